This design comes from an exercise in tuning for small area, a short achievable clock period and few clock cycles per item on the open sky130 flow, not from production work. Where RTL was checked, it was by simulation tests only, not by an equivalence proof against the original. Order is by start time. A run may have started before the one above it ended, and the first run may already hold edits. The series may have gaps, and a smaller design here may also do less where the tests do not look. Only the layout flow was run in runs 2 and 5 to 8; the RTL was not checked for function there. Power figures rest on the tool's default switching activity, not on a simulated workload.

### flow/design.v
`timescale 1ns / 1ps 
`timescale 1ns / 1ps
 `timescale 1ns / 1ps 
module muldiv#(parameter XLEN = 32)
(
    input                   clk_i,
    input                   rst_i,
    input  [XLEN-1 : 0]     a_i,
    input  [XLEN-1 : 0]     b_i,
    input                   req_i,
    input  [ 2 : 0]         operation_sel_i,
    output reg [XLEN-1 : 0] muldiv_result_o,
    output reg              ready_o
);
function [XLEN-1 : 0] abs;
    input [XLEN-1 : 0] num;
    abs = num[XLEN-1] ? -num : num;
endfunction
wire operation_mul, operation_mulh, operation_mulhsu, operation_mulhu,
     operation_div, operation_divu, operation_rem, operation_remu;
assign operation_mul = (operation_sel_i == 3'b000);
assign operation_mulh = (operation_sel_i == 3'b001);
assign operation_mulhsu = (operation_sel_i == 3'b010);
assign operation_mulhu = (operation_sel_i == 3'b011);
assign operation_div = (operation_sel_i == 3'b100);
assign operation_divu = (operation_sel_i == 3'b101);
assign operation_rem = (operation_sel_i == 3'b110);
assign operation_remu = (operation_sel_i == 3'b111);
wire is_divider, is_a_zero, is_b_zero,
     is_a_neg, is_b_neg, signed_adjust, mul_overflow;
assign is_divider = operation_sel_i[2];
assign is_a_zero = (a_i == 32'b0);
assign is_b_zero = (b_i == 32'b0);
assign is_a_neg  = a_i[31] & (operation_mulh | operation_mulhsu | operation_div | operation_rem);
assign is_b_neg  = b_i[31] & (operation_mulh | operation_div | operation_rem);
assign signed_adjust = is_a_neg ^ is_b_neg;
assign mul_overflow   = (is_a_neg & (a_i[30: 0] == 31'b0));
wire [XLEN-1 : 0] op_a, op_b;
assign op_a = ( | is_a_neg)? abs(a_i) : a_i;
assign op_b = ( | is_b_neg)? abs(b_i) : b_i;
wire              is_calc_done;
reg  [XLEN-1 : 0] reg32;
reg  [XLEN*2 : 0] result;        
reg  [ 5 : 0]     cnt;
reg  [XLEN-1 : 0]   op_a_r, op_b_r;
reg  [XLEN*2-1 : 0] fast_result, mul0, mul1;
reg  [ 1 : 0]       fast_mul_counter;
assign is_calc_done = !(operation_mul | operation_mulh | operation_mulhsu |
                        operation_mulhu)? ~|cnt : & fast_mul_counter;
wire [XLEN-1 : 0] mull, mulh, quotient, remainder;
assign mull = result[31 : 0];
assign mulh = result[63 : 32];
assign quotient = result[31 : 0];
assign remainder = result[64 : 33];
localparam S_IDLE        = 3'b000,
           S_CALC        = 3'b001,
           S_SIGN_ADJUST = 3'b010,
           S_DONE        = 3'b011,
           S_STALL       = 3'b100;
reg [2 : 0] S, S_nxt;
always @(posedge clk_i)
begin
    if (rst_i)
        S <= S_IDLE;
    else
        S <= S_nxt;
end
always @(*)
begin
    case (S)
        S_IDLE:
            S_nxt = (req_i)? (is_a_zero | is_b_zero)? S_DONE : S_CALC : S_IDLE;
        S_CALC:
            S_nxt = (is_calc_done)? S_SIGN_ADJUST : S_CALC;
        S_SIGN_ADJUST:
            S_nxt = S_DONE;
        S_DONE:
            S_nxt = S_IDLE;
        default:
            S_nxt = S_IDLE;
    endcase
end
wire mul_add = result[0];
wire div_sub = (result[63: 32] >= reg32);
wire [32 : 0] adder_opa, adder_opb;
assign adder_opa = is_divider ? -reg32 : reg32;
assign adder_opb = result[63: 32];
wire [32 : 0] adder_tmp = adder_opa + adder_opb;
wire [64 : 0] result_tmp = {adder_tmp, result[31: 0]};
always @(posedge clk_i)
begin
    if (rst_i || ((S == S_IDLE) & req_i)) begin
        fast_result <= 32'b0;
        fast_mul_counter <= 2'b0; 
    end
    else begin
        op_a_r <= op_a;
        op_b_r <= op_b;
        mul0 <= op_a_r * op_b_r;
        mul1 <= mul0;
        fast_result <= mul1;
        fast_mul_counter <= (& fast_mul_counter)? fast_mul_counter : fast_mul_counter + 1;
    end
end
always @(posedge clk_i)
begin
    if ( (S == S_IDLE) & req_i)
    begin
        if (is_divider)
        begin                        
            if (is_b_zero)
            begin                    
                result[64: 33] <= a_i;
                result[32]  <= 1'b0;
                result[31: 0] <= {32{1'b1}};
            end
            else
            begin
                cnt <= 'd32;
                reg32 <= op_b;
                result <= {1'b0, 32'b0, op_a};   
            end
        end
        else
        begin                        
            if (is_a_zero | is_b_zero)
            begin
                result <= 65'b0;
            end
            else
            begin
                cnt <= 'd31;
                reg32 <= op_a;
                result <= {1'b0, 32'b0, op_b};   
            end
        end
    end
    else if (S == S_CALC)
    begin
        cnt <= cnt - 'd1;
        if (is_divider)
        begin
            result <= (div_sub)? {result_tmp[63 : 0], 1'b1} : {result[63 : 0], 1'b0};
        end
        else
        begin
            result <= (mul_add)? {1'b0, result_tmp[64 : 1]} : {1'b0, result[64 : 1]};
        end
    end
    else if (S == S_SIGN_ADJUST)
    begin
        if (is_divider)
        begin
            result[64: 33] <= (is_a_neg)? -remainder : remainder;
            result[31: 0] <= (signed_adjust)? -quotient : quotient;
        end
        else
        begin
            result <= (operation_mulh | operation_mulhu)? (signed_adjust)? -fast_result : fast_result
                    : (operation_mulhsu)? (is_a_neg)? -fast_result : fast_result : fast_result;
        end
    end
end
always @(posedge clk_i)
begin
    if (S == S_DONE || S == S_STALL)
        ready_o <= 1;
    else
        ready_o <= 0;
end
always @(posedge clk_i)
begin
    if (S == S_DONE)
        muldiv_result_o <= ( {32{operation_mul}} & mull)
                      | ( {32{operation_mulh | operation_mulhsu | operation_mulhu}} & mulh)
                      | ( {32{operation_div | operation_divu}} & quotient)
                      | ( {32{operation_rem | operation_remu}} & remainder)
                      ;
    else
        muldiv_result_o <= muldiv_result_o;
end
endmodule
### flow/run.sh
#!/bin/bash
# synth_recipe.tcl (not shown) runs the flow's synth.tcl, then flattens the netlist and writes it again
# the make line also repeats each setting of config.mk as NAME=value (left out here)
make -C /OpenROAD-flow-scripts/flow DESIGN_CONFIG=/design/flow/config.mk WORK_HOME=/design/flow/orfs CLKGATE_MAP_FILE= SYNTH_SCRIPT=/design/flow/synth_recipe.tcl finish
### flow/config.mk
export PLATFORM = sky130hd
export DESIGN_NAME = muldiv
export DESIGN_NICKNAME = muldiv
export VERILOG_FILES = /design/flow/design.v
export SDC_FILE = /design/flow/constraint.sdc
export NUM_CORES = 4
export LEC_CHECK = 0
export CAP_MARGIN = 20
export CORE_MARGIN = 2
export CORE_UTILIZATION = 40
export PLACE_DENSITY = 0.6
export SLEW_MARGIN = 20
### flow/constraint.sdc
create_clock -name core_clock -period 8.5 [get_ports {clk_i}]
set_input_delay 1.7000 -clock core_clock [delete_from_list [all_inputs] [get_ports {clk_i}]]
set_output_delay 1.7000 -clock core_clock [all_outputs]
set_load 0.01 [all_outputs]
==> out/qor.yml, run 1 <==
finish:
  num-fill-cells: 13700
  nNetsFinal: 7293
  drive_above_1_share_pct: 5.21
  final-seq-area_sq_um: 11200
  area_growth_pct: 9.56
  multi_input_area_sq_um: 40500
  fin_area_sq_um: 62000
routing:
  routed_wl_mm: 180
  drt_iter0_markers: 3822
  ant_nets: 0
  routed-via-count: 43100
  vias_per_cell: 5.44
  drc: 0
  first_pass_iters: 6
  wl_per_cell_um: 22.8
die:
  io_pins: 103
  num_rows: 138
  die-area_sq_um: 145000
  initial_core_util_pct: 40.1
  core_area_sq_um: 141000
  die_w_um: 380
  dieHeight_um: 380
synth:
  syn-instance-count: 6023
  synth_edf_count: 326
  synth_cell_type_count: 84
  synthFlopType: "edfxtp_1"
  yosys-top-cells-area: "fa_1 32%, edfxtp_1 17%, ha_1 7.5%"
  synth_top_area_cell: "fa_1"
  synth.net_count: 7329
  synth_seq_area_share_pct: 19.8
  yosys_warnings: 1
  synthArstFlopShare_pct: 0
  yosys_register_bits: 396
  synth_top_area_share_pct: 31.7
  avgSynthCellArea_sq_um: 9.40
  synth_area_sq_um: 56600
sta:
  fin_tns_setup_ns: 0
  fin_skew_ns: 0.0363
  fmax_ghz: 0.122
  rsz0062_at_grt: "no"
  finalCritPeriodShare_pct: 96.0
  drv_slew: 0
  finalCriticalPeriod_ns: 8.16
  worst_hold_slack_ns: 0.413
  max-slew-margin-rel_pct: 10.8
  hold_viol_final: 0
  setup-violations-final: 0
  tightest_slew_ns: 1.33
placed_design:
  hpwl_mm: 142
  gp_congestion: 0.979
  place_area_sq_um: 60100
  io_buffers: 102
outcome:
  status: "timing/DRC/antenna clean"
clock_network:
  cts-htree-levels: 2
  cts_tree: "yes"
  cts_buffers: 45
  root_buffer: "clkbuf_16"
  clock_path_buffers: 3
  path_clk_slew_ns: 0.06
  cts.sinks: 396
  cts_hold_buf: 0
  insertion_delay_ns: 0.61
flow_run:
  cap_violations: 0
setup_path:
  max_stage_delay_ns: 0.55
  crit_path_cell_trace: "buf_12 > and2_1 > fa_1 > fa_1 > fa_1 > inv_1 > fa_1 > inv_1 > fa_1 > fa_1 > fa_1 > inv_1 > fa_1 > inv_1 > ha_1 > a21o_1 > a21o_1 > a21o_1 > a2111oi_2 > a211o_1 > a2111oi_0 > or3_1 > a311o_1 > xor2_1"
  setup.worst_path.start_class: "flop"
  cp.required_ns: 8.83
  reg2regPathDepth: 24
  cp_max_fo: 8
  crit_type: "reg2reg"
  crit_path_top_delay_cell: "fa_1"
  worst_setup_path_end_kind: "flop"
  crit_path_frequent_cell: "fa_1"
  cp.arrival_ns: 8.49
global_route:
  grt_pass1_vias: 44100
  antenna_found_initial: 10
  grt_overflow: 0
  groute.usage.overall_pct: 25.1
  grt_pass1_wl_mm: 276
  grt_max_degree: 178
hold_path:
  hp-class: "reg2reg"
  hold_depth: 0
==> Yosys cell counts, types with 14 or more instances <==
cell type / instances
and2_1: 653
nand3_1: 35
o211ai_1: 22
o31ai_1: 43
o21ai_0: 148
o21bai_1: 19
clkbuf_1: 331
nor2_1: 256
inv_1: 987
or4_1: 14
fa_1: 897
a31oi_1: 32
edfxtp_1: 326
nand4_1: 29
a21o_1: 69
nor2b_1: 16
a21oi_1: 255
a221oi_1: 19
xor2_1: 117
nand2_1: 635
ha_1: 339
a211oi_1: 36
buf_1: 14
nor4_1: 30
mux2i_1: 74
dfxtp_1: 70
nand2b_1: 29
nor3_1: 61
xnor2_1: 179
o22ai_1: 49
and3_1: 16
or3_1: 23
==> through the flow <==
stage	setup WS (ns)	std cells	utilization (%)
after floorplan	0.595	6023	-
after global placement	-0.137	7805	42.6
after detailed placement	-0.173	7806	42.6
after CTS	0.0684	7889	43.7
after global routing	0.0158	7913	43.9
final	0.336	7920	44.0
==> placed cells by master, fill, tap and decap left out, drive strengths merged, types with 32 or more instances in the layout <==
| cell type | synthesis | routed |
|---|---|---|
| inv | 988 | 992 |
| nor2 | 257 | 257 |
| nand3 | 35 | 35 |
| nand2 | 636 | 636 |
| mux2i | 74 | 74 |
| clkbuf | 331 | 59 |
| fa | 897 | 897 |
| a21oi | 255 | 255 |
| o31ai | 43 | 43 |
| o21ai | 164 | 164 |
| and2 | 654 | 654 |
| xor2 | 117 | 117 |
| nor3 | 63 | 63 |
| nor4 | 35 | 35 |
| ha | 339 | 339 |
| buf | 15 | 162 |
| clkdlybuf4s50 | 0 | 101 |
| xnor2 | 179 | 179 |
| a211oi | 36 | 36 |
| o22ai | 49 | 49 |
| a31oi | 32 | 32 |
| edfxtp | 326 | 326 |
| dfxtp | 70 | 70 |
| a21o | 69 | 69 |
==> final timing paths <==
path | slack [ns] | startpoint | to
setup / recovery | 0.34 | op_a_r[13] | mul0[58]
hold / removal | 0.41 | mul0[36] | mul1[36]
setup reg to reg | 0.34 | op_a_r[13] | mul0[58]
hold reg to reg | 0.41 | mul0[36] | mul1[36]
==> routing by layer <==
layer / track usage [%] / vias to the layer above / wire, um
met5: 0 / - / 30
met4: 9.33 / 4 / 7290
met3: 3.76 / 311 / 13200
met2: 40.3 / 1581 / 84100
met1: 34.3 / 22100 / 75600
li1: - / 19100 / -
==> final cells by class <==
cell class,instances,share of cell area [%]
timing repair buffer,263,4.37
inverter,989,5.99
clock inverter,24,0.450
sequential,396,18.0
antenna,7,0.0282
multi-input combinational,4292,65.3
clock buffer,59,2.00
tap,1890,3.81
==> sequential cells by signal, indices dropped and copies added (netlist names) <==
register and flops:
muldiv_result_o 32, mul1 64, op_a_r 32, fast_result 64, fast_mul_counter 2, S 2, mul0 64, op_b_r 32
reg32 32, result 65, cnt 6, ready_o 1
==> kinds of logic after synthesis <==
| logic type | share of synthesized area [%] |
|---|---|
| compound gates | 9.20 |
| xor+xnor | 4.58 |
| fa+ha+maj | 39.2 |
| buf+inv | 8.86 |
| flops | 19.8 |
| mux | 1.75 |
| simple gates | 16.6 |
==> critical path: cells and delay by family (launching register included) <==
family | cells | cell delay (ns)
XOR/XNOR | 1 | 0.17
flip-flops | 1 | 0.52
adder cells (fa/ha/maj) | 9 | 4.27
AO/OA/AOI/OAI | 7 | 1.96
AND/OR/NAND/NOR | 2 | 0.58
buffers and inverters | 5 | 0.40
==> repair_timing <==
action                                  4_1_cts  5_1_grt
gates resized for setup                       4        8
buffers inserted                              0       24
pin swaps                                     0        2
endpoints found under the setup margin        6       10
Testbench counts, summed over its fixed seeds: cycles 66,369, ops 3,200.
Power of run 1 is left out: the tool's default activity adds up to more than one toggle a clock period on the data nets, which glitch-free logic cannot reach.
==> inputs of run 2 (changes only) <==
==> flow/design.v (replaced) <==
`timescale 1ns / 1ps 
`timescale 1ns / 1ps
 `timescale 1ns / 1ps 
module muldiv#(parameter XLEN = 32)
(
    input                   clk_i,
    input                   rst_i,
    input  [XLEN-1 : 0]     a_i,
    input  [XLEN-1 : 0]     b_i,
    input                   req_i,
    input  [ 2 : 0]         operation_sel_i,
    output [XLEN-1 : 0]     muldiv_result_o,
    output reg              ready_o
);
localparam K = 4;                  
localparam NSTEP = 32 / K;
localparam S_IDLE = 3'd0, S_MUL = 3'd1, S_NORM = 3'd2, S_DIV = 3'd3,
           S_FIX  = 3'd4, S_DONE = 3'd5;
reg  [2:0]  S;
reg  [4:0]  cnt;
reg  [32:0] acc_hi;    
reg  [31:0] acc_lo;    
reg  [32:0] opd;       
reg         neg;       
reg         out_hi;    
wire [2:0] op = operation_sel_i;
wire is_div  = op[2];
wire a_sgn   = (op == 3'd1) | (op == 3'd2) | (op == 3'd4) | (op == 3'd6);
wire b_sgn   = (op == 3'd1) | (op == 3'd4) | (op == 3'd6);
wire a_neg   = a_sgn & a_i[31];
wire b_neg   = b_sgn & b_i[31];
wire b_zero  = (b_i == 32'b0);
wire is_rem  = op[1];
wire [31:0] a_abs = a_neg ? -a_i : a_i;
wire [31:0] b_abs = b_neg ? -b_i : b_i;
wire        last_step = (cnt == 5'd0);
wire [K:0]  digit = {last_step & b_sgn & acc_lo[K-1], acc_lo[K-1:0]};
wire signed [33+K:0] prod = $signed(opd) * $signed(digit);
wire signed [33+K:0] mt   = $signed({acc_hi[32], acc_hi}) + prod;
function [5:0] bitlen;
    input [31:0] x;
    integer i;
    begin
        bitlen = 6'd0;
        for (i = 0; i < 32; i = i + 1)
            if (x[i]) bitlen = i + 1;
    end
endfunction
wire [5:0]  la = bitlen(acc_lo);
wire [5:0]  lb = bitlen(opd[31:0]);
wire        q_zero = (la < lb);
wire [5:0]  nq = la - lb;              
wire [4:0]  sh = 5'd31 - nq[4:0];      
wire [63:0] norm = {32'b0, acc_lo} << sh;
wire [32:0] rem_sh = {acc_hi[31:0], acc_lo[31]};
wire [33:0] dsub   = {1'b0, rem_sh} - {1'b0, opd};
wire        q_bit  = ~dsub[33];
wire [31:0] fix_src = is_rem ? acc_hi[31:0] : acc_lo;
always @(posedge clk_i)
begin
    if (rst_i) begin
        S <= S_IDLE;
        ready_o <= 1'b0;
    end
    else begin
        ready_o <= 1'b0;
        case (S)
            S_IDLE:
                if (req_i) begin
                    if (!is_div) begin
                        acc_hi <= 33'b0;
                        acc_lo <= b_i;
                        opd    <= {a_neg, a_i};
                        cnt    <= NSTEP - 1;
                        out_hi <= (op != 3'd0);
                        S      <= S_MUL;
                    end
                    else if (b_zero) begin
                        acc_hi <= {1'b0, a_i};
                        acc_lo <= 32'hffffffff;
                        out_hi <= is_rem;
                        S      <= S_DONE;
                        ready_o <= 1'b1;
                    end
                    else begin
                        acc_lo <= a_abs;
                        opd    <= {1'b0, b_abs};
                        neg    <= is_rem ? a_neg : (a_neg ^ b_neg);
                        S      <= S_NORM;
                    end
                end
            S_MUL: begin
                acc_hi <= mt[33+K:K];
                acc_lo <= {mt[K-1:0], acc_lo[31:K]};
                cnt    <= cnt - 5'd1;
                if (last_step) begin
                    S <= S_DONE;
                    ready_o <= 1'b1;
                end
            end
            S_NORM: begin
                if (q_zero) begin
                    acc_hi <= {1'b0, a_i};
                    acc_lo <= 32'b0;
                    out_hi <= is_rem;
                    S      <= S_DONE;
                    ready_o <= 1'b1;
                end
                else begin
                    acc_hi <= {1'b0, norm[63:32]};
                    acc_lo <= norm[31:0];
                    cnt    <= nq[4:0];
                    S      <= S_DIV;
                end
            end
            S_DIV: begin
                acc_hi <= q_bit ? dsub[32:0] : rem_sh;
                acc_lo <= {acc_lo[30:0], q_bit};
                cnt    <= cnt - 5'd1;
                out_hi <= is_rem;
                if (last_step) begin
                    if (neg)
                        S <= S_FIX;
                    else begin
                        S <= S_DONE;
                        ready_o <= 1'b1;
                    end
                end
            end
            S_FIX: begin
                acc_lo <= -fix_src;
                out_hi <= 1'b0;
                S      <= S_DONE;
                ready_o <= 1'b1;
            end
            default:    
                S <= S_IDLE;
        endcase
    end
end
assign muldiv_result_o = out_hi ? acc_hi[31:0] : acc_lo;
endmodule
==> run 2 against run 1 <==
Effect of this change:
- critical path type is now in2reg
- still clean
- wire length decreased by 56%
- global-route usage is 6.1 points higher
- die area shrank 65%
==> out/qor.yml, run 2 <==
die:
  die_w_um: 225
  die-area_sq_um: 50500
  num_rows: 80
  dieHeight_um: 225
  initial_core_util_pct: 40.7
  io_pins: 103
  core_area_sq_um: 47800
setup_path:
  crit_cells: 21
  critPathTopFamily: "compound AO/OA/AOI/OAI gates"
  worst_setup_path_end_kind: "flop"
  cp_max_fo: 5
  crit_end: "acc_hi[18]"
  cp-startpoint: "operation_sel_i[0]"
  worst-path-buf-inv: 2
  r2r_start: "opd[4]"
  crit_path_cell_trace: "clkdlybuf4s50_1 > nand2b_1 > o21ai_2 > nand3_1 > or2_2 > fa_1 > fa_1 > fa_1 > fa_1 > inv_1 > ha_1 > a21o_1 > a41oi_1 > o21ai_0 > a221o_1 > a31o_2 > a311o_1 > a311oi_1 > xnor2_1 > a222oi_1 > o21ai_0"
  reg2regPathDepth: 20
  crit_path_top_delay_cell: "fa_1"
  timing.rr.end: "acc_hi[11]"
  max_stage_delay_ns: 0.61
  cp.arrival_ns: 8.12
  crit_type: "in2reg"
  crit_path_frequent_cell: "fa_1"
  regToRegSetupSlack_ns: 1.53
  cp.required_ns: 8.64
  setup.worst_path.start_class: "input pin"
hold_path:
  hp-class: "reg2reg"
  hold_depth: 5
synth:
  synth_commonest_cells: "224 x nand2_1, 210 x a21oi_1, 200 x nor2_1"
  yosys_register_bits: 109
  synth_top_area_share_pct: 16.2
  synth_area_sq_um: 19500
  yosys_warnings: 1
  synthMostInstantiatedCell: "nand2_1"
  synthArstFlopShare_pct: 0
  avgSynthCellArea_sq_um: 8.14
  synth_top_area_cell: "edfxtp_1"
  synthFlopType: "edfxtp_1"
  synth_edf_count: 105
  syn-instance-count: 2391
  synth.net_count: 2711
  yosys-top-cells-area: "edfxtp_1 16%, fa_1 14%, ha_1 7.5%"
  synth_cell_type_count: 77
  synth_seq_area_share_pct: 16.6
clock_network:
  cts_buffers: 9
  ctsResizeCount: 0
  cts_tree: "yes"
  root_buffer: "clkbuf_16"
  path_clk_slew_ns: 0.09
  cts-htree-levels: 3
  insertion_delay_ns: 0.41
  clock_path_buffers: 2
  post_cts_buffers: 0
  cts_hold_buf: 0
  cts.sinks: 109
finish:
  drive_above_1_share_pct: 6.10
  antenna_cells: 0
  nNetsFinal: 2711
  area_growth_pct: 9.73
  most-common-layout-cells: "224 x nand2_1, 210 x a21oi_1, 199 x nor2_1"
  largestRegisters: "acc_hi (33), opd (33), acc_lo (32)"
  layout_commonest_cell: "nand2_1"
sta:
  fin_skew_ns: 0.0237
  hold_viol_final: 0
  finalCriticalPeriod_ns: 7.98
  drv_slew: 0
  max-slew-margin-rel_pct: 27.8
  fmax_ghz: 0.125
  setup-violations-final: 0
  finalCritPeriodShare_pct: 93.9
  fin_tns_setup_ns: 0
  tightest_slew_ns: 1.08
  rsz0062_at_grt: "no"
routing:
  routed-via-count: 19200
  routed_wl_mm: 78.9
  first_pass_iters: 8
  vias_per_cell: 6.38
  drc: 0
  wl_per_cell_um: 26.2
  ant_nets: 0
  drt_iter0_markers: 2345
outcome:
  status: "timing/DRC/antenna clean"
placed_design:
  gp_congestion: 1.00
  hpwl_mm: 61.8
  io_buffers: 102
global_route:
  grt_max_degree: 92
  grt_pass1_wl_mm: 118
  grt_pass1_vias: 18200
  antenna_found_initial: 2
  grt_overflow: 0
  groute.usage.overall_pct: 31.2
flow_run:
  cap_violations: 0
## run 2: metal layers
metal  wire length (um)  vias up  global-route usage, %
li1                   -     8598                      -
met1              33000     9414                   43.5
met2              34800     1064                   47.7
met3               7720      133                   5.72
met4               3460        0                   12.5
met5                  0        -                      0
## run 2: cells by family after synthesis
kind of cell	after synthesis	share of synthesized area (%)
buffers and inverters	322	6.30
multiplexers	155	9.19
adder cells (fa/ha/maj)	250	21.2
AO/OA/AOI/OAI	662	21.3
AND/OR/NAND/NOR	736	18.3
XOR/XNOR	157	7.06
flip-flops	109	16.6
## run 2: cell type report
| type | instances | area (sq um) |
|---|---|---|
| fillers | 4812 | 26500 |
| multi-input cells | 1960 | 15100 |
| flip-flops and latches | 109 | 3230 |
| repair buffers | 147 | 1350 |
| well taps | 615 | 769 |
| inverters | 164 | 616 |
| clock buffers | 9 | 225 |
| clock inverters | 6 | 71.3 |
## run 2: how the worst min path moves through the flow
| stage | start | to | slack [ns] |
|---|---|---|---|
| after floorplan | cnt[4] | cnt[4] | 0.63 |
| after global placement | neg | S[0] | 0.68 |
| after detailed placement | neg | S[0] | 0.69 |
| after CTS | neg | S[0] | 0.69 |
| after global routing | neg | S[0] | 0.76 |
| final | neg | S[0] | 0.69 |
## run 2: tightest hold or removal path: stages, from the launching register on
cell and delay (ns):
edfxtp_1 0.33, nand2_1 0.07, nand2_1 0.06, a221oi_1 0.06, o21ai_0 0.07, a21oi_1 0.06
## run 2: metrics by stage
stage	utilization (%)	cells	setup WS, ns	hold slack (ns)	cell area [sq um]
2_1_floorplan	-	2391	0.679	0.629	19500
3_3_place_gp	44.0	2995	0.240	0.684	21100
3_5_place_dp	44.0	2995	0.205	0.693	21100
4_1_cts	44.7	3010	0.563	0.692	21400
5_1_grt	44.7	3010	0.259	0.756	21400
6_report	44.7	3010	0.516	0.687	21400
Power of run 2 is left out for the same reason.
==> inputs of run 3 (changes only) <==
==> flow/design.v (replaced) <==
`timescale 1ns / 1ps 
`timescale 1ns / 1ps
 `timescale 1ns / 1ps 
module muldiv#(parameter XLEN = 32)
(
    input                   clk_i,
    input                   rst_i,
    input  [XLEN-1 : 0]     a_i,
    input  [XLEN-1 : 0]     b_i,
    input                   req_i,
    input  [ 2 : 0]         operation_sel_i,
    output [XLEN-1 : 0]     muldiv_result_o,
    output reg              ready_o
);
reg st_idle, st_mul, st_corr, st_norm, st_div, st_fix, st_done;
reg  [4:0]  cnt;       
reg  [32:0] acc_hi;    
reg  [31:0] acc_lo;    
reg  [32:0] opd;       
reg         corr;      
reg         negq;      
reg         negr;      
reg         is_rem, out_hi;
reg  [5:0]  la, lb;    
reg c_one1, c_two1, c_neg1, c_one2, c_two2, c_neg2;
reg c_z0, c_z1, c_cz, c_cin;
wire [2:0] op = operation_sel_i;
wire is_div  = op[2];
wire a_sgn   = (op == 3'd1) | (op == 3'd2) | (op == 3'd4) | (op == 3'd6);
wire b_sgn   = (op == 3'd1) | (op == 3'd4) | (op == 3'd6);
wire a_neg   = a_sgn & a_i[31];
wire b_neg   = b_sgn & b_i[31];
wire b_zero  = (b_i == 32'b0);
wire [36:0] m1x = {{4{opd[32]}}, opd};
wire [36:0] m2x = {{3{opd[32]}}, opd, 1'b0};
wire [36:0] pp1 = ({37{c_one1}} & m1x | {37{c_two1}} & m2x) ^ {37{c_neg1}};
wire [36:0] pp2 = ({37{c_one2}} & m1x | {37{c_two2}} & m2x) ^ {37{c_neg2}};
wire [36:0] row_x = {{4{acc_hi[32]}}, acc_hi};
wire [36:0] row_y = pp1;
wire [36:0] row_z = {pp2[34:0], c_z1, c_z0};
wire [36:0] csa_s = row_x ^ row_y ^ row_z;
wire [36:0] csa_c = {(row_x[35:0] & row_y[35:0]) | (row_x[35:0] & row_z[35:0]) |
                     (row_y[35:0] & row_z[35:0]), c_cz};
wire [37:0] tsum  = {csa_s, c_cin} + {csa_c, c_cin};
wire [36:0] T     = tsum[37:1];
wire        q_bit = ~T[36];
function [2:0] booth;
    input [2:0] x;
    booth = {x[2], x[1] ^ x[0], (x[2] & ~x[1] & ~x[0]) | (~x[2] & x[1] & x[0])};
endfunction
function [5:0] bitlen;
    input [31:0] x;
    integer i;
    begin
        bitlen = 6'd0;
        for (i = 0; i < 32; i = i + 1)
            if (x[i]) bitlen = i + 1;
    end
endfunction
wire [5:0]  nq = la - lb;                  
wire        q_zero = negq ? T[36] : nq[5];
wire [32:0] dnorm = opd << nq[4:0];
wire        last = (cnt == 5'd0);
wire start     = (st_idle | st_done) & req_i;
wire mul_end   = st_mul & last;
wire norm_end  = st_norm & q_zero;
wire div_end   = st_div & last;
wire fix_next  = (norm_end | div_end) & is_rem & negr;
wire done_next = (start & is_div & b_zero) | (mul_end & ~corr) | st_corr |
                 ((norm_end | div_end) & ~(is_rem & negr)) | st_fix;
always @(posedge clk_i)
begin
    if (rst_i) begin
        st_idle <= 1'b1;
        st_mul  <= 1'b0;
        st_corr <= 1'b0;
        st_norm <= 1'b0;
        st_div  <= 1'b0;
        st_fix  <= 1'b0;
        st_done <= 1'b0;
        ready_o <= 1'b0;
    end
    else begin
        st_idle <= (st_idle | st_done) & ~req_i;
        st_mul  <= (start & ~is_div) | (st_mul & ~last);
        st_corr <= mul_end & corr;
        st_norm <= start & is_div & ~b_zero;
        st_div  <= (st_norm & ~q_zero) | (st_div & ~last);
        st_fix  <= fix_next;
        st_done <= done_next;
        ready_o <= done_next;
    end
end
always @(posedge clk_i)
begin
    is_rem <= op[1];
    negq   <= (a_neg ^ b_neg) & ~b_zero & ~op[1];
    negr   <= a_neg & ~b_zero;
    corr   <= ~b_sgn & b_i[31] & (op[1:0] != 2'b00);
    out_hi <= is_div ? op[1] : (op[1:0] != 2'b00);
    la     <= bitlen(a_i ^ {32{a_neg}}) + {5'd0, a_neg};
    lb     <= bitlen(b_neg ? (~b_i | 32'd1) : b_i);
end
always @(posedge clk_i)
begin
    if (st_mul)
        acc_hi <= T[36:4];
    else if (st_corr | st_norm | (st_div & q_bit))
        acc_hi <= T[32:0];
    else if (st_fix)
        acc_hi <= ~T[32:0];             
    else if (!st_div)
        acc_hi <= is_div ? {1'b0, a_i ^ {32{a_neg & ~b_zero}}} : 33'b0;
    if (st_mul)
        acc_lo <= {T[3:0], acc_lo[31:4]};
    else if (st_div)
        acc_lo <= {acc_lo[30:0], q_bit ^ negq};
    else if (st_norm)
        acc_lo <= {32{negq & ~q_zero}};
    else
        acc_lo <= is_div ? 32'hffffffff : b_i;
    if (st_norm)
        opd <= dnorm;
    else if (st_div)
        opd <= {opd[32], opd[32:1]};
    else
        opd <= is_div ? {b_neg, b_i} : {a_neg, a_i};
    if (st_norm)
        cnt <= nq[4:0];
    else if (st_mul | st_div)
        cnt <= cnt - 5'd1;
    else
        cnt <= 5'd7;
end
always @(posedge clk_i)
begin
    {c_one1, c_two1, c_neg1, c_one2, c_two2, c_neg2} <= 6'b0;
    {c_z0, c_z1, c_cz, c_cin} <= 4'b0;
    if (st_idle | st_done) begin
        if (!is_div) begin
            {c_neg1, c_one1, c_two1} <= booth({b_i[1:0], 1'b0});
            {c_neg2, c_one2, c_two2} <= booth(b_i[3:1]);
            c_z0  <= b_i[1];
            c_z1  <= b_i[3];
            c_cz  <= b_i[3];
            c_cin <= b_i[3];
        end
        else begin
            c_one1 <= (a_neg ^ b_neg) & ~op[1];
            c_neg1 <= (a_neg ^ b_neg) & ~op[1] & ~b_neg;
            c_z0   <= (a_neg ^ b_neg) & ~op[1] & ~b_neg;
            c_cz   <= a_neg;
        end
    end
    else if (st_mul) begin
        if (!last) begin
            {c_neg1, c_one1, c_two1} <= booth(acc_lo[5:3]);
            {c_neg2, c_one2, c_two2} <= booth(acc_lo[7:5]);
            c_z0  <= acc_lo[5];
            c_z1  <= acc_lo[7];
            c_cz  <= acc_lo[7];
            c_cin <= acc_lo[7];
        end
        else
            c_one1 <= 1'b1;             
    end
    else if ((st_norm & ~q_zero) | (st_div & ~last)) begin
        c_one1 <= 1'b1;                 
        c_neg1 <= ~opd[32];
        c_z0   <= ~opd[32];
    end
    else if (st_norm | st_div)
        c_neg1 <= 1'b1;                 
end
assign muldiv_result_o = out_hi ? acc_hi[31:0] : acc_lo;
endmodule
--- a/flow/config.mk
+++ b/flow/config.mk
@@ -9,4 +9,5 @@
 export CORE_MARGIN = 2
 export CORE_UTILIZATION = 40
 export PLACE_DENSITY = 0.6
+export SETUP_SLACK_MARGIN = 5.0
 export SLEW_MARGIN = 20
==> run 3 against run 2 <==
Effect of this change:
- area after synthesis shrank 25%
- utilization increased by 11 points
- critical path depth is 5 lower
- sequential share of layout area rose by 0.53 points
- via count down 13%
- setup slack better by 3.7 ns
- synthesized cell count decreased by 22%
- cell area shrank 7.0%
- critical endpoint is now acc_hi[8]
- largest cell class unchanged
==> out/qor.yml, run 3 <==
outcome:
  status: "timing/DRC/antenna clean"
setup_path:
  max_stage_delay_ns: 0.50
  cp.arrival_ns: 4.50
  crit_path_cell_trace: "buf_4 > buf_16 > a22oi_2 > xnor2_2 > fa_1 > ha_4 > o21a_2 > o32ai_4 > or4_4 > o221ai_4 > or4_4 > buf_12 > and3_4 > o221ai_2 > o211ai_1 > o21ai_1"
  crit_path_frequent_cell: "or4_4"
  setup.worst_path.start_class: "flop"
  critPathTopFamily: "compound AO/OA/AOI/OAI gates"
  cp_max_fo: 8
  worst-path-buf-inv: 3
  crit_type: "reg2reg"
  crit_path_top_delay_cell: "fa_1"
  cp.required_ns: 8.68
  worst_setup_path_end_kind: "flop"
synth:
  avgSynthCellArea_sq_um: 7.82
  synth_cell_type_count: 89
  synth_commonest_cells: "160 x nand2_1, 160 x nor2_1, 128 x clkbuf_1"
  yosys_register_bits: 135
  synthFlopType: "dfxtp_1"
  synth_top_area_cell: "dfxtp_1"
  yosys_warnings: 1
  synth_seq_area_share_pct: 21.0
  synth_top_area_share_pct: 13.8
  synth.net_count: 2010
  synth_area_sq_um: 14500
  yosys-top-cells-area: "dfxtp_1 14%, edfxtp_1 7.2%, xnor2_1 6.9%"
  synth_edf_count: 35
  synthArstFlopShare_pct: 0
  syn-instance-count: 1857
sta:
  drv_slew: 0
  hold_viol_final: 0
  fin_ws_ns: 4.18
  finalCritPeriodShare_pct: 50.8
  max-slew-margin-rel_pct: 31.1
  fin_tns_setup_ns: 0
  tightest_slew_ns: 1.03
  setup-violations-final: 0
  fin_skew_ns: 0.0145
  rsz0062_at_grt: "yes"
  finalCriticalPeriod_ns: 4.32
  fmax_ghz: 0.231
finish:
  antenna_cells: 0
  area_growth_pct: 36.8
  layout_commonest_cell: "nor2_1"
  drive_above_1_share_pct: 27.5
  nNetsFinal: 2151
  num-fill-cells: 3118
  postLayoutCoreUtil_pct: 55.7
  most-common-layout-cells: "157 x nor2_1, 153 x nand2_1, 114 x a21oi_1"
  largestRegisters: "acc_hi (33), opd (33), acc_lo (32)"
hold_path:
  hp-class: "reg2reg"
placed_design:
  place_ws_ns: 3.03
  hpwl_mm: 44.9
  gp_congestion: 0.993
  io_buffers: 102
pwr:
  leakage_uw: 0.00768
  vdd_drop_max_v: 0.000279
  power.density_nw_per_um2: 407
clock_network:
  cts_tree: "yes"
  cts_buffers: 17
  cts.sinks: 135
  insertion_delay_ns: 0.44
  root_buffer: "clkbuf_16"
  path_clk_slew_ns: 0.07
  clock_path_buffers: 2
  cts-htree-levels: 4
routing:
  routed_wl_mm: 69.4
  vias_per_cell: 6.73
  ant_nets: 0
  routed-via-count: 16600
  drc: 0
  wl_per_cell_um: 28.1
  first_pass_iters: 8
  drt_iter0_markers: 2237
die:
  initial_core_util_pct: 40.7
  num_rows: 69
  dieHeight_um: 195
  die_w_um: 195
  io_pins: 103
  core_area_sq_um: 35700
  die-area_sq_um: 37800
global_route:
  antenna_found_initial: 0
  grt_max_degree: 70
  groute.usage.overall_pct: 34.7
  grt_pass1_vias: 15600
  grt_overflow: 0
  grt_pass1_wl_mm: 99.4
flow_run:
  cap_violations: 0
[run 3: cell count changes in the layout (fill, tap and decap cells not counted), moves of 53 or more]
cell             change
inv_1              -115
ha_1               -102
a21oi_1             -96
fa_1                -96
clkdlybuf4s50_1     -79
and2_1              -73
nand2_1             -71
edfxtp_1            -70
dfxtp_1             +62
buf_4               +61
dlygate4sd2_1       +58
a22oi_1             +53
[run 3: metal layers]
| metal | share of wire (%) | wire length [um] | GRT usage (%) | vias to the layer above |
|---|---|---|---|---|
| met5 | 0 | 0 | 0 | - |
| met4 | 7.3 | 5070 | 19.7 | 0 |
| met3 | 12 | 8370 | 8.19 | 293 |
| met2 | 42 | 29200 | 52.4 | 1300 |
| met1 | 39 | 26800 | 45.5 | 7899 |
| li1 | - | - | - | 7155 |
[run 3: stage by stage]
stage | instances | total power, uW | instance area (sq um) | hold slack [ns]
2_1_floorplan | 1857 | 4130 | 15000 | 0.428
3_3_place_gp | 2273 | 5350 | 15800 | 0.452
3_5_place_dp | 2273 | 5400 | 15800 | 0.458
4_1_cts | 2437 | 7330 | 19000 | 0.480
5_1_grt | 2472 | 8430 | 19900 | 0.515
6_report | 2472 | 8080 | 19900 | 0.499
[run 3: area by class of cell]
| cell class | count | area [sq um] | share of cell area, % |
|---|---|---|---|
| sequential | 135 | 3110 | 15.7 |
| tap | 461 | 577 | 2.90 |
| clock inverter | 15 | 159 | 0.800 |
| timing repair buffer | 279 | 3020 | 15.2 |
| multi-input combinational | 1510 | 12400 | 62.2 |
| inverter | 55 | 209 | 1.05 |
| clock buffer | 17 | 425 | 2.14 |
[run 3: worst reg2reg max path: cells and delay by family (launching register included)]
kind                     cells  cell delay [ns]
AO/OA/AOI/OAI                7             1.20
AND/OR/NAND/NOR              3             1.04
adder cells (fa/ha/maj)      2             0.84
buffers and inverters        3             0.45
flip-flops                   1             0.37
XOR/XNOR                     1             0.17
[run 3: path summary, 6_finish.rpt]
check         start   endpoint  slack (ns)  depth (start not counted)
max reg2reg  c_one1  acc_hi[8]        4.18                         16
min reg2reg    corr    st_corr        0.50                          1
min            corr    st_corr        0.50                          1
max          c_one1  acc_hi[8]        4.18                         16
[run 3: where the power goes]
group	internal, uW	leakage (uW)	switching (uW)
Clock	415	0.000282	345
Sequential	857	0.00124	276
Combinational	2630	0.00616	3560
Total	3900	0.00768	4180
[run 3: repair_timing]
action	in CTS	in global routing
hold buffers	0	0
pin swaps	110	93
buffers inserted	111	30
gates cloned	21	5
endpoints found under the hold margin	0	0
resized for setup	335	116
endpoints found under the setup margin	148	121
[run 3: logic make-up after synthesis]
| logic type | after synthesis | synth area share, % |
|---|---|---|
| AO/OA/AOI/OAI | 637 | 29.7 |
| XOR/XNOR | 140 | 8.44 |
| adder cells (fa/ha/maj) | 83 | 9.12 |
| buffers and inverters | 222 | 6.26 |
| flip-flops | 135 | 21.0 |
| multiplexers | 114 | 8.35 |
| AND/OR/NAND/NOR | 526 | 17.1 |
Testbench counts for the RTL of run 3, summed over its fixed seeds: cycles 30,115, ops 3,200.
==> inputs of run 4 (changes only) <==
--- a/flow/config.mk
+++ b/flow/config.mk
@@ -9,5 +9,5 @@
 export CORE_MARGIN = 2
 export CORE_UTILIZATION = 40
 export PLACE_DENSITY = 0.6
-export SETUP_SLACK_MARGIN = 5.0
+export SETUP_SLACK_MARGIN = 4.0
 export SLEW_MARGIN = 20
==> run 4 against run 3 <==
Effect of this change:
- wire length is 9.7% lower
- critical path depth is 5 lower
- maximum frequency is 6.2% lower
- register-to-register slack worse by 0.07 ns
- area after synthesis stayed put
- power is 17% lower
- combinational power is 22% lower
- final cell count is 5.9% lower
- setup slack worse by 0.28 ns
- non-clock buffer count is 143 lower
- critical endpoint is now la[4]
==> out/qor.yml, run 4 <==
synth:
  synthFlopType: "dfxtp_1"
  synth_commonest_cells: "160 x nand2_1, 160 x nor2_1, 128 x clkbuf_1"
  yosys-top-cells-area: "dfxtp_1 14%, edfxtp_1 7.2%, xnor2_1 6.9%"
  synth_top_area_share_pct: 13.8
  synth.net_count: 2010
  avgSynthCellArea_sq_um: 7.82
  synth_top_area_cell: "dfxtp_1"
  yosys_warnings: 1
  syn-instance-count: 1857
  synth_area_sq_um: 14500
  synth_cell_type_count: 89
  synthArstFlopShare_pct: 0
  synth_seq_area_share_pct: 21.0
  yosys_register_bits: 135
  synth_edf_count: 35
sta:
  max-slew-margin-rel_pct: 37.0
  fin_tns_setup_ns: 0
  hold_viol_final: 0
  fin_ws_ns: 3.89
  rsz0062_at_grt: "yes"
  fmax_ghz: 0.217
  tightest_slew_ns: 0.938
  drv_slew: 0
  fin_skew_ns: 0.0162
  finalCriticalPeriod_ns: 4.61
  finalCritPeriodShare_pct: 54.2
  setup-violations-final: 0
placed_design:
  io_buffers: 102
  place_inst: 2275
  gp_congestion: 1.03
  place_ws_ns: 2.67
  hpwl_mm: 46.6
global_route:
  grt_overflow: 0
  grt_pass1_wl_mm: 91.1
  groute.usage.overall_pct: 31.9
  antenna_found_initial: 3
  grt_max_degree: 75
  grt_pass1_vias: 14100
die:
  initial_core_util_pct: 40.7
  num_rows: 69
  io_pins: 103
  die_w_um: 195
  dieHeight_um: 195
  die-area_sq_um: 37800
  core_area_sq_um: 35700
hold_path:
  hold_depth: 2
  hp-class: "reg2reg"
finish:
  nNetsFinal: 2006
  largestRegisters: "acc_hi (33), opd (33), acc_lo (32)"
  fin_cells: 2327
  final-seq-area_sq_um: 3080
  most-common-layout-cells: "160 x nand2_1, 160 x nor2_1, 121 x a21oi_1"
  drive_above_1_share_pct: 12.0
  multi_input_area_sq_um: 11100
  area_growth_pct: 16.4
  num-fill-cells: 3530
clock_network:
  root_buffer: "clkbuf_16"
  cts_hold_buf: 0
  cts-htree-levels: 4
  insertion_delay_ns: 0.45
  cts_tree: "yes"
  clock_path_buffers: 2
  path_clk_slew_ns: 0.06
  cts_buffers: 17
  cts.sinks: 135
setup_path:
  cp_max_fo: 9
  crit_type: "in2reg"
  worst_setup_path_end_kind: "flop"
  cp.arrival_ns: 4.94
  cp.required_ns: 8.84
  setup.worst_path.start_class: "input pin"
  reg2regPathDepth: 15
routing:
  routed-via-count: 15500
  ant_nets: 0
  first_pass_iters: 6
  drc: 0
  drt_iter0_markers: 1996
  routed_wl_mm: 62.7
  vias_per_cell: 6.66
  wl_per_cell_um: 26.9
pwr:
  leakage_uw: 0.00634
  vdd_drop_max_v: 0.000205
  power.density_nw_per_um2: 399
flow_run:
  cap_violations: 0
outcome:
  status: "timing/DRC/antenna clean"
-- run 4: changes by cell type in the layout (fill, tap and decap cells not counted), sizes merged, moves of 2 or more --
cell / delta
clkdlybuf4s15: -7
clkinvlp: -2
buf: -139
bufbuf: -3
clkinv: +2
clkbuf: -4
inv: -4
dlymetal6s2s: -6
clkdlybuf4s50: +77
dlygate4sd2: -58
-- run 4: power breakdown --
group / internal (uW) / switching [uW] / leakage, uW
Combinational: 1800 / 3050 / 0.00482
Sequential: 854 / 297 / 0.00123
Clock: 425 / 309 / 0.000286
Total: 3080 / 3650 / 0.00634
-- run 4: through the flow --
step                      instance area (sq um)  utilization, %  power, uW  hold slack, ns
after CTS                                 16500            46.3       6300           0.460
final                                     16900            47.4       6740           0.464
after global routing                      16900            47.4       7080           0.504
after floorplan                           14500               -       4000           0.428
after global placement                    15700            43.9       5420           0.451
after detailed placement                  15700            43.9       5420           0.447
-- run 4: layout make-up --
| class | instances | share of cell area [%] |
|---|---|---|
| clock buffer | 20 | 2.77 |
| sequential | 135 | 18.2 |
| antenna | 1 | 0.0148 |
| multi-input combinational | 1508 | 65.8 |
| timing repair buffer | 136 | 8.04 |
| tap | 461 | 3.41 |
| clock inverter | 11 | 0.562 |
| inverter | 55 | 1.22 |
-- run 4: path summary, 6_finish.rpt --
path           start         end  slack [ns]
min             negr      st_fix        0.46
max          a_i[21]       la[4]        3.89
min reg2reg     negr      st_fix        0.46
max reg2reg   c_one1  acc_hi[22]        4.11
-- run 4: cells by family after synthesis --
family	share of synthesized area, %
AO/OA/AOI/OAI	29.7
XOR/XNOR	8.44
adder cells (fa/ha/maj)	9.12
buffers and inverters	6.26
flip-flops	21.0
multiplexers	8.35
AND/OR/NAND/NOR	17.1
-- run 4: worst max-delay path: stages --
cell	delay [ns]
clkdlybuf4s50_1	0.89
nand2_1	0.14
or4_1	0.51
o32ai_1	0.21
nand3_1	0.12
o211ai_1	0.52
a21oi_1	0.17
ha_1	0.26
o21ai_0	0.10
o2111ai_1	0.12
and3_1	0.21
-- run 4: repair_timing --
action	4_1_cts	5_1_grt
endpoints found under the setup margin	110	104
pin swaps	5	9
cloned	4	4
buffers inserted	4	8
gates resized for setup	44	65
-- run 4: layer usage --
layer  up-vias  global-route usage (%)  part of all wire, %
met5         -                       0                0.043
met2       907                    48.2                   43
met1      7519                    44.2                   42
met4         4                    14.5                  5.5
li1       6881                       -                    -
met3       180                    5.88                  9.6
==> inputs of run 5 (changes only) <==
--- a/flow/design.v
+++ b/flow/design.v
@@ -57,7 +57,7 @@
             if (x[i]) bitlen = i + 1;
     end
 endfunction
-wire [5:0]  nq = la - lb;                  
+wire [5:0]  nq = la + {5'd0, negr} - lb;   
 wire        q_zero = negq ? T[36] : nq[5];
 wire [32:0] dnorm = opd << nq[4:0];
 wire        last = (cnt == 5'd0);
@@ -98,8 +98,8 @@
     negr   <= a_neg & ~b_zero;
     corr   <= ~b_sgn & b_i[31] & (op[1:0] != 2'b00);
     out_hi <= is_div ? op[1] : (op[1:0] != 2'b00);
-    la     <= bitlen(a_i ^ {32{a_neg}}) + {5'd0, a_neg};
-    lb     <= bitlen(b_neg ? (~b_i | 32'd1) : b_i);
+    la     <= bitlen({a_i[31] & ~a_sgn, a_i[30:0] ^ a_i[31:1]});
+    lb     <= bitlen({b_i[31] & ~b_sgn, b_i[30:0] ^ b_i[31:1]} | 32'd1);
 end
 always @(posedge clk_i)
 begin
==> run 5 against run 4 <==
Effect of this change:
- setup slack better by 0.14 ns
- area after synthesis is 1.5% lower
- sequential power hardly changed
- maximum frequency is 3.1% higher
- critical endpoint is now acc_hi[32]
- sequential share of layout area is 0.070 points higher
- worst hold slack better by 0.017 ns
- count of clock-buffer cells in the layout is 1 lower
- critical path depth is 3 higher
- global-route usage is 0.16 points lower
- still clean on timing, DRC and antenna
==> out/qor.yml, run 5 <==
outcome:
  status: "timing/DRC/antenna clean"
setup_path:
  max_stage_delay_ns: 0.58
  cp_max_fo: 17
  crit_path_cell_trace: "buf_12 > a22oi_2 > xnor2_2 > fa_1 > ha_2 > a211o_1 > a31o_1 > or4b_1 > o21a_4 > mux2_4 > nor2_8 > buf_12 > nor2_4 > a211o_1"
  worst-path-buf-inv: 2
  cp.required_ns: 8.68
  timing.rr.end: "acc_hi[32]"
  critPathTopFamily: "compound AO/OA/AOI/OAI gates"
  regToRegSetupSlack_ns: 4.03
  cp.arrival_ns: 4.64
  worst_setup_path_end_kind: "flop"
  crit_type: "reg2reg"
  cp-startpoint: "c_two2"
  reg2regPathDepth: 14
  crit_path_top_delay_cell: "fa_1"
  setup.worst_path.start_class: "flop"
  r2r_start: "c_two2"
routing:
  vias_per_cell: 6.41
  routed-via-count: 14800
  routed_wl_mm: 60.3
  wl_per_cell_um: 26.1
  first_pass_iters: 5
  drc: 0
  ant_nets: 0
  drt_iter0_markers: 1814
sta:
  fin_skew_ns: 0.0137
  rsz0062_at_grt: "yes"
  finalCritPeriodShare_pct: 52.6
  tightest_slew_ns: 1.09
  fin_tns_setup_ns: 0
  fin_ws_ns: 4.03
  setup-violations-final: 0
  max-slew-margin-rel_pct: 26.8
  fmax_ghz: 0.224
  finalCriticalPeriod_ns: 4.47
  drv_slew: 0
  worst_hold_slack_ns: 0.480
  hold_viol_final: 0
global_route:
  groute.usage.overall_pct: 31.8
  antenna_found_initial: 1
  grt_pass1_wl_mm: 87.1
  grt_max_degree: 73
  grt_pass1_vias: 13700
  grt_overflow: 0
die:
  core_area_sq_um: 35400
  dieHeight_um: 193
  initial_core_util_pct: 40.4
  num_rows: 69
  io_pins: 103
  die_w_um: 193
  die-area_sq_um: 37300
clock_network:
  cts_hold_buf: 0
  cts_tree: "yes"
  clock_path_buffers: 2
  cts.sinks: 135
  cts-htree-levels: 4
  insertion_delay_ns: 0.45
  cts_buffers: 17
  root_buffer: "clkbuf_16"
  path_clk_slew_ns: 0.07
hold_path:
  min_to: "acc_lo[1]"
  worstHoldStart: "acc_lo[0]"
  hp-class: "reg2reg"
  hold_depth: 2
placed_design:
  gp_congestion: 0.981
  hpwl_mm: 44.8
  place_ws_ns: 3.10
  io_buffers: 102
synth:
  yosys-top-cells-area: "dfxtp_1 14%, edfxtp_1 7.3%, xnor2_1 7.3%"
  synth_xor_area_share_pct: 9.74
  synthArstFlopShare_pct: 0
  synth.net_count: 1987
  synth_top_family_by_area: "compound AO/OA/AOI/OAI gates"
  synthFlopType: "dfxtp_1"
  synth_top_area_share_pct: 14.0
  synth-simple-area-share_pct: 15.1
  synth_seq_area_share_pct: 21.3
  synth_commonest_cells: "167 x nor2_1, 144 x nand2_1, 133 x o21ai_0"
  avgSynthCellArea_sq_um: 7.89
  synthMostInstantiatedCell: "nor2_1"
  yosys_register_bits: 135
  syn-instance-count: 1813
  synth_top_area_cell: "dfxtp_1"
  synth_area_sq_um: 14300
  synth_edf_count: 35
  synth-compound-area-share_pct: 26.2
  yosys_warnings: 1
  synth_cell_type_count: 86
  muxShareOfSynthArea_pct: 10.3
  synth_fa_ha_area_share_pct: 11.1
pwr:
  leakage_uw: 0.00673
  power.total_uw: 6530
  power.density_nw_per_um2: 386
  vdd_drop_max_v: 0.000188
finish:
  nNetsFinal: 2013
  area_growth_pct: 18.1
  layout_commonest_cell: "nor2_1"
  drive_above_1_share_pct: 12.5
  most-common-layout-cells: "166 x nor2_1, 143 x nand2_1, 129 x o21ai_0"
  postLayoutCoreUtil_pct: 47.7
  largestRegisters: "acc_hi (33), opd (33), acc_lo (32)"
  antenna_cells: 0
flow_run:
  cap_violations: 0
run 5: worst min-delay path, delay by kind of cell, from the launching register on:
| family | cells | cell delay, ns |
|---|---|---|
| DFF | 1 | 0.33 |
| AOI/OAI and AO/OA | 2 | 0.12 |
run 5: final cells by class:
cell class	instances	area (sq um)
Tap cell	461	577
Clock inverter	13	143
Fill cell	3457	18500
Timing Repair Buffer	150	1570
Multi-Input combinational cell	1451	10700
Sequential cell	135	3090
Clock buffer	19	475
Inverter	84	315
run 5: repair_timing:
item                       4_1_cts  5_1_grt
gates cloned                     3        2
pin swaps                        7        5
buffers inserted                18        6
resized for setup               27       62
setup endpoints to repair      102       94
run 5: worst max-delay path by stage:
| stage | endpoint | depth (start not counted) |
|---|---|---|
| finish | acc_hi[32] | 14 |
| floorplan | acc_hi[0] | 14 |
| global route | acc_hi[22] | 14 |
| detailed placement | acc_lo[28] | 14 |
| global placement | acc_lo[28] | 12 |
| CTS | acc_hi[9] | 14 |
run 5: metal layers:
metal  up-vias  GRT usage [%]  routed length [um]
met2       872           45.9               25000
met3       154           5.72                6080
met4         2           15.9                3370
met1      7164           45.2               25800
li1       6634              -                   -
met5         -              0                  13
run 5: logic make-up (layout without fill, tap and decap cells):
family | after synthesis | count (layout)
muxes | 135 | 135
xor gates and xnor gates | 159 | 159
adders and majority gates | 104 | 104
buffers and inverters | 230 | 266
and+or+nand+nor | 474 | 476
DFF | 135 | 135
AOI/OAI and AO/OA | 576 | 577
run 5: power by group:
part           internal (uW)  total (uW)  leakage (uW)  switching (uW)
registers                848        1130       0.00124             283
logic                   1710        4590       0.00520            2880
clock network            469         802      0.000294             333
run 5: through the flow:
step,area (sq um),instances
4_1_cts,16600,2305
3_3_place_gp,15600,2252
2_1_floorplan,14400,1813
3_5_place_dp,15600,2252
5_1_grt,16900,2313
6_report,16900,2313
==> inputs of run 6 (changes only) <==
--- a/flow/design.v
+++ b/flow/design.v
@@ -12,7 +12,7 @@
     output [XLEN-1 : 0]     muldiv_result_o,
     output reg              ready_o
 );
-reg st_idle, st_mul, st_corr, st_norm, st_div, st_fix, st_done;
+reg st_idle, st_mul, st_corr, st_norm, st_div, st_rcor, st_fix, st_done;
 reg  [4:0]  cnt;       
 reg  [32:0] acc_hi;    
 reg  [31:0] acc_lo;    
@@ -21,7 +21,7 @@
 reg         negq;      
 reg         negr;      
 reg         is_rem, out_hi;
-reg  [5:0]  la, lb;    
+reg  [5:0]  nq;        
 reg c_one1, c_two1, c_neg1, c_one2, c_two2, c_neg2;
 reg c_z0, c_z1, c_cz, c_cin;
 wire [2:0] op = operation_sel_i;
@@ -43,7 +43,7 @@
                      (row_y[35:0] & row_z[35:0]), c_cz};
 wire [37:0] tsum  = {csa_s, c_cin} + {csa_c, c_cin};
 wire [36:0] T     = tsum[37:1];
-wire        q_bit = ~T[36];
+wire        t_neg = T[36];
 function [2:0] booth;
     input [2:0] x;
     booth = {x[2], x[1] ^ x[0], (x[2] & ~x[1] & ~x[0]) | (~x[2] & x[1] & x[0])};
@@ -57,17 +57,18 @@
             if (x[i]) bitlen = i + 1;
     end
 endfunction
-wire [5:0]  nq = la + {5'd0, negr} - lb;   
-wire        q_zero = negq ? T[36] : nq[5];
+wire        q_zero = negq ? t_neg : nq[5];
 wire [32:0] dnorm = opd << nq[4:0];
 wire        last = (cnt == 5'd0);
 wire start     = (st_idle | st_done) & req_i;
 wire mul_end   = st_mul & last;
 wire norm_end  = st_norm & q_zero;
 wire div_end   = st_div & last;
-wire fix_next  = (norm_end | div_end) & is_rem & negr;
+wire rcor_next = div_end & is_rem & t_neg;
+wire fix_next  = (norm_end | (div_end & ~(is_rem & t_neg)) | st_rcor) & is_rem & negr;
 wire done_next = (start & is_div & b_zero) | (mul_end & ~corr) | st_corr |
-                 ((norm_end | div_end) & ~(is_rem & negr)) | st_fix;
+                 ((norm_end | (div_end & ~(is_rem & t_neg)) | st_rcor) &
+                  ~(is_rem & negr)) | st_fix;
 always @(posedge clk_i)
 begin
     if (rst_i) begin
@@ -76,6 +77,7 @@
         st_corr <= 1'b0;
         st_norm <= 1'b0;
         st_div  <= 1'b0;
+        st_rcor <= 1'b0;
         st_fix  <= 1'b0;
         st_done <= 1'b0;
         ready_o <= 1'b0;
@@ -86,6 +88,7 @@
         st_corr <= mul_end & corr;
         st_norm <= start & is_div & ~b_zero;
         st_div  <= (st_norm & ~q_zero) | (st_div & ~last);
+        st_rcor <= rcor_next;
         st_fix  <= fix_next;
         st_done <= done_next;
         ready_o <= done_next;
@@ -97,32 +100,34 @@
     negq   <= (a_neg ^ b_neg) & ~b_zero & ~op[1];
     negr   <= a_neg & ~b_zero;
     corr   <= ~b_sgn & b_i[31] & (op[1:0] != 2'b00);
-    out_hi <= is_div ? op[1] : (op[1:0] != 2'b00);
-    la     <= bitlen({a_i[31] & ~a_sgn, a_i[30:0] ^ a_i[31:1]});
-    lb     <= bitlen({b_i[31] & ~b_sgn, b_i[30:0] ^ b_i[31:1]} | 32'd1);
+    out_hi <= st_fix ? 1'b0 : is_div ? op[1] : (op[1:0] != 2'b00);
+    nq     <= bitlen({a_i[31] & ~a_sgn, a_i[30:0] ^ a_i[31:1]}) + {5'd0, a_neg}
+            - bitlen({b_i[31] & ~b_sgn, b_i[30:0] ^ b_i[31:1]} | 32'd1);
 end
 always @(posedge clk_i)
 begin
     if (st_mul)
         acc_hi <= T[36:4];
-    else if (st_corr | st_norm | (st_div & q_bit))
+    else if (st_corr | st_norm | st_div | st_rcor)
         acc_hi <= T[32:0];
-    else if (st_fix)
-        acc_hi <= ~T[32:0];             
-    else if (!st_div)
+    else
         acc_hi <= is_div ? {1'b0, a_i ^ {32{a_neg & ~b_zero}}} : 33'b0;
     if (st_mul)
         acc_lo <= {T[3:0], acc_lo[31:4]};
     else if (st_div)
-        acc_lo <= {acc_lo[30:0], q_bit ^ negq};
+        acc_lo <= {acc_lo[30:0], ~t_neg ^ negq};
     else if (st_norm)
         acc_lo <= {32{negq & ~q_zero}};
+    else if (st_fix)
+        acc_lo <= ~T[31:0];             
     else
         acc_lo <= is_div ? 32'hffffffff : b_i;
     if (st_norm)
         opd <= dnorm;
-    else if (st_div)
+    else if (st_div & ~last)
         opd <= {opd[32], opd[32:1]};
+    else if (st_div | st_rcor)
+        opd <= opd;
     else
         opd <= is_div ? {b_neg, b_i} : {a_neg, a_i};
     if (st_norm)
@@ -164,12 +169,17 @@
         else
             c_one1 <= 1'b1;             
     end
-    else if ((st_norm & ~q_zero) | (st_div & ~last)) begin
+    else if (st_norm & ~q_zero) begin
         c_one1 <= 1'b1;                 
         c_neg1 <= ~opd[32];
         c_z0   <= ~opd[32];
     end
-    else if (st_norm | st_div)
+    else if ((st_div & ~last) | rcor_next) begin
+        c_one1 <= 1'b1;                 
+        c_neg1 <= t_neg ~^ opd[32];
+        c_z0   <= t_neg ~^ opd[32];
+    end
+    else if (st_norm | st_div | st_rcor)
         c_neg1 <= 1'b1;                 
 end
 assign muldiv_result_o = out_hi ? acc_hi[31:0] : acc_lo;
--- a/flow/config.mk
+++ b/flow/config.mk
@@ -9,5 +9,5 @@
 export CORE_MARGIN = 2
 export CORE_UTILIZATION = 40
 export PLACE_DENSITY = 0.6
-export SETUP_SLACK_MARGIN = 4.0
+export SETUP_SLACK_MARGIN = 4.5
 export SLEW_MARGIN = 20
==> run 6 against run 5 <==
Effect of this change:
- setup slack better by 0.094 ns
- cell area rose by 16%
- sequential share of layout area decreased by 3.2 points
- wire length increased by 13%
- maximum frequency is 2.1% higher
==> out/qor.yml, run 6 <==
setup_path:
  worst_setup_path_end_kind: "flop"
  setup.worst_path.start_class: "input pin"
  cp_max_fo: 4
  cp.required_ns: 8.88
  crit_type: "in2reg"
  cp.arrival_ns: 4.76
sta:
  worst_hold_slack_ns: 0.466
  finalCriticalPeriod_ns: 4.37
  tightest_slew_ns: 1.25
  hold_viol_final: 0
  fmax_ghz: 0.229
  finalCritPeriodShare_pct: 51.4
  fin_skew_ns: 0.00884
  max-slew-margin-rel_pct: 16.9
  fin_tns_setup_ns: 0
  setup-violations-final: 0
  rsz0062_at_grt: "yes"
  drv_slew: 0
global_route:
  gr-max-usage-layer: "met2"
  grt_overflow: 0
  grt_max_degree: 92
  grt_use_met3_pct: 5.65
  groute.usage.overall_pct: 34.2
  use_met2_pct: 50.2
  antenna_found_initial: 1
  grt_pass1_wl_mm: 97.1
  grtUsageMet1_pct: 46.3
  grt_pass1_vias: 15100
synth:
  syn-instance-count: 1795
  synth.net_count: 1967
  synth_cell_type_count: 94
  avgSynthCellArea_sq_um: 8.02
  synthMostInstantiatedCell: "nor2_1"
  synth_commonest_cells: "152 x nor2_1, 129 x a21oi_1, 125 x nand2_1"
  yosys-top-cells-area: "dfxtp_1 13%, edfxtp_1 6.9%, xnor2_1 6.8%"
  synthFlopType: "dfxtp_1"
  yosys_register_bits: 130
  synth_seq_area_share_pct: 20.4
  synth_area_sq_um: 14400
  synth_top_area_share_pct: 13.5
  synth_edf_count: 33
  yosys_warnings: 1
  synthArstFlopShare_pct: 0
  synth_top_area_cell: "dfxtp_1"
die:
  die_w_um: 194
  io_pins: 103
  initial_core_util_pct: 40.6
  num_rows: 69
  core_area_sq_um: 35500
  die-area_sq_um: 37500
  dieHeight_um: 194
clock_network:
  cts_hold_buf: 0
  root_buffer: "clkbuf_16"
  cts.sinks: 130
  path_clk_slew_ns: 0.06
  cts_tree: "yes"
  cts_buffers: 17
  clock_path_buffers: 2
  insertion_delay_ns: 0.45
  cts-htree-levels: 4
finish:
  drive_above_1_share_pct: 30.5
  area_growth_pct: 36.6
  most-common-layout-cells: "155 x buf_4, 145 x nor2_1, 122 x nand2_1"
  layout_commonest_cell: "buf_4"
  num-fill-cells: 3155
  largestRegisters: "acc_hi (33), opd (33), acc_lo (32)"
  nNetsFinal: 2139
hold_path:
  hp-class: "reg2reg"
routing:
  vias_per_cell: 6.62
  routed-via-count: 16200
  drt_iter0_markers: 2003
  routed_wl_mm: 68.0
  first_pass_iters: 6
  ant_nets: 0
  drc: 0
  wl_per_cell_um: 27.9
placed_design:
  io_buffers: 102
  gp_congestion: 0.995
  hpwl_mm: 45.2
outcome:
  status: "timing/DRC/antenna clean"
flow_run:
  cap_violations: 0
[run 6: cell count changes in the layout (fill, tap and decap cells not counted), sizes merged, moves of 25 or more]
cell,previous run,this run
clkdlybuf4s50,101,45
o21ai,138,106
mux2i,82,48
a22oi,106,68
nor3,34,59
buf,47,210
[run 6: path summary, 6_finish.rpt]
check                to     from  slack, ns  cells past startpoint
max               nq[5]  b_i[16]       4.13                     16
min reg2reg     st_corr     corr       0.47                      1
max reg2reg  acc_lo[24]   c_one1       4.31                     18
min             st_corr     corr       0.47                      1
[run 6: worst max-delay path, stage by stage]
cell and delay [ns]:
dlygate4sd2_1 0.45, inv_1 0.09, ha_1 0.35, nor2_1 0.11, o31ai_1 0.09, a211oi_1 0.22
o31ai_1 0.10, a211oi_1 0.23, o21ai_1 0.12, ha_1 0.33, ha_1 0.29, a21o_1 0.16
a21oi_2 0.13, o21bai_1 0.09, a21oi_1 0.15, xnor2_1 0.13
[run 6: final cells by class]
| class | instances | area [sq um] | share of cell area [%] |
|---|---|---|---|
| Sequential cell | 130 | 2960 | 15.0 |
| Timing Repair Buffer | 301 | 2890 | 14.7 |
| Clock buffer | 20 | 478 | 2.43 |
| Tap cell | 461 | 577 | 2.93 |
| Antenna cell | 2 | 5.00 | 0.0254 |
| Multi-Input combinational cell | 1427 | 12300 | 62.7 |
| Inverter | 90 | 345 | 1.76 |
| Clock inverter | 10 | 100 | 0.509 |
[run 6: metrics by stage]
step           instances  setup slack (ns)  util [%]  cell area, sq um
2_1_floorplan       1795              4.01         -             14500
3_3_place_gp        2231              3.08      44.0             15600
3_5_place_dp        2231              3.06      44.0             15600
4_1_cts             2394              4.07      52.0             18500
5_1_grt             2439              4.00      55.4             19700
6_report            2441              4.13      55.5             19700
[run 6: routing by layer]
layer  share of wire, %  vias to the layer above  wire (um)
li1                   -                     6933          -
met2                 42                     1141      28600
met3                 11                      239       7290
met4                7.5                        0       5130
met1                 40                     7855      27000
met5                  0                        -          0
[run 6: kinds of logic (layout without fill, tap and decap cells)]
kind of cell	Yosys count	count (layout)	share of synthesized area, %
adders and majority gates	102	102	10.8
muxes	111	111	9.83
xor gates and xnor gates	157	157	9.55
and+or+nand+nor	473	475	15.4
other	0	2	0
AOI/OAI and AO/OA	582	582	27.5
DFF	130	130	20.4
buffers and inverters	240	421	6.52
[run 6: what timing repair did]
item	4_1_cts	5_1_grt
gates cloned	6	3
pin swaps	107	141
endpoints found under the setup margin	105	60
setup buffers	127	42
gates resized for setup	312	222
Power of run 6 is not shown: the default activity estimate is doubtful for this run.
==> inputs of run 7 (changes only) <==
--- a/flow/design.v
+++ b/flow/design.v
@@ -21,7 +21,7 @@
 reg         negq;      
 reg         negr;      
 reg         is_rem, out_hi;
-reg  [5:0]  nq;        
+reg  [5:0]  la, lb;    
 reg c_one1, c_two1, c_neg1, c_one2, c_two2, c_neg2;
 reg c_z0, c_z1, c_cz, c_cin;
 wire [2:0] op = operation_sel_i;
@@ -57,6 +57,7 @@
             if (x[i]) bitlen = i + 1;
     end
 endfunction
+wire [5:0]  nq = la + {5'd0, negr} - lb;   
 wire        q_zero = negq ? t_neg : nq[5];
 wire [32:0] dnorm = opd << nq[4:0];
 wire        last = (cnt == 5'd0);
@@ -101,8 +102,8 @@
     negr   <= a_neg & ~b_zero;
     corr   <= ~b_sgn & b_i[31] & (op[1:0] != 2'b00);
     out_hi <= st_fix ? 1'b0 : is_div ? op[1] : (op[1:0] != 2'b00);
-    nq     <= bitlen({a_i[31] & ~a_sgn, a_i[30:0] ^ a_i[31:1]}) + {5'd0, a_neg}
-            - bitlen({b_i[31] & ~b_sgn, b_i[30:0] ^ b_i[31:1]} | 32'd1);
+    la     <= bitlen({a_i[31] & ~a_sgn, a_i[30:0] ^ a_i[31:1]});
+    lb     <= bitlen({b_i[31] & ~b_sgn, b_i[30:0] ^ b_i[31:1]} | 32'd1);
 end
 always @(posedge clk_i)
 begin
==> run 7 against run 6 <==
Effect of this change:
- critical path depth decreased by 1
- final cell count shrank 1.7%
- cell area decreased by 9.1%
- first-iteration DRC count grew 5.7%
- count of clock-buffer cells in the layout increased by 1
- maximum frequency grew 0.88%
- area after synthesis rose by 0.28%
- sequential cell count is 6 higher
- worst hold slack improved by 0.0014 ns
- wire length fell by 8.8%
- utilization shrank 5.2 points
- critical path type is now reg2reg
- global-route usage is 2.7 points lower
==> out/qor.yml, run 7 <==
sta:
  fin_tns_setup_ns: 0
  finalCritPeriodShare_pct: 51.0
  fin_skew_ns: 0.0134
  rsz0062_at_grt: "yes"
  worst_hold_slack_ns: 0.468
  tightest_slew_ns: 1.20
  fmax_ghz: 0.231
  hold_viol_final: 0
  max-slew-margin-rel_pct: 19.8
  setup-violations-final: 0
  finalCriticalPeriod_ns: 4.33
  drv_slew: 0
routing:
  drt_iter0_markers: 2117
  ant_nets: 0
  drc: 0
  vias_per_cell: 6.49
  first_pass_iters: 6
  routed_wl_mm: 62.0
  routed-via-count: 15600
  wl_per_cell_um: 25.9
global_route:
  grt_overflow: 0
  grt_pass1_wl_mm: 90.4
  antenna_found_initial: 1
  grt_pass1_vias: 14500
  groute.usage.overall_pct: 31.5
  grt_max_degree: 80
pwr:
  seq_power_share_pct: 13.7
  p_switching_uw: 3940
  power.density_nw_per_um2: 420
  internal-power_uw: 3570
  leakage_uw: 0.00700
  power.total_uw: 7510
  switching_share_pct: 52.5
  vdd_drop_max_v: 0.000301
  clockPowerShare_pct: 9.9
  p_comb_share_pct: 76.4
setup_path:
  crit_path_cell_trace: "a22oi_2 > xnor2_1 > fa_1 > ha_1 > o211ai_1 > o211ai_2 > nand4_4 > a2111oi_4 > o21ai_2 > o221ai_4 > o31ai_4 > buf_6 > bufbuf_16 > o22ai_1 > o21ai_1"
  max_stage_delay_ns: 0.50
  worst_setup_path_end_kind: "flop"
  cp.arrival_ns: 4.64
  crit_type: "reg2reg"
  critPathTopFamily: "compound AO/OA/AOI/OAI gates"
  crit_path_top_delay_cell: "edfxtp_1"
  cp_max_fo: 13
  setup.worst_path.start_class: "flop"
  worst-path-buf-inv: 2
  cp.required_ns: 8.80
synth:
  syn-instance-count: 1830
  synthArstFlopShare_pct: 0
  synth_top_area_share_pct: 14.3
  synth_edf_count: 33
  synthMostInstantiatedCell: "nand2_1"
  yosys_warnings: 1
  synth_commonest_cells: "158 x nand2_1, 137 x nor2_1, 134 x a21oi_1"
  avgSynthCellArea_sq_um: 7.89
  synth_seq_area_share_pct: 21.1
  synth_area_sq_um: 14400
  synth_cell_type_count: 81
  yosys-top-cells-area: "dfxtp_1 14%, edfxtp_1 6.9%, xnor2_1 6.5%"
  synthFlopType: "dfxtp_1"
  synth.net_count: 2002
  yosys_register_bits: 136
  synth_top_area_cell: "dfxtp_1"
clock_network:
  cts_hold_buf: 0
  cts-htree-levels: 4
  cts_tree: "yes"
  cts_buffers: 17
  root_buffer: "clkbuf_16"
  clock_path_buffers: 2
  cts.sinks: 136
  insertion_delay_ns: 0.44
  path_clk_slew_ns: 0.07
finish:
  nNetsFinal: 2097
  drive_above_1_share_pct: 18.2
  layout_commonest_cell: "nand2_1"
  antenna_cells: 0
  most-common-layout-cells: "157 x nand2_1, 133 x nor2_1, 120 x a21oi_1"
  largestRegisters: "acc_hi (33), opd (33), acc_lo (32)"
  postLayoutCoreUtil_pct: 50.3
  area_growth_pct: 23.8
die:
  num_rows: 69
  initial_core_util_pct: 40.6
  dieHeight_um: 194
  die-area_sq_um: 37600
  core_area_sq_um: 35600
  io_pins: 103
  die_w_um: 194
outcome:
  status: "timing/DRC/antenna clean"
flow_run:
  cap_violations: 0
placed_design:
  hpwl_mm: 44.2
  io_buffers: 102
  gp_congestion: 1.03
hold_path:
  hp-class: "reg2reg"
-- run 7: changes by cell type in the layout (fill, tap and decap cells not counted), sizes merged, moves of 9 or more --
cell           change
mux4              -17
a21o              -12
dlygate4sd2       -11
nor2              -18
o21ai             +33
nor3              -10
clkdlybuf4s50     +45
mux2i             +16
nand3             -10
nand2             +31
buf               -87
clkbuf             -9
-- run 7: power by group through the flow --
stage                     registers, uW  logic (uW)  clock network, uW
after floorplan                     940        3360                  0
after global placement             1110        4520                  0
after detailed placement           1110        4540                  0
after CTS                          1030        5090                742
after global routing               1040        6090                764
final                              1030        5740                743
-- run 7: routing by layer --
layer | track usage [%] | vias to the layer above | wire, um | share of wire, %
met3 | 6.59 | 207 | 6890 | 11
met1 | 42.3 | 7468 | 24600 | 40
li1 | - | 6903 | - | -
met2 | 46.7 | 1000 | 26400 | 43
met5 | 0 | - | 16 | 0.026
met4 | 17.9 | 2 | 4130 | 6.7
-- run 7: final timing paths --
| path | from | endpoint | slack (ns) | cells after the start |
|---|---|---|---|---|
| setup / recovery | opd[3] | acc_lo[30] | 4.17 | 15 |
| hold / removal | corr | st_corr | 0.47 | 1 |
| setup reg to reg | opd[3] | acc_lo[30] | 4.17 | 15 |
| hold reg to reg | corr | st_corr | 0.47 | 1 |
-- run 7: area by class of cell --
| type | count | area, sq um |
|---|---|---|
| clock buffer | 21 | 482 |
| clock inverter | 11 | 88.8 |
| fill | 3402 | 17700 |
| inverter | 85 | 322 |
| multi-input combinational | 1460 | 11200 |
| sequential | 136 | 3090 |
| tap | 461 | 577 |
| timing repair buffer | 225 | 2170 |
-- run 7: stage by stage --
step / area (sq um) / instances / setup slack, ns
final: 17900 / 2399 / 4.17
after global placement: 15600 / 2263 / 2.95
after global routing: 17900 / 2399 / 4.10
after detailed placement: 15600 / 2263 / 2.93
after floorplan: 14500 / 1830 / 4.48
after CTS: 17200 / 2365 / 4.29
-- run 7: cells by family after synthesis --
| logic type | synth area share (%) |
|---|---|
| AOI/OAI and AO/OA | 28.8 |
| and+or+nand+nor | 14.6 |
| buffers and inverters | 6.74 |
| xor gates and xnor gates | 9.28 |
| DFF | 21.1 |
| muxes | 8.57 |
| adders and majority gates | 10.8 |
-- run 7: timing repair --
| item | CTS | global route |
|---|---|---|
| pin swaps | 9 | 34 |
| endpoints found under the setup margin | 104 | 69 |
| setup buffers | 68 | 34 |
| resized for setup | 85 | 92 |
| gates cloned | 2 | 0 |
==> inputs of run 8 (changes only) <==
--- a/flow/config.mk
+++ b/flow/config.mk
@@ -9,5 +9,5 @@
 export CORE_MARGIN = 2
 export CORE_UTILIZATION = 40
 export PLACE_DENSITY = 0.6
-export SETUP_SLACK_MARGIN = 4.5
+export SETUP_SLACK_MARGIN = 4.2
 export SLEW_MARGIN = 20
==> run 8 against run 7 <==
Effect of this change:
- still clean
- count of clock-buffer cells in the layout fell by 2
- first-iteration DRC count increased by 0.47%
- setup slack lost 0.069 ns
- register-to-register slack lost 0.07 ns
- critical endpoint is now acc_lo[27]
- largest cell class unchanged
- highest routed layer is now met4
==> out/qor.yml, run 8 <==
outcome:
  status: "timing/DRC/antenna clean"
finish:
  nNetsFinal: 2054
  most-common-layout-cells: "156 x nand2_1, 133 x nor2_1, 129 x a21oi_1"
  num-fill-cells: 3492
  drive_above_1_share_pct: 15.0
  final-seq-area_sq_um: 3080
  area_growth_pct: 20.4
  multi_input_area_sq_um: 11000
  fin_cells: 2356
  largestRegisters: "acc_hi (33), opd (33), acc_lo (32)"
  layout_commonest_cell: "nand2_1"
  antenna_cells: 0
synth:
  synth_top_area_share_pct: 14.3
  synthMostInstantiatedCell: "nand2_1"
  synth_area_sq_um: 14400
  yosys-top-cells-area: "dfxtp_1 14%, edfxtp_1 6.9%, xnor2_1 6.5%"
  syn-instance-count: 1830
  synth_top_area_cell: "dfxtp_1"
  yosys_warnings: 1
  synth_seq_area_share_pct: 21.1
  avgSynthCellArea_sq_um: 7.89
  synth.net_count: 2002
  synthArstFlopShare_pct: 0
  synth_edf_count: 33
  synth_cell_type_count: 81
  synth_commonest_cells: "158 x nand2_1, 137 x nor2_1, 134 x a21oi_1"
  yosys_register_bits: 136
  synthFlopType: "dfxtp_1"
setup_path:
  crit_type: "reg2reg"
  crit_path_top_delay_cell: "edfxtp_1"
  max_stage_delay_ns: 0.56
  regToRegSetupSlack_ns: 4.10
  critPathTopFamily: "compound AO/OA/AOI/OAI gates"
  worst_setup_path_end_kind: "flop"
  setup.worst_path.start_class: "flop"
  cp_max_fo: 27
  timing.rr.end: "acc_lo[27]"
  cp.arrival_ns: 4.70
  cp.required_ns: 8.80
  worst-path-buf-inv: 2
  r2r_start: "opd[0]"
  crit_path_cell_trace: "buf_6 > a22oi_2 > xnor2_1 > fa_1 > ha_4 > o211ai_1 > o211ai_2 > nand4_4 > a2111oi_4 > o21ai_2 > o221ai_4 > o31ai_4 > buf_12 > a311oi_1 > o31ai_1"
  reg2regPathDepth: 15
routing:
  vias_per_cell: 6.49
  drc: 0
  routed_wl_mm: 60.5
  wl_met1_mm: 24.5
  wl_per_cell_um: 25.7
  routed-via-count: 15300
  dr_wl_met3_mm: 6.70
  ant_nets: 0
  wl_met2_mm: 26.1
  top_layer_used: "met4"
  drt_iter0_markers: 2127
  first_pass_iters: 7
pwr:
  power.total_uw: 7230
  power.density_nw_per_um2: 416
  leakage_uw: 0.00670
  vdd_drop_max_v: 0.000278
die:
  die-area_sq_um: 37600
  initial_core_util_pct: 40.6
  die_w_um: 194
  num_rows: 69
  core_area_sq_um: 35600
  io_pins: 103
  dieHeight_um: 194
global_route:
  grt_overflow: 0
  grt_pass1_vias: 14200
  grt_max_degree: 91
  groute.usage.overall_pct: 30.9
  antenna_found_initial: 0
  grt_pass1_wl_mm: 88.3
clock_network:
  path_clk_slew_ns: 0.08
  cts_buffers: 17
  cts_tree: "yes"
  root_buffer: "clkbuf_16"
  clock_path_buffers: 2
  cts.sinks: 136
  cts-htree-levels: 4
  insertion_delay_ns: 0.46
placed_design:
  hpwl_mm: 44.1
  gp_congestion: 1.01
  io_buffers: 102
  place_inst: 2261
  place_ws_ns: 3.01
sta:
  setup-violations-final: 0
  fin_ws_ns: 4.10
  finalCritPeriodShare_pct: 51.8
  tightest_slew_ns: 1.05
  fin_skew_ns: 0.0188
  hold_viol_final: 0
  fin_tns_setup_ns: 0
  max-slew-margin-rel_pct: 30.1
  finalCriticalPeriod_ns: 4.40
  worst_hold_slack_ns: 0.457
  drv_slew: 0
  fmax_ghz: 0.227
  rsz0062_at_grt: "yes"
hold_path:
  hold_depth: 1
  min_to: "st_corr"
  worstHoldStart: "corr"
  hp-class: "reg2reg"
flow_run:
  cap_violations: 0
-- run 8: cell counts after synthesis --
No cell type changed its count.
-- run 8: where the power goes --
group	leakage, uW	total [uW]	internal (uW)	switching, uW
clock	0.000319	839	482	357
sequential	0.00122	1040	824	219
combinational	0.00516	5350	2100	3250
total	0.00670	7230	3410	3820
-- run 8: worst max-delay path by stage --
stage | end | depth (start not counted) | startpoint | slack (ns)
finish | acc_lo[27] | 15 | opd[0] | 4.10
global route | acc_lo[27] | 14 | opd[19] | 4.02
CTS | acc_lo[27] | 15 | opd[1] | 4.20
detailed placement | acc_lo[25] | 14 | c_one2 | 3.01
global placement | acc_lo[24] | 14 | c_one2 | 3.10
floorplan | acc_lo[1] | 16 | c_neg1 | 4.31
-- run 8: through the flow --
step / cell area (sq um) / util (%)
6_report: 17400 / 48.9
5_1_grt: 17400 / 48.9
3_3_place_gp: 15600 / 43.7
3_5_place_dp: 15600 / 43.7
4_1_cts: 16700 / 46.9
2_1_floorplan: 14400 / -
-- run 8: cells by family after synthesis --
group	share of synthesized area [%]
AOI/OAI and AO/OA	28.8
and+or+nand+nor	14.6
buffers and inverters	6.74
xor gates and xnor gates	9.28
DFF	21.1
muxes	8.57
adders and majority gates	10.8
-- run 8: layer usage --
| layer | vias to the layer above | GRT usage (%) |
|---|---|---|
| li1 | 6816 | - |
| met1 | 7332 | 41.6 |
| met2 | 959 | 46.7 |
| met3 | 181 | 6.78 |
| met4 | 0 | 14.8 |
| met5 | - | 0 |
-- run 8: layout make-up --
cell class / instances / share of cell area, %
tap: 461 / 3.32
clock inverter: 13 / 0.971
multi-input combinational: 1460 / 63.2
sequential: 136 / 17.7
clock buffer: 19 / 2.73
inverter: 85 / 1.86
timing repair buffer: 182 / 10.2
-- run 8: what timing repair did --
action | in CTS | in global routing
hold buffers | 0 | 0
setup buffers | 32 | 31
resized for setup | 44 | 84
pin swaps | 7 | 29
setup endpoints to repair | 68 | 71
==> inputs of run 9 (changes only) <==
--- a/flow/design.v
+++ b/flow/design.v
@@ -127,9 +127,7 @@
         opd <= dnorm;
     else if (st_div & ~last)
         opd <= {opd[32], opd[32:1]};
-    else if (st_div | st_rcor)
-        opd <= opd;
-    else
+    else                                 
         opd <= is_div ? {b_neg, b_i} : {a_neg, a_i};
     if (st_norm)
         cnt <= nq[4:0];
--- a/flow/config.mk
+++ b/flow/config.mk
@@ -7,7 +7,7 @@
 export LEC_CHECK = 0
 export CAP_MARGIN = 20
 export CORE_MARGIN = 2
-export CORE_UTILIZATION = 40
-export PLACE_DENSITY = 0.6
+export CORE_UTILIZATION = 55
+export PLACE_DENSITY = 0.75
 export SETUP_SLACK_MARGIN = 4.2
 export SLEW_MARGIN = 20
==> run 9 against run 8 <==
Effect of this change:
- count of clock-buffer cells in the layout decreased by 2
- still clean
- final cell count fell by 7.7%
- wire length down 7.4%
- largest cell class unchanged
==> out/qor.yml, run 9 <==
finish:
  area_growth_pct: 17.7
  largestRegisters: "acc_hi (33), opd (33), acc_lo (32)"
  drive_above_1_share_pct: 12.3
  most-common-layout-cells: "179 x nand2_1, 145 x o21ai_0, 121 x nor2_1"
  num-fill-cells: 2129
  antenna_cells: 0
  nNetsFinal: 2009
  layout_commonest_cell: "nand2_1"
  fin_cells: 2174
die:
  initial_core_util_pct: 56.3
  die-area_sq_um: 26300
  dieHeight_um: 162
  core_area_sq_um: 24400
  num_rows: 57
  io_pins: 103
  die_w_um: 162
sta:
  finalCriticalPeriod_ns: 4.37
  tightest_slew_ns: 1.05
  setup-violations-final: 0
  fin_ws_ns: 4.13
  max-slew-margin-rel_pct: 30.3
  fin_skew_ns: 0.0140
  worst_hold_slack_ns: 0.470
  rsz0062_at_grt: "yes"
  finalCritPeriodShare_pct: 51.4
  drv_slew: 0
  fin_tns_setup_ns: 0
  hold_viol_final: 0
  fmax_ghz: 0.229
synth:
  synth-compound-area-share_pct: 27.8
  synth_seq_area_share_pct: 20.0
  synth.net_count: 1982
  syn-instance-count: 1810
  yosys_register_bits: 136
  synthFlopType: "dfxtp_1"
  yosys-top-cells-area: "dfxtp_1 20%, xnor2_1 7.0%, ha_1 5.8%"
  synthArstFlopShare_pct: 0
  synth_top_area_cell: "dfxtp_1"
  synth_xor_area_share_pct: 10.3
  synth_commonest_cells: "181 x nand2_1, 151 x o21ai_0, 134 x dfxtp_1"
  synthMostInstantiatedCell: "nand2_1"
  synth_top_area_share_pct: 19.5
  synth_cell_type_count: 76
  muxShareOfSynthArea_pct: 8.03
  synth_area_sq_um: 13700
  yosys_warnings: 1
  synth_edf_count: 2
  avgSynthCellArea_sq_um: 7.59
  synth_fa_ha_area_share_pct: 11.4
  synth_top_family_by_area: "compound AO/OA/AOI/OAI gates"
  synth-simple-area-share_pct: 15.8
setup_path:
  cp.required_ns: 8.83
  regToRegSetupSlack_ns: 4.13
  cp_max_fo: 17
  r2r_start: "c_one1"
  cp.arrival_ns: 4.69
  worst_setup_path_end_kind: "flop"
  setup.worst_path.start_class: "flop"
  crit_type: "reg2reg"
  timing.rr.end: "acc_lo[18]"
  reg2regPathDepth: 16
placed_design:
  place_ws_ns: 3.45
  place_inst: 2110
  hpwl_mm: 41.4
  gp_congestion: 1.02
  io_buffers: 102
routing:
  dr_wl_met3_mm: 7.28
  wl_per_cell_um: 25.8
  routed-via-count: 15100
  drt_iter0_markers: 2441
  vias_per_cell: 6.93
  top_layer_used: "met5"
  drc: 0
  wl_met1_mm: 22.2
  routed_wl_mm: 56.0
  first_pass_iters: 9
  wl_met2_mm: 23.5
  ant_nets: 0
hold_path:
  hp-class: "reg2reg"
  worstHoldStart: "corr"
  min_to: "st_corr"
  hold_depth: 2
global_route:
  groute.usage.overall_pct: 40.8
  grt_pass1_vias: 13300
  grt_max_degree: 99
  grt_pass1_wl_mm: 81.0
  grt_overflow: 0
  antenna_found_initial: 1
clock_network:
  insertion_delay_ns: 0.44
  cts.sinks: 136
  cts-htree-levels: 4
  path_clk_slew_ns: 0.07
  root_buffer: "clkbuf_16"
  cts_buffers: 17
  clock_path_buffers: 2
  cts_tree: "yes"
flow_run:
  cap_violations: 0
outcome:
  status: "timing/DRC/antenna clean"
## run 9: cell types whose count changed in the layout (fill, tap and decap cells not counted), moves of 18 or more
cell / delta
a211oi_1: -26
a22oi_2: -18
buf_4: -21
dfxtp_2: +22
edfxtp_1: -31
nand2_1: +23
o21ai_0: +34
## run 9: what timing repair did
item / in CTS / in global routing
pin swaps: 8 / 23
hold buffers: 0 / 0
resized for setup: 33 / 80
setup endpoints to repair: 68 / 59
gates cloned: 1 / 2
setup buffers: 9 / 20
## run 9: per-layer routing
layer / global-route usage [%] / vias to the layer above
met3: 9.98 / 214
met4: 16.9 / 2
met1: 56.9 / 7112
met5: 0 / -
met2: 60.3 / 1136
li1: - / 6596
## run 9: critical path, stage by stage, from the launching register on
cell      delay, ns
dfxtp_4        0.37
buf_12         0.16
a22oi_2        0.21
xor2_1         0.11
fa_1           0.49
inv_1          0.04
ha_1           0.35
o21ai_0        0.15
o211ai_1       0.46
a32oi_2        0.27
o31ai_4        0.35
buf_4          0.18
xor2_1         0.44
a21oi_1        0.18
a211o_1        0.35
o211ai_1       0.10
nand2_1        0.07
## run 9: layout make-up
type / count / area, sq um / area share [%]
Sequential cell: 136 / 2790 / 17.3
Timing Repair Buffer: 153 / 1540 / 9.53
Multi-Input combinational cell: 1435 / 10500 / 64.8
Inverter: 94 / 353 / 2.18
Clock buffer: 17 / 425 / 2.63
Clock inverter: 15 / 173 / 1.07
Tap cell: 324 / 405 / 2.51
## run 9: how the worst max path moves through the flow
stage | start | end | depth (start not counted)
global route | c_two2 | ready_o | 17
detailed placement | c_one2 | c_z0 | 14
CTS | c_one2 | acc_lo[29] | 15
finish | c_one1 | acc_lo[18] | 16
global placement | c_neg1 | c_z0 | 12
floorplan | c_neg1 | acc_hi[21] | 14
## run 9: kinds of logic after synthesis
group	Yosys count
buf+inv	240
mux	100
xor+xnor	161
flops	136
fa+ha+maj	102
compound gates	587
simple gates	484
## run 9: through the flow
stage	util [%]	instance area, sq um
CTS	64.0	15600
detailed placement	60.6	14800
finish	66.3	16200
floorplan	-	13700
global placement	60.6	14800
global route	66.3	16200
Testbench counts for the RTL of run 9, summed over its fixed seeds: cycles 30,308, ops 3,200.
Power of run 9 is not shown: the default activity estimate is doubtful for this run.
==> inputs of run 10 (changes only) <==
--- a/flow/config.mk
+++ b/flow/config.mk
@@ -9,5 +9,5 @@
 export CORE_MARGIN = 2
 export CORE_UTILIZATION = 55
 export PLACE_DENSITY = 0.75
-export SETUP_SLACK_MARGIN = 4.2
+export SETUP_SLACK_MARGIN = 4.4
 export SLEW_MARGIN = 20
==> run 10 against run 9 <==
Effect of this change:
- count of clock-buffer cells in the layout is the same
- non-clock buffer count grew 21
- critical endpoint is now acc_hi[31]
- critical path type unchanged
- utilization grew 2.7 points
- final cell count grew 1.0%
- cell area grew 4.1%
- sequential cell count is the same
==> out/qor.yml, run 10 <==
sta:
  fmax_ghz: 0.241
  rsz0062_at_grt: "yes"
  fin_skew_ns: 0.0157
  max-slew-margin-rel_pct: 24.2
  setup-violations-final: 0
  tightest_slew_ns: 1.14
  fin_tns_setup_ns: 0
  finalCriticalPeriod_ns: 4.15
  drv_slew: 0
  finalCritPeriodShare_pct: 48.8
  hold_viol_final: 0
setup_path:
  setup.worst_path.start_class: "flop"
  reg2regPathDepth: 16
  cp_max_fo: 7
  max_stage_delay_ns: 0.49
  worst_setup_path_end_kind: "flop"
  r2r_start: "c_one2"
  cp-startpoint: "c_one2"
  cp.required_ns: 8.83
  crit_type: "reg2reg"
  crit_path_cell_trace: "buf_6 > buf_4 > a22oi_1 > xnor2_1 > fa_1 > ha_4 > a21oi_1 > o21ai_0 > a311o_1 > nand2_1 > nor3b_2 > o31ai_1 > a21oi_1 > xor2_1 > o22ai_1 > mux2_2"
  timing.rr.end: "acc_hi[31]"
  crit_path_top_delay_cell: "fa_1"
  crit_end: "acc_hi[31]"
  regToRegSetupSlack_ns: 4.35
  crit_path_frequent_cell: "a21oi_1"
  cp.arrival_ns: 4.47
finish:
  antenna_cells: 0
  most-common-layout-cells: "179 x nand2_1, 137 x o21ai_0, 118 x nor2_1"
  largestRegisters: "acc_hi (33), opd (33), acc_lo (32)"
  layout_commonest_cell: "nand2_1"
  area_growth_pct: 22.5
  nNetsFinal: 2031
  drive_above_1_share_pct: 16.7
synth:
  synth_commonest_cells: "181 x nand2_1, 151 x o21ai_0, 134 x dfxtp_1"
  synth_top_area_cell: "dfxtp_1"
  synthMostInstantiatedCell: "nand2_1"
  synth-compound-area-share_pct: 27.8
  synth_cell_type_count: 76
  synth_xor_area_share_pct: 10.3
  yosys_register_bits: 136
  synth_seq_area_share_pct: 20.0
  synth-simple-area-share_pct: 15.8
  synth_top_family_by_area: "compound AO/OA/AOI/OAI gates"
  synthArstFlopShare_pct: 0
  avgSynthCellArea_sq_um: 7.59
  synth_fa_ha_area_share_pct: 11.4
  syn-instance-count: 1810
  synth_area_sq_um: 13700
  yosys_warnings: 1
  yosys-top-cells-area: "dfxtp_1 20%, xnor2_1 7.0%, ha_1 5.8%"
  synth_edf_count: 2
  synth.net_count: 1982
  synth_top_area_share_pct: 19.5
  muxShareOfSynthArea_pct: 8.03
  synthFlopType: "dfxtp_1"
routing:
  first_pass_iters: 7
  routed_wl_mm: 58.0
  drt_iter0_markers: 2566
  drc: 0
  routed-via-count: 15300
  wl_per_cell_um: 26.4
  vias_per_cell: 6.97
  ant_nets: 0
outcome:
  status: "timing/DRC/antenna clean"
global_route:
  groute.usage.overall_pct: 41.1
  gr-max-usage-layer: "met2"
  grt_pass1_vias: 13500
  grt_pass1_wl_mm: 81.6
  antenna_found_initial: 1
  grt_use_met3_pct: 9.93
  grt_max_degree: 99
  grt_overflow: 0
  grtUsageMet1_pct: 57.2
  use_met2_pct: 61.0
die:
  num_rows: 57
  die_w_um: 162
  dieHeight_um: 162
  core_area_sq_um: 24400
  io_pins: 103
  initial_core_util_pct: 56.3
  die-area_sq_um: 26300
clock_network:
  clock_path_buffers: 2
  insertion_delay_ns: 0.45
  root_buffer: "clkbuf_16"
  cts_tree: "yes"
  cts_buffers: 17
  path_clk_slew_ns: 0.07
  cts-htree-levels: 4
  cts.sinks: 136
placed_design:
  hpwl_mm: 41.4
  gp_congestion: 1.02
  io_buffers: 102
flow_run:
  cap_violations: 0
hold_path:
  hold_depth: 2
  hp-class: "reg2reg"
==> run 10: worst min path at each step <==
stage	from	to	slack, ns
5_1_grt	corr	st_corr	0.50
3_3_place_gp	corr	st_corr	0.44
3_5_place_dp	corr	st_corr	0.44
4_1_cts	corr	st_corr	0.46
6_report	corr	st_corr	0.47
2_1_floorplan	corr	st_corr	0.42
==> run 10: logic make-up (layout without fill, tap and decap cells) <==
| group | count (synthesis) | after routing |
|---|---|---|
| fa+ha+maj | 102 | 102 |
| buf+inv | 240 | 300 |
| simple gates | 484 | 486 |
| flops | 136 | 136 |
| compound gates | 587 | 587 |
| xor+xnor | 161 | 161 |
| mux | 100 | 100 |
==> run 10: final cells by class <==
cell class / instances / area (sq um)
multi-input combinational: 1436 / 10900
timing repair buffer: 174 / 1750
fill: 2037 / 7560
sequential: 136 / 2800
inverter: 94 / 353
clock buffer: 17 / 425
clock inverter: 15 / 173
tap: 324 / 405
==> run 10: timing repair <==
item,4_1_cts,5_1_grt
gates resized for setup,71,143
pin swaps,13,65
hold endpoints to repair,0,0
buffers inserted,15,32
hold buffers,0,0
cloned,1,6
setup endpoints to repair,71,60
==> run 10: metrics by stage <==
stage	instance area (sq um)	setup WS, ns	hold slack [ns]	utilization (%)	instances
after floorplan	13700	4.47	0.425	-	1810
after global placement	14800	3.52	0.437	60.6	2110
after detailed placement	14800	3.45	0.443	60.6	2110
after CTS	15800	4.39	0.456	64.8	2158
after global routing	16800	4.23	0.496	69.0	2196
final	16800	4.35	0.466	69.0	2196
==> run 10: worst max-delay path: cells and delay by family, from the launching register on <==
| family | cells | cell delay, ns |
|---|---|---|
| compound gates | 7 | 1.44 |
| fa+ha+maj | 2 | 0.76 |
| xor+xnor | 2 | 0.51 |
| flops | 1 | 0.38 |
| simple gates | 2 | 0.38 |
| mux | 1 | 0.29 |
| buf+inv | 2 | 0.27 |
==> run 10: metal layers <==
layer | wire, um | part of all wire [%] | up-vias
met3 | 7660 | 13 | 243
met4 | 3660 | 6.3 | 2
li1 | - | - | 6645
met5 | 13 | 0.022 | -
met2 | 24200 | 42 | 1156
met1 | 22500 | 39 | 7261
Power of run 10 is not shown: the default activity estimate is doubtful for this run.
==> inputs of run 11 (changes only) <==
--- a/flow/config.mk
+++ b/flow/config.mk
@@ -9,5 +9,5 @@
 export CORE_MARGIN = 2
 export CORE_UTILIZATION = 55
 export PLACE_DENSITY = 0.75
-export SETUP_SLACK_MARGIN = 4.4
+export SETUP_SLACK_MARGIN = 4.0
 export SLEW_MARGIN = 20
==> run 11 against run 10 <==
Effect of this change:
- global-route usage fell by 0.56 points
- first-iteration DRC count down 5.2%
- count of clock-buffer cells in the layout stayed put
- via count fell by 3.0%
- wire length decreased by 4.9%
- maximum frequency fell by 6.6%
- synthesized cell count stayed put
- cell area shrank 6.7%
- setup slack worse by 0.29 ns
- critical path type unchanged
- critical endpoint is now acc_lo[18]
- highest routed layer unchanged
==> out/qor.yml, run 11 <==
synth:
  synth_top_family_by_area: "compound AO/OA/AOI/OAI gates"
  synth_seq_area_share_pct: 20.0
  synthArstFlopShare_pct: 0
  synth_top_area_share_pct: 19.5
  synthFlopType: "dfxtp_1"
  syn-instance-count: 1810
  yosys_warnings: 1
  avgSynthCellArea_sq_um: 7.59
  synth_cell_type_count: 76
  yosys_register_bits: 136
  synth_edf_count: 2
  synth_top_area_cell: "dfxtp_1"
  synth.net_count: 1982
  synth_area_sq_um: 13700
  muxShareOfSynthArea_pct: 8.03
  synth-compound-area-share_pct: 27.8
  synthMostInstantiatedCell: "nand2_1"
  yosys-top-cells-area: "dfxtp_1 20%, xnor2_1 7.0%, ha_1 5.8%"
  synth_fa_ha_area_share_pct: 11.4
  synth_xor_area_share_pct: 10.3
  synth-simple-area-share_pct: 15.8
  synth_commonest_cells: "181 x nand2_1, 151 x o21ai_0, 134 x dfxtp_1"
setup_path:
  crit_type: "reg2reg"
  setup.worst_path.start_class: "flop"
  r2r_start: "c_neg1"
  cp.arrival_ns: 4.77
  max_stage_delay_ns: 0.60
  crit_path_cell_trace: "buf_12 > xnor2_1 > fa_1 > ha_1 > o21ai_0 > o211ai_1 > a32oi_2 > o31ai_2 > buf_4 > buf_4 > xor2_1 > a21oi_1 > a211o_1 > o211ai_1 > nand2_1"
  cp_max_fo: 18
  crit_path_top_delay_cell: "dfxtp_4"
  cp.required_ns: 8.83
  cp-startpoint: "c_neg1"
  worst_setup_path_end_kind: "flop"
clock_network:
  path_clk_slew_ns: 0.07
  cts_buffers: 17
  clock_path_buffers: 2
  insertion_delay_ns: 0.44
  cts_tree: "yes"
  cts.sinks: 136
  cts-htree-levels: 4
  root_buffer: "clkbuf_16"
routing:
  ant_nets: 0
  vias_per_cell: 6.88
  drt_iter0_markers: 2432
  first_pass_iters: 9
  wl_per_cell_um: 25.6
  routed_wl_mm: 55.2
  routed-via-count: 14900
  drc: 0
global_route:
  grt_pass1_vias: 13200
  antenna_found_initial: 1
  groute.usage.overall_pct: 40.5
  grt_pass1_wl_mm: 80.4
  grt_overflow: 0
  grt_max_degree: 99
die:
  num_rows: 57
  core_area_sq_um: 24400
  die_w_um: 162
  io_pins: 103
  die-area_sq_um: 26300
  dieHeight_um: 162
  initial_core_util_pct: 56.3
hold_path:
  hp-class: "reg2reg"
  worstHoldStart: "corr"
finish:
  fin_cells: 2159
  area_growth_pct: 14.4
  final-seq-area_sq_um: 2770
  largestRegisters: "acc_hi (33), opd (33), acc_lo (32)"
  multi_input_area_sq_um: 10200
  nNetsFinal: 1993
  most-common-layout-cells: "179 x nand2_1, 149 x o21ai_0, 121 x nor2_1"
  drive_above_1_share_pct: 9.49
  layout_commonest_cell: "nand2_1"
  num-fill-cells: 2169
flow_run:
  cap_violations: 0
sta:
  tightest_slew_ns: 1.07
  hold_viol_final: 0
  fin_skew_ns: 0.0124
  drv_slew: 0
  finalCriticalPeriod_ns: 4.44
  finalCritPeriodShare_pct: 52.3
  fmax_ghz: 0.225
  worst_hold_slack_ns: 0.457
  fin_tns_setup_ns: 0
  rsz0062_at_grt: "no"
  setup-violations-final: 0
  max-slew-margin-rel_pct: 28.7
placed_design:
  gp_congestion: 1.02
  hpwl_mm: 41.4
  io_buffers: 102
  place_inst: 2110
outcome:
  status: "timing/DRC/antenna clean"
-- run 11: repair_timing --
action | 4_1_cts | 5_1_grt
setup buffers | 3 | 12
pin swaps | 4 | 8
hold buffers | 0 | 0
gates cloned | 0 | 1
endpoints found under the setup margin | 46 | 58
resized for setup | 13 | 35
-- run 11: path summary, 6_finish.rpt --
kind	slack, ns	endpoint	depth (start not counted)
max reg2reg	4.06	acc_lo[18]	15
max	4.06	acc_lo[18]	15
min reg2reg	0.46	st_corr	2
min	0.46	st_corr	2
-- run 11: cell type report --
class	instances	share of cell area, %
Tap cell	324	2.58
Multi-Input combinational cell	1435	65.2
Antenna cell	1	0.0159
Clock inverter	15	1.10
Inverter	94	2.25
Clock buffer	17	2.71
Sequential cell	136	17.6
Timing Repair Buffer	137	8.54
-- run 11: cells by family after synthesis --
kind of cell / after synthesis
xor gates and xnor gates: 161
adders and majority gates: 102
and+or+nand+nor: 484
buffers and inverters: 240
muxes: 100
DFF: 136
AOI/OAI and AO/OA: 587
-- run 11: routing by layer --
| layer | track usage [%] | share of wire, % |
|---|---|---|
| met5 | 0 | 0.024 |
| met4 | 16.7 | 5.2 |
| met3 | 9.19 | 13 |
| met2 | 60.0 | 42 |
| met1 | 57.0 | 40 |
-- run 11: critical path, delay by kind of cell (launching register included) --
family	cells	cell delay (ns)
AO/OA/AOI/OAI	7	1.73
XOR/XNOR	2	0.58
adder cells (fa/ha/maj)	2	0.81
buffers and inverters	3	0.52
flip-flops	1	0.60
AND/OR/NAND/NOR	1	0.07
-- run 11: through the flow --
stage	area [sq um]	worst slack [ns]	utilization, %
3_5_place_dp	14800	3.45	60.6
5_1_grt	15700	3.93	64.4
4_1_cts	15500	4.00	63.5
3_3_place_gp	14800	3.52	60.6
2_1_floorplan	13700	4.47	-
6_report	15700	4.06	64.4
Power of run 11 is not shown: the default activity estimate is doubtful for this run.
==> inputs of run 12 (changes only) <==
--- a/flow/design.v
+++ b/flow/design.v
@@ -21,6 +21,8 @@
 reg         negq;      
 reg         negr;      
 reg         is_rem, out_hi;
+reg         out_inv;   
+reg         out_zero;  
 reg  [5:0]  la, lb;    
 reg c_one1, c_two1, c_neg1, c_one2, c_two2, c_neg2;
 reg c_z0, c_z1, c_cz, c_cin;
@@ -101,7 +103,9 @@
     negq   <= (a_neg ^ b_neg) & ~b_zero & ~op[1];
     negr   <= a_neg & ~b_zero;
     corr   <= ~b_sgn & b_i[31] & (op[1:0] != 2'b00);
-    out_hi <= st_fix ? 1'b0 : is_div ? op[1] : (op[1:0] != 2'b00);
+    out_hi <= is_div ? op[1] : (op[1:0] != 2'b00);
+    out_inv <= st_fix;
+    out_zero <= st_norm;     
     la     <= bitlen({a_i[31] & ~a_sgn, a_i[30:0] ^ a_i[31:1]});
     lb     <= bitlen({b_i[31] & ~b_sgn, b_i[30:0] ^ b_i[31:1]} | 32'd1);
 end
@@ -109,7 +113,7 @@
 begin
     if (st_mul)
         acc_hi <= T[36:4];
-    else if (st_corr | st_norm | st_div | st_rcor)
+    else if (st_corr | st_norm | st_div | st_rcor | st_fix)
         acc_hi <= T[32:0];
     else
         acc_hi <= is_div ? {1'b0, a_i ^ {32{a_neg & ~b_zero}}} : 33'b0;
@@ -118,9 +122,7 @@
     else if (st_div)
         acc_lo <= {acc_lo[30:0], ~t_neg ^ negq};
     else if (st_norm)
-        acc_lo <= {32{negq & ~q_zero}};
-    else if (st_fix)
-        acc_lo <= ~T[31:0];             
+        acc_lo <= {32{negq}};
     else
         acc_lo <= is_div ? 32'hffffffff : b_i;
     if (st_norm)
@@ -181,5 +183,6 @@
     else if (st_norm | st_div | st_rcor)
         c_neg1 <= 1'b1;                 
 end
-assign muldiv_result_o = out_hi ? acc_hi[31:0] : acc_lo;
+assign muldiv_result_o = out_hi ? acc_hi[31:0] ^ {32{out_inv}} :
+                         acc_lo & {32{~out_zero}};
 endmodule
==> run 12 against run 11 <==
Effect of this change:
- via count fell by 2.5%
- critical path type unchanged
- utilization fell by 1.8 points
- die area rose by 2.5%
- area after synthesis rose by 2.5%
- critical path depth did not move
- first-iteration DRC count fell by 12%
- non-clock buffer count fell by 17
- highest routed layer is now met4
- critical endpoint is now acc_hi[23]
- clock skew rose by 0.0046 ns
- count of clock-buffer cells in the layout did not move
- still clean on timing, DRC and antenna
- worst hold slack got worse by 0.057 ns
- sequential share of layout area rose by 0.061 points
- setup slack improved by 0.13 ns
==> out/qor.yml, run 12 <==
outcome:
  status: "timing/DRC/antenna clean"
sta:
  finalCriticalPeriod_ns: 4.31
  max-slew-margin-rel_pct: 30.0
  fin_tns_setup_ns: 0
  fin_skew_ns: 0.0171
  hold_viol_final: 0
  drv_slew: 0
  fmax_ghz: 0.232
  finalCritPeriodShare_pct: 50.8
  rsz0062_at_grt: "no"
  tightest_slew_ns: 1.05
  setup-violations-final: 0
finish:
  num-fill-cells: 2265
  layout_commonest_cell: "o21ai_0"
  nNetsFinal: 2017
  area_growth_pct: 12.0
  most-common-layout-cells: "210 x o21ai_0, 207 x nand2_1, 129 x dfxtp_1"
  largestRegisters: "acc_hi (33), opd (33), acc_lo (32)"
  drive_above_1_share_pct: 7.70
  fin_area_sq_um: 15800
pwr:
  leakage_uw: 0.00642
  vdd_drop_max_v: 0.000300
  p_switching_uw: 3230
  clockPowerShare_pct: 12.9
  internal-power_uw: 2840
  power.density_nw_per_um2: 384
  p_comb_share_pct: 68.8
  seq_power_share_pct: 18.3
  switching_share_pct: 53.2
routing:
  drt_iter0_markers: 2138
  routed_wl_mm: 51.6
  vias_per_cell: 6.61
  first_pass_iters: 6
  wl_per_cell_um: 23.6
  ant_nets: 0
  routed-via-count: 14500
  drc: 0
synth:
  yosys_warnings: 1
  avgSynthCellArea_sq_um: 7.62
  synthFlopType: "dfxtp_1"
  synth_commonest_cells: "210 x o21ai_0, 208 x nand2_1, 136 x dfxtp_1"
  synth.net_count: 2021
  syn-instance-count: 1849
  synth_top_area_share_pct: 19.3
  synth_edf_count: 2
  synth_area_sq_um: 14100
  synthArstFlopShare_pct: 0
  synth_top_area_cell: "dfxtp_1"
  synth_seq_area_share_pct: 19.8
  synth_cell_type_count: 82
  synthMostInstantiatedCell: "o21ai_0"
  yosys-top-cells-area: "dfxtp_1 19%, o21ai_0 7.5%, xnor2_1 7.1%"
  yosys_register_bits: 138
setup_path:
  cp.required_ns: 8.80
  crit_path_cell_trace: "buf_4 > nand2_1 > xor2_1 > fa_1 > inv_1 > fa_1 > a211oi_1 > o21ai_1 > a41oi_2 > o22ai_1 > o311a_1 > o21ai_0 > nand2b_1 > xnor2_1 > o21ai_0"
  cp_max_fo: 34
  max_stage_delay_ns: 0.51
  critPathTopFamily: "compound AO/OA/AOI/OAI gates"
  crit_path_top_delay_cell: "fa_1"
  worst_setup_path_end_kind: "flop"
  crit_type: "reg2reg"
  setup.worst_path.start_class: "flop"
  worst-path-buf-inv: 2
  cp.arrival_ns: 4.61
hold_path:
  hp-class: "reg2reg"
clock_network:
  clock_path_buffers: 2
  cts_hold_buf: 0
  cts-htree-levels: 4
  cts_buffers: 17
  post_cts_buffers: 0
  insertion_delay_ns: 0.45
  cts_tree: "yes"
  cts.sinks: 138
  path_clk_slew_ns: 0.07
  ctsResizeCount: 0
  root_buffer: "clkbuf_16"
placed_design:
  io_buffers: 102
  gp_congestion: 1.03
  hpwl_mm: 39.0
  place_area_sq_um: 15100
die:
  io_pins: 103
  die_w_um: 164
  die-area_sq_um: 26900
  core_area_sq_um: 25200
  initial_core_util_pct: 55.9
  dieHeight_um: 164
  num_rows: 58
flow_run:
  cap_violations: 0
global_route:
  groute.usage.overall_pct: 38.2
  antenna_found_initial: 1
  grt_pass1_wl_mm: 77.3
  grt_max_degree: 71
  grt_pass1_vias: 13500
  grt_overflow: 0
-- run 12: cell types whose count changed in the layout (fill, tap and decap cells not counted), sizes merged, moves of 13 or more --
| cell | delta |
|---|---|
| nor3 | -26 |
| o21ai | +60 |
| a221oi | -13 |
| nand2b | +36 |
| o22ai | -18 |
| inv | -15 |
| buf | -17 |
| xor2 | +29 |
| nand2 | +27 |
-- run 12: per-stage QoR --
stage | cells | power [uW] | hold slack, ns | util, % | setup slack [ns]
4_1_cts | 2187 | 5940 | 0.390 | 62.5 | 4.00
6_report | 2189 | 6070 | 0.400 | 62.7 | 4.19
3_5_place_dp | 2155 | 5140 | 0.387 | 60.2 | 3.82
5_1_grt | 2189 | 6430 | 0.403 | 62.7 | 4.02
2_1_floorplan | 1849 | 3930 | 0.340 | - | 4.63
3_3_place_gp | 2155 | 5090 | 0.379 | 60.2 | 3.86
-- run 12: final cells by class --
cell class / instances / area [sq um] / share of cell area, %
clock inverter: 15 / 176 / 1.12
inverter: 80 / 300 / 1.90
clock buffer: 17 / 425 / 2.70
tap: 330 / 413 / 2.62
sequential: 138 / 2790 / 17.7
timing repair buffer: 120 / 1160 / 7.37
multi-input combinational: 1488 / 10500 / 66.6
antenna: 1 / 2.50 / 0.0159
-- run 12: path summary, 6_finish.rpt --
path | startpoint | to | slack (ns) | depth (start not counted)
worst max-delay path | c_one1 | acc_hi[23] | 4.19 | 15
worst min-delay path | st_fix | out_inv | 0.40 | 0
worst max register to register | c_one1 | acc_hi[23] | 4.19 | 15
worst min register to register | st_fix | out_inv | 0.40 | 0
-- run 12: metal layers --
metal / wire length, um / vias up / global-route usage, %
li1: - / 6581 / -
met1: 20400 / 6838 / 51.1
met2: 22400 / 896 / 59.0
met3: 5770 / 165 / 6.14
met4: 3020 / 0 / 20.7
met5: 0 / - / 0
-- run 12: cell families after synthesis --
group                      after synthesis  synth area share [%]
AOI/OAI and AO/OA                      596                  27.1
xor gates and xnor gates               194                  12.1
adders and majority gates              102                  11.1
buffers and inverters                  223                  6.06
DFF                                    138                  19.8
muxes                                   96                  7.70
and+or+nand+nor                        500                  16.2
-- run 12: power groups by stage --
| stage | Combinational (uW) | Sequential (uW) | Clock (uW) |
|---|---|---|---|
| after floorplan | 2990 | 943 | 0 |
| after detailed placement | 4030 | 1110 | 0 |
| after CTS | 4070 | 1090 | 783 |
| final | 4180 | 1110 | 782 |
| after global placement | 3980 | 1110 | 0 |
| after global routing | 4510 | 1110 | 807 |
Testbench counts for the RTL of run 12, summed over its fixed seeds: cycles 30,308, ops 3,200.
==> inputs of run 13 (changes only) <==
--- a/flow/design.v
+++ b/flow/design.v
@@ -21,8 +21,6 @@
 reg         negq;      
 reg         negr;      
 reg         is_rem, out_hi;
-reg         out_inv;   
-reg         out_zero;  
 reg  [5:0]  la, lb;    
 reg c_one1, c_two1, c_neg1, c_one2, c_two2, c_neg2;
 reg c_z0, c_z1, c_cz, c_cin;
@@ -103,9 +101,7 @@
     negq   <= (a_neg ^ b_neg) & ~b_zero & ~op[1];
     negr   <= a_neg & ~b_zero;
     corr   <= ~b_sgn & b_i[31] & (op[1:0] != 2'b00);
-    out_hi <= is_div ? op[1] : (op[1:0] != 2'b00);
-    out_inv <= st_fix;
-    out_zero <= st_norm;     
+    out_hi <= st_fix ? 1'b0 : is_div ? op[1] : (op[1:0] != 2'b00);
     la     <= bitlen({a_i[31] & ~a_sgn, a_i[30:0] ^ a_i[31:1]});
     lb     <= bitlen({b_i[31] & ~b_sgn, b_i[30:0] ^ b_i[31:1]} | 32'd1);
 end
@@ -113,7 +109,7 @@
 begin
     if (st_mul)
         acc_hi <= T[36:4];
-    else if (st_corr | st_norm | st_div | st_rcor | st_fix)
+    else if (st_corr | st_norm | st_div | st_rcor)
         acc_hi <= T[32:0];
     else
         acc_hi <= is_div ? {1'b0, a_i ^ {32{a_neg & ~b_zero}}} : 33'b0;
@@ -122,7 +118,9 @@
     else if (st_div)
         acc_lo <= {acc_lo[30:0], ~t_neg ^ negq};
     else if (st_norm)
-        acc_lo <= {32{negq}};
+        acc_lo <= {32{negq & ~q_zero}};
+    else if (st_fix)
+        acc_lo <= ~T[31:0];             
     else
         acc_lo <= is_div ? 32'hffffffff : b_i;
     if (st_norm)
@@ -183,6 +181,5 @@
     else if (st_norm | st_div | st_rcor)
         c_neg1 <= 1'b1;                 
 end
-assign muldiv_result_o = out_hi ? acc_hi[31:0] ^ {32{out_inv}} :
-                         acc_lo & {32{~out_zero}};
+assign muldiv_result_o = out_hi ? acc_hi[31:0] : acc_lo;
 endmodule
--- a/flow/config.mk
+++ b/flow/config.mk
@@ -9,5 +9,5 @@
 export CORE_MARGIN = 2
 export CORE_UTILIZATION = 55
 export PLACE_DENSITY = 0.75
-export SETUP_SLACK_MARGIN = 4.0
+export SETUP_SLACK_MARGIN = 3.8
 export SLEW_MARGIN = 20
==> run 13 against run 12 <==
Effect of this change:
- utilization rose by 1.1 points
- area after synthesis fell by 2.5%
- worst hold slack improved by 0.057 ns
- final cell count fell by 1.7%
- critical path type unchanged
- critical endpoint is now acc_lo[29]
==> out/qor.yml, run 13 <==
setup_path:
  worst-path-buf-inv: 2
  max_stage_delay_ns: 0.50
  crit_type: "reg2reg"
  crit_path_top_delay_cell: "fa_1"
  cp.arrival_ns: 4.84
  setup.worst_path.start_class: "flop"
  timing.rr.end: "acc_lo[29]"
  cp_max_fo: 33
  cp.required_ns: 8.83
  r2r_start: "c_two1"
  critPathTopFamily: "compound AO/OA/AOI/OAI gates"
  reg2regPathDepth: 16
  regToRegSetupSlack_ns: 4.00
  crit_path_frequent_cell: "o21ai_0"
  worst_setup_path_end_kind: "flop"
  crit_path_cell_trace: "buf_4 > a22oi_1 > xor2_1 > fa_1 > inv_1 > ha_1 > nor2b_1 > o31a_1 > o21ai_2 > a21oi_1 > nor3b_1 > or2_2 > xnor2_1 > o21ai_0 > o21ai_0 > a22o_1"
synth:
  synthFlopType: "dfxtp_1"
  synthMostInstantiatedCell: "nand2_1"
  synth_edf_count: 2
  syn-instance-count: 1810
  synth_area_sq_um: 13700
  yosys-top-cells-area: "dfxtp_1 20%, xnor2_1 7.0%, ha_1 5.8%"
  yosys_warnings: 1
  synth_top_area_share_pct: 19.5
  synth_top_area_cell: "dfxtp_1"
  synth.net_count: 1982
  synth_cell_type_count: 76
  avgSynthCellArea_sq_um: 7.59
  synth_commonest_cells: "181 x nand2_1, 151 x o21ai_0, 134 x dfxtp_1"
  yosys_register_bits: 136
  synthArstFlopShare_pct: 0
  synth_seq_area_share_pct: 20.0
sta:
  tightest_slew_ns: 1.09
  setup-violations-final: 0
  finalCriticalPeriod_ns: 4.50
  fmax_ghz: 0.222
  hold_viol_final: 0
  drv_slew: 0
  max-slew-margin-rel_pct: 27.1
  fin_skew_ns: 0.0144
  rsz0062_at_grt: "yes"
  fin_tns_setup_ns: 0
  finalCritPeriodShare_pct: 53.0
routing:
  drt_iter0_markers: 2533
  vias_per_cell: 6.84
  first_pass_iters: 7
  drc: 0
  wl_per_cell_um: 25.3
  ant_nets: 0
  routed_wl_mm: 54.5
  routed-via-count: 14700
die:
  io_pins: 103
  num_rows: 57
  dieHeight_um: 162
  die_w_um: 162
  initial_core_util_pct: 56.3
  die-area_sq_um: 26300
  core_area_sq_um: 24400
hold_path:
  hold_depth: 2
  worstHoldStart: "corr"
  min_to: "st_corr"
  hp-class: "reg2reg"
finish:
  antenna_cells: 0
  fin_area_sq_um: 15600
  largestRegisters: "acc_hi (33), opd (33), acc_lo (32)"
  drive_above_1_share_pct: 8.42
  num-fill-cells: 2192
  layout_commonest_cell: "nand2_1"
  most-common-layout-cells: "179 x nand2_1, 150 x o21ai_0, 124 x dfxtp_1"
  area_growth_pct: 13.3
  nNetsFinal: 1987
global_route:
  grt_pass1_wl_mm: 80.1
  groute.usage.overall_pct: 40.4
  grt_pass1_vias: 13200
  grt_overflow: 0
  antenna_found_initial: 0
  grt_max_degree: 99
clock_network:
  root_buffer: "clkbuf_16"
  cts_buffers: 17
  cts_tree: "yes"
  clock_path_buffers: 2
  path_clk_slew_ns: 0.07
  insertion_delay_ns: 0.44
  cts.sinks: 136
  cts-htree-levels: 4
placed_design:
  hpwl_mm: 41.4
  place_area_sq_um: 14800
  gp_congestion: 1.02
  io_buffers: 102
outcome:
  status: "timing/DRC/antenna clean"
flow_run:
  cap_violations: 0
==> run 13: cell count changes after synthesis, sizes merged, moves of 11 or more <==
| cell | change |
|---|---|
| xor2 | -29 |
| nand3 | +11 |
| nand2b | -36 |
| nand2 | -27 |
| o21ai | -60 |
| a221oi | +13 |
| nor3 | +26 |
| inv | +14 |
| o22ai | +18 |
| a211o | +11 |
==> run 13: cell type report <==
| cell class | count | area, sq um | area share, % |
|---|---|---|---|
| clock buffers | 17 | 425 | 2.73 |
| clock inverters | 15 | 173 | 1.11 |
| inverters | 94 | 353 | 2.27 |
| well taps | 324 | 405 | 2.60 |
| multi-input cells | 1434 | 10200 | 65.5 |
| repair buffers | 132 | 1250 | 8.04 |
| flip-flops and latches | 136 | 2760 | 17.8 |
==> run 13: metal layers <==
| layer | routed length (um) | part of all wire [%] | vias to the layer above | track usage (%) |
|---|---|---|---|---|
| met1 | 22000 | 40 | 6914 | 56.9 |
| met2 | 22800 | 42 | 1065 | 59.8 |
| met5 | 0 | 0 | - | 0 |
| met4 | 2640 | 4.8 | 0 | 16.6 |
| li1 | - | - | 6562 | - |
| met3 | 7000 | 13 | 174 | 9.07 |
==> run 13: how the worst max path moves through the flow <==
stage	startpoint	end	cells past startpoint
after floorplan	c_neg1	acc_hi[21]	14
after global placement	c_neg1	c_z0	12
after detailed placement	c_one2	c_z0	14
after CTS	c_one2	c_z0	14
after global routing	c_one2	acc_lo[30]	16
final	c_two1	acc_lo[29]	16
==> run 13: what timing repair did <==
item                       CTS  global route
pin swaps                    0             4
setup buffers                0            10
setup endpoints to repair   40            40
hold buffers                 0             0
resized for setup            7            17
==> run 13: kinds of logic after synthesis <==
kind of cell / Yosys count / share of synthesized area [%]
XOR/XNOR: 161 / 10.3
multiplexers: 100 / 8.03
flip-flops: 136 / 20.0
adder cells (fa/ha/maj): 102 / 11.4
AO/OA/AOI/OAI: 587 / 27.8
buffers and inverters: 240 / 6.72
AND/OR/NAND/NOR: 484 / 15.8
==> run 13: through the flow <==
| step | worst slack, ns | instances | util [%] | hold slack [ns] |
|---|---|---|---|---|
| 2_1_floorplan | 4.47 | 1810 | - | 0.425 |
| 3_3_place_gp | 3.52 | 2110 | 60.6 | 0.437 |
| 3_5_place_dp | 3.45 | 2110 | 60.6 | 0.443 |
| 4_1_cts | 3.76 | 2142 | 63.2 | 0.456 |
| 5_1_grt | 3.76 | 2152 | 63.8 | 0.489 |
| 6_report | 4.00 | 2152 | 63.8 | 0.457 |
==> run 13: tightest hold or removal path, delay by kind of cell, from the launching register on <==
| family | cells | cell delay (ns) |
|---|---|---|
| flip-flops | 1 | 0.31 |
| AND/OR/NAND/NOR | 2 | 0.10 |
Testbench counts for the RTL of run 13, summed over its fixed seeds: cycles 30,308, ops 3,200.
Power of run 13 is not shown: the default activity estimate is doubtful for this run.
==> inputs of run 14 (changes only) <==
--- a/flow/design.v
+++ b/flow/design.v
@@ -21,6 +21,8 @@
 reg         negq;      
 reg         negr;      
 reg         is_rem, out_hi;
+reg         out_inv;   
+reg         out_zero;  
 reg  [5:0]  la, lb;    
 reg c_one1, c_two1, c_neg1, c_one2, c_two2, c_neg2;
 reg c_z0, c_z1, c_cz, c_cin;
@@ -101,7 +103,9 @@
     negq   <= (a_neg ^ b_neg) & ~b_zero & ~op[1];
     negr   <= a_neg & ~b_zero;
     corr   <= ~b_sgn & b_i[31] & (op[1:0] != 2'b00);
-    out_hi <= st_fix ? 1'b0 : is_div ? op[1] : (op[1:0] != 2'b00);
+    out_hi <= is_div ? op[1] : (op[1:0] != 2'b00);
+    out_inv <= st_fix;
+    out_zero <= st_norm;     
     la     <= bitlen({a_i[31] & ~a_sgn, a_i[30:0] ^ a_i[31:1]});
     lb     <= bitlen({b_i[31] & ~b_sgn, b_i[30:0] ^ b_i[31:1]} | 32'd1);
 end
@@ -109,7 +113,7 @@
 begin
     if (st_mul)
         acc_hi <= T[36:4];
-    else if (st_corr | st_norm | st_div | st_rcor)
+    else if (st_corr | st_norm | st_div | st_rcor | st_fix)
         acc_hi <= T[32:0];
     else
         acc_hi <= is_div ? {1'b0, a_i ^ {32{a_neg & ~b_zero}}} : 33'b0;
@@ -118,9 +122,7 @@
     else if (st_div)
         acc_lo <= {acc_lo[30:0], ~t_neg ^ negq};
     else if (st_norm)
-        acc_lo <= {32{negq & ~q_zero}};
-    else if (st_fix)
-        acc_lo <= ~T[31:0];             
+        acc_lo <= {32{negq}};
     else
         acc_lo <= is_div ? 32'hffffffff : b_i;
     if (st_norm)
@@ -181,5 +183,6 @@
     else if (st_norm | st_div | st_rcor)
         c_neg1 <= 1'b1;                 
 end
-assign muldiv_result_o = out_hi ? acc_hi[31:0] : acc_lo;
+assign muldiv_result_o = out_hi ? acc_hi[31:0] ^ {32{out_inv}} :
+                         acc_lo & {32{~out_zero}};
 endmodule
--- a/flow/config.mk
+++ b/flow/config.mk
@@ -8,6 +8,7 @@
 export CAP_MARGIN = 20
 export CORE_MARGIN = 2
 export CORE_UTILIZATION = 55
+export CTS_BUF_LIST = sky130_fd_sc_hd__clkbuf_8
 export PLACE_DENSITY = 0.75
-export SETUP_SLACK_MARGIN = 3.8
+export SETUP_SLACK_MARGIN = 4.0
 export SLEW_MARGIN = 20
==> run 14 against run 13 <==
Effect of this change:
- still clean on timing, DRC and antenna
- synthesized cell count rose by 2.2%
- global-route usage down 2.4 points
- clock skew is 0.0085 ns higher
- setup slack improved by 0.10 ns
- via count is 0.83% lower
- worst hold slack lost 0.054 ns
- sequential share of layout area is 0.16 points higher
- area after synthesis grew 2.5%
- critical path depth down 4
- non-clock buffer count is 12 lower
- maximum frequency grew 2.3%
- critical path type is now in2reg
- critical endpoint is now acc_hi[24]
- largest cell class unchanged
==> out/qor.yml, run 14 <==
outcome:
  status: "timing/DRC/antenna clean"
routing:
  drc: 0
  first_pass_iters: 6
  ant_nets: 0
  routed-via-count: 14600
  vias_per_cell: 6.67
  drt_iter0_markers: 2112
  routed_wl_mm: 51.6
  wl_per_cell_um: 23.6
global_route:
  grt_pass1_vias: 13500
  grt_overflow: 0
  grt_pass1_wl_mm: 77.1
  groute.usage.overall_pct: 38.0
  grt_max_degree: 71
  antenna_found_initial: 2
sta:
  drv_slew: 0
  max-slew-margin-rel_pct: 29.6
  setup-violations-final: 0
  rsz0062_at_grt: "no"
  hold_viol_final: 0
  fin_tns_setup_ns: 0
  fin_skew_ns: 0.0229
  finalCritPeriodShare_pct: 51.8
  finalCriticalPeriod_ns: 4.40
  tightest_slew_ns: 1.06
  fmax_ghz: 0.227
pwr:
  leakage_uw: 0.00633
  vdd_drop_max_v: 0.000298
  power.density_nw_per_um2: 377
setup_path:
  crit_type: "in2reg"
  max_stage_delay_ns: 0.73
  critPathTopFamily: "simple AND/OR/NAND/NOR gates"
  cp.required_ns: 8.83
  crit_path_frequent_cell: "nand4_1"
  crit_path_cell_trace: "clkdlybuf4s50_1 > inv_1 > ha_1 > nand4_1 > nor2_1 > nand4_1 > nor4_1 > nor2_4 > buf_16 > xor2_1 > a221oi_1 > a21oi_1"
  crit_path_top_delay_cell: "nor4_1"
  worst_setup_path_end_kind: "flop"
  cp.arrival_ns: 4.73
  cp_max_fo: 17
  worst-path-buf-inv: 3
  setup.worst_path.start_class: "input pin"
synth:
  synthArstFlopShare_pct: 0
  synth.net_count: 2021
  synthFlopType: "dfxtp_1"
  synth_edf_count: 2
  yosys_register_bits: 138
  synth_seq_area_share_pct: 19.8
  synth_top_area_share_pct: 19.3
  yosys_warnings: 1
  synthMostInstantiatedCell: "o21ai_0"
  synth_cell_type_count: 82
  synth_top_area_cell: "dfxtp_1"
  avgSynthCellArea_sq_um: 7.62
  yosys-top-cells-area: "dfxtp_1 19%, o21ai_0 7.5%, xnor2_1 7.1%"
  synth_commonest_cells: "210 x o21ai_0, 208 x nand2_1, 136 x dfxtp_1"
  synth_area_sq_um: 14100
  syn-instance-count: 1849
placed_design:
  hpwl_mm: 39.0
  gp_congestion: 1.03
  io_buffers: 102
  place_inst: 2155
finish:
  num-fill-cells: 2311
  postLayoutCoreUtil_pct: 61.9
  fin_cells: 2189
  largestRegisters: "acc_hi (33), opd (33), acc_lo (32)"
  area_growth_pct: 10.7
  drive_above_1_share_pct: 7.70
  most-common-layout-cells: "210 x o21ai_0, 207 x nand2_1, 129 x dfxtp_1"
  multi_input_area_sq_um: 10500
  nNetsFinal: 2017
  final-seq-area_sq_um: 2790
  layout_commonest_cell: "o21ai_0"
die:
  core_area_sq_um: 25200
  num_rows: 58
  io_pins: 103
  initial_core_util_pct: 55.9
  die-area_sq_um: 26900
  die_w_um: 164
  dieHeight_um: 164
clock_network:
  path_clk_slew_ns: 0.09
  cts_buffers: 17
  ctsResizeCount: 1
  insertion_delay_ns: 0.49
  post_cts_buffers: 0
  root_buffer: "clkbuf_8"
  cts.sinks: 138
  cts_hold_buf: 0
  cts-htree-levels: 4
  cts_tree: "yes"
  clock_path_buffers: 2
hold_path:
  hp-class: "reg2reg"
flow_run:
  cap_violations: 0
-- run 14: cell count changes after synthesis, moves of 18 or more --
cell and change:
o21ai_0 +59, nand2b_1 +35, nand2_1 +27, xor2_1 +29
nor3_1 -26, o22ai_1 -18
-- run 14: final timing paths --
path	cells past startpoint	slack [ns]	to	startpoint
setup / recovery	12	4.10	acc_hi[24]	b_i[3]
hold / removal	0	0.40	out_inv	st_fix
setup reg to reg	15	4.20	acc_hi[27]	c_one1
hold reg to reg	0	0.40	out_inv	st_fix
-- run 14: worst reg2reg max path, delay by kind of cell, from the launching register on --
| kind | cells | cell delay (ns) |
|---|---|---|
| AO/OA/AOI/OAI | 8 | 2.04 |
| adder cells (fa/ha/maj) | 2 | 0.93 |
| buffers and inverters | 2 | 0.44 |
| XOR/XNOR | 2 | 0.32 |
| AND/OR/NAND/NOR | 1 | 0.13 |
| flip-flops | 1 | 0.32 |
-- run 14: through the flow --
stage	setup slack [ns]	hold slack (ns)	area (sq um)	total power [uW]
after floorplan	4.63	0.340	14100	3930
after global placement	3.86	0.379	15100	5090
after detailed placement	3.82	0.387	15100	5140
after CTS	4.23	0.390	15600	5740
after global routing	4.02	0.403	15600	6230
final	4.10	0.403	15600	5880
-- run 14: area by class of cell --
| type | instances | share of cell area, % |
|---|---|---|
| multi-input combinational | 1488 | 67.4 |
| sequential | 138 | 17.9 |
| timing repair buffer | 120 | 7.51 |
| tap | 330 | 2.65 |
| inverter | 80 | 1.93 |
| clock buffer | 17 | 1.50 |
| clock inverter | 15 | 1.13 |
| antenna | 1 | 0.0160 |
-- run 14: metal layers --
metal | track usage [%] | share of wire, % | vias up
met3 | 7.02 | 12 | 174
met1 | 50.8 | 40 | 6861
met5 | 0 | 0 | -
met2 | 58.0 | 43 | 993
li1 | - | - | 6565
met4 | 20.7 | 5.8 | 0
-- run 14: logic make-up (layout without fill, tap and decap cells) --
logic type | Yosys count | in the layout | synth area share, %
muxes | 96 | 96 | 7.70
buffers and inverters | 223 | 232 | 6.06
AOI/OAI and AO/OA | 596 | 596 | 27.1
DFF | 138 | 138 | 19.8
other | 0 | 1 | 0
xor gates and xnor gates | 194 | 194 | 12.1
and+or+nand+nor | 500 | 500 | 16.2
adders and majority gates | 102 | 102 | 11.1
-- run 14: report_power, final --
group | leakage (uW) | total, uW | switching (uW) | internal [uW]
Clock | 0.000205 | 590 | 340 | 249
Combinational | 0.00497 | 4180 | 2570 | 1610
Sequential | 0.00116 | 1110 | 300 | 807
Total | 0.00633 | 5880 | 3210 | 2670
Testbench counts for the RTL of run 14, summed over its fixed seeds: cycles 30,308, ops 3,200.
==> inputs of run 15 (changes only) <==
--- a/flow/config.mk
+++ b/flow/config.mk
@@ -8,7 +8,6 @@
 export CAP_MARGIN = 20
 export CORE_MARGIN = 2
 export CORE_UTILIZATION = 55
-export CTS_BUF_LIST = sky130_fd_sc_hd__clkbuf_8
 export PLACE_DENSITY = 0.75
-export SETUP_SLACK_MARGIN = 4.0
+export SETUP_SLACK_MARGIN = 4.2
 export SLEW_MARGIN = 20
==> run 15 against run 14 <==
Effect of this change:
- sequential share of layout area decreased by 0.27 points
- via count decreased by 0.12%
- synthesized cell count unchanged
- power increased by 4.2%
- die area unchanged
- setup slack improved by 0.24 ns
- clock skew decreased by 0.0036 ns
- utilization increased by 0.99 points
- area after synthesis unchanged
- first-iteration DRC count increased by 2.7%
- register-to-register slack improved by 0.14 ns
- critical path type is now reg2out
- worst hold slack got worse by 0.0049 ns
==> out/qor.yml, run 15 <==
outcome:
  status: "timing/DRC/antenna clean"
setup_path:
  setup.worst_path.start_class: "flop"
  cp.required_ns: 6.80
  crit_type: "reg2out"
  timing.rr.end: "c_z0"
  crit_path_cell_trace: "xor2_1 > nand2_1 > o21ai_0 > clkdlybuf4s50_1"
  regToRegSetupSlack_ns: 4.34
  crit_path_top_delay_cell: "dfxtp_2"
  worst-path-buf-inv: 1
  max_stage_delay_ns: 0.95
  worst_setup_path_end_kind: "primary output"
  cp.arrival_ns: 2.46
  crit_cells: 4
  reg2regPathDepth: 15
  r2r_start: "c_one2"
  critPathTopFamily: "flip-flops"
  cp-startpoint: "out_inv"
  cp_max_fo: 32
die:
  die_w_um: 164
  dieHeight_um: 164
  num_rows: 58
  io_pins: 103
  die-area_sq_um: 26900
  initial_core_util_pct: 55.9
  core_area_sq_um: 25200
hold_path:
  hp-class: "reg2reg"
  worstHoldStart: "st_fix"
  hold_depth: 0
  min_to: "out_inv"
synth:
  synth_cell_type_count: 82
  syn-instance-count: 1849
  avgSynthCellArea_sq_um: 7.62
  synth.net_count: 2021
  synth_top_area_share_pct: 19.3
  synthArstFlopShare_pct: 0
  yosys-top-cells-area: "dfxtp_1 19%, o21ai_0 7.5%, xnor2_1 7.1%"
  synth_area_sq_um: 14100
  synthMostInstantiatedCell: "o21ai_0"
  yosys_warnings: 1
  yosys_register_bits: 138
  synth_seq_area_share_pct: 19.8
  synth_top_area_cell: "dfxtp_1"
  synthFlopType: "dfxtp_1"
  synth_commonest_cells: "210 x o21ai_0, 208 x nand2_1, 136 x dfxtp_1"
  synth_edf_count: 2
sta:
  worst_hold_slack_ns: 0.398
  finalCritPeriodShare_pct: 49.0
  fin_tns_setup_ns: 0
  finalCriticalPeriod_ns: 4.16
  tightest_slew_ns: 1.07
  drv_slew: 0
  hold_viol_final: 0
  max-slew-margin-rel_pct: 28.9
  fmax_ghz: 0.240
  rsz0062_at_grt: "yes"
  fin_skew_ns: 0.0193
  setup-violations-final: 0
clock_network:
  cts_tree: "yes"
  cts_hold_buf: 0
  root_buffer: "clkbuf_16"
  cts.sinks: 138
  insertion_delay_ns: 0.45
  clock_path_buffers: 2
  cts_buffers: 17
  cts-htree-levels: 4
  path_clk_slew_ns: 0.07
pwr:
  leakage_uw: 0.00644
  power.density_nw_per_um2: 386
  power.total_uw: 6120
  vdd_drop_max_v: 0.000297
routing:
  routed_wl_mm: 52.0
  drc: 0
  wl_per_cell_um: 23.7
  drt_iter0_markers: 2169
  routed-via-count: 14600
  vias_per_cell: 6.65
  first_pass_iters: 6
  ant_nets: 0
finish:
  fin_area_sq_um: 15800
  drive_above_1_share_pct: 7.96
  postLayoutCoreUtil_pct: 62.9
  most-common-layout-cells: "210 x o21ai_0, 207 x nand2_1, 128 x dfxtp_1"
  largestRegisters: "acc_hi (33), opd (33), acc_lo (32)"
  area_growth_pct: 12.5
  layout_commonest_cell: "o21ai_0"
  nNetsFinal: 2019
global_route:
  grt_pass1_vias: 13500
  antenna_found_initial: 1
  grt_max_degree: 71
  groute.usage.overall_pct: 38.2
  grt_pass1_wl_mm: 77.3
  grt_overflow: 0
placed_design:
  place_area_sq_um: 15100
  gp_congestion: 1.03
  hpwl_mm: 39.0
  io_buffers: 102
flow_run:
  cap_violations: 0
## run 15: changes by cell type in the layout (fill, tap and decap cells not counted)
cell | previous run | this run
xnor2_1 | 112 | 111
nor4_1 | 9 | 8
dfxtp_2 | 6 | 7
clkbuf_16 | 0 | 17
nor4_2 | 0 | 1
buf_6 | 0 | 4
buf_4 | 17 | 13
buf_12 | 0 | 2
buf_8 | 0 | 1
dfxtp_1 | 129 | 128
buf_16 | 1 | 0
clkbuf_8 | 17 | 0
xnor2_2 | 2 | 3
## run 15: cells by family after synthesis
family                   after synthesis  share of synthesized area, %
AO/OA/AOI/OAI                        596                          27.1
flip-flops                           138                          19.8
AND/OR/NAND/NOR                      500                          16.2
adder cells (fa/ha/maj)              102                          11.1
buffers and inverters                223                          6.06
XOR/XNOR                             194                          12.1
multiplexers                          96                          7.70
## run 15: what timing repair did
action	CTS	global route
setup endpoints to repair	13	23
hold endpoints to repair	0	0
pin swaps	0	2
buffers inserted	0	2
resized for setup	1	9
## run 15: final cells by class
type | count | area (sq um)
repair buffers | 122 | 1210
diodes | 1 | 2.50
inverters | 80 | 300
clock inverters | 15 | 176
clock buffers | 17 | 425
flip-flops and latches | 138 | 2800
well taps | 330 | 413
fillers | 2256 | 9340
multi-input cells | 1488 | 10500
## run 15: power breakdown
group / switching, uW / internal [uW] / total (uW) / leakage (uW)
clock: 364 / 421 / 785 / 0.000293
combinational: 2600 / 1630 / 4230 / 0.00499
sequential: 297 / 808 / 1110 / 0.00116
## run 15: per-layer routing
layer | wire (um) | vias to the layer above | share of wire [%] | global-route usage (%)
li1 | - | 6579 | - | -
met1 | 20600 | 6877 | 40 | 51.1
met2 | 22400 | 935 | 43 | 59.0
met3 | 5790 | 185 | 11 | 6.14
met4 | 3180 | 0 | 6.1 | 20.7
met5 | 0 | - | 0 | 0
## run 15: worst reg2reg max path: cells and delay by family, from the launching register on
family	cells	cell delay, ns
AO/OA/AOI/OAI	9	1.97
adder cells (fa/ha/maj)	2	0.89
buffers and inverters	2	0.48
flip-flops	1	0.34
XOR/XNOR	1	0.22
AND/OR/NAND/NOR	1	0.15
## run 15: how the worst max path moves through the flow
| stage | endpoint | slack, ns |
|---|---|---|
| global route | c_z0 | 4.14 |
| CTS | c_neg1 | 4.24 |
| floorplan | acc_hi[31] | 4.63 |
| global placement | acc_hi[24] | 3.86 |
| detailed placement | acc_hi[24] | 3.82 |
| finish | muldiv_result_o[2] | 4.34 |
## run 15: metrics by stage
step / setup slack, ns / cells
global placement: 3.86 / 2155
floorplan: 4.63 / 1849
global route: 4.14 / 2191
CTS: 4.24 / 2187
detailed placement: 3.82 / 2155
finish: 4.34 / 2191

[static timing again, ports no longer ideal]
The results above use ideal ports. As a check the final layouts listed here were re-extracted and re-timed, cells and wires unchanged.
Step 1 (the two cells are an assumption about what drives the block):
set clk [get_ports {clk_i}]
set_driving_cell -lib_cell sky130_fd_sc_hd__clkbuf_16 $clk
set_driving_cell -lib_cell sky130_fd_sc_hd__buf_2 [delete_from_list [all_inputs] $clk]
Step 2 also shifts input and output timing later by t, the mid clock arrival at the registers, as if the neighbouring blocks saw the same clock.
a / b / c = ideal / step 1 / step 2; a / b = the first two.
| run | t (ns) | setup WS [ns] | worst setup path after step 2 | worst register clock-pin slew, ns |
|---|---|---|---|---|
| run 1 | 0.662 | 0.336 / 0.336 / 0.336 | register to register | 0.09 / 0.09 |
| run 2 | 0.445 | 0.516 / 0.543 / 0.098 | input to register | 0.10 / 0.10 |
| run 3 | 0.489 | 4.178 / 4.178 / 3.877 | input to register | 0.07 / 0.07 |
| run 4 | 0.498 | 3.894 / 3.925 / 3.427 | input to register | 0.07 / 0.07 |
| run 5 | 0.494 | 4.033 / 4.033 / 3.681 | input to register | 0.07 / 0.07 |
| run 6 | 0.508 | 4.127 / 4.141 / 3.633 | input to register | 0.07 / 0.07 |
| run 7 | 0.491 | 4.165 / 4.165 / 4.090 | input to register | 0.07 / 0.07 |
| run 8 | 0.502 | 4.096 / 4.096 / 3.756 | input to register | 0.08 / 0.08 |
| run 9 | 0.477 | 4.134 / 4.134 / 3.855 | input to register | 0.07 / 0.07 |
| run 10 | 0.489 | 4.351 / 4.351 / 3.943 | input to register | 0.07 / 0.07 |
| run 11 | 0.479 | 4.058 / 4.058 / 3.636 | input to register | 0.07 / 0.07 |
| run 12 | 0.489 | 4.186 / 4.186 / 3.715 | input to register | 0.08 / 0.08 |
| run 13 | 0.484 | 3.995 / 3.995 / 3.555 | input to register | 0.07 / 0.07 |
| run 14 | 0.520 | 4.098 / 4.106 / 3.586 | input to register | 0.11 / 0.11 |
| run 15 | 0.493 | 4.337 / 4.286 / 3.927 | input to register | 0.08 / 0.08 |
After both steps setup and hold are still met in every run listed. The setup slack of run 14, which loses most, moves by +0.008 ns with the drivers and by -0.512 ns with both steps.
